This design comes from an exercise in tuning for small area and a short achievable clock period on the open sky130 flow, not from production work. Only simulation tests tie the RTL to the original design; equivalence was not proved. Order is by start time. A run may have started before the one above it ended, and the first run may already hold edits. Not every run is shown, and edits may drop behaviour that the tests do not exercise. No activity file was given, so power comes from the tool's default toggle rates.

### flow/config.mk
export PLATFORM = sky130hd
export DESIGN_NAME = mips_core
export DESIGN_NICKNAME = mips_core
export VERILOG_FILES = /design/flow/design.v
export SDC_FILE = /design/flow/constraint.sdc
export NUM_CORES = 4
export LEC_CHECK = 0
export CAP_MARGIN = 20
export CORE_MARGIN = 2
export CORE_UTILIZATION = 40
export SLEW_MARGIN = 20
### flow/constraint.sdc
create_clock -name core_clock -period 6.5 [get_ports {clk}]
set_input_delay 1.3000 -clock core_clock [delete_from_list [all_inputs] [get_ports {clk}]]
set_output_delay 1.3000 -clock core_clock [all_outputs]
set_load 0.01 [all_outputs]
### flow/design.v
module adder(
    input [32-1:0] Ain,
    input [32-1:0] Bin,
    output [32-1:0] add_out
    );
    assign add_out = Ain+Bin;
endmodule
module mux#(
    parameter SIZE=8)(
    input [SIZE-1:0] Ain,
    input [SIZE-1:0] Bin,
    input control,
    output [SIZE-1:0] mux_out
    );
    assign mux_out = control?Bin:Ain;
endmodule
module register(
    input clk,
    input reset,
    input  [32-1:0] D,
    output reg [32-1:0] Q
    );
    always @(posedge(clk))begin
        if (reset==1'b1)
            Q<=32'b0;
        else
            Q <= D;
    end
endmodule
module sign_extender(
    input [(32/2)-1:0] in,
    output [32-1:0] out
    );
    assign out = {{(32/2){in[(32/2-1)]}} , in };
endmodule
module control(
    input [5:0] Opcode,
    output reg  RegDst,
    output reg  Branch,
    output reg  MemRead,
    output reg  MemtoReg,
    output reg  [1:0] ALUOp,
    output reg  MemWrite,
    output reg  ALUSrc,
    output reg  RegWrite
    );
    always@(*) begin
        case (Opcode)
        6'b000000: begin
                RegDst<=1;
                Branch<=0;
                MemRead<=0;
                MemtoReg<=0;
                ALUOp<=2'b10;
                MemWrite<=0;
                ALUSrc<=0;
                RegWrite<=1;
            end
        6'b100011: begin
                RegDst<=0;
                Branch<=0;
                MemRead<=1;
                MemtoReg<=1;
                ALUOp<=2'b00;
                MemWrite<=0;
                ALUSrc<=1;
                RegWrite<=1;
            end
        6'b101011: begin
                RegDst<=0;
                Branch<=0;
                MemRead<=0;
                MemtoReg<=0;
                ALUOp<=2'b00;
                MemWrite<=1;
                ALUSrc<=1;
                RegWrite<=0;
            end
        6'b000100: begin
                RegDst<=0;
                Branch<=1;
                MemRead<=0;
                MemtoReg<=0;
                ALUOp<=2'b01;
                MemWrite<=0;
                ALUSrc<=0;
                RegWrite<=0;
            end
        default: begin
                RegDst<=1;
                Branch<=1;
                MemRead<=1;
                MemtoReg<=1;
                ALUOp<=2'b00;
                MemWrite<=1;
                ALUSrc<=1;
                RegWrite<=1;
            end
        endcase
    end
endmodule
module ALU_control(
    input [1:0] ALUOp,
    input [5:0] funct,
    output reg  [3:0] ALU_control
    );
    always@(*) begin
    case (ALUOp)
    2'b00 : ALU_control = 4'b0010;
    2'b01 : ALU_control = 4'b0110;
    2'b10   :
                case (funct)
                6'b100000 : ALU_control = 4'b0010;
                6'b100010 : ALU_control = 4'b0110;
                6'b100100 : ALU_control = 4'b0000;
                6'b100101  : ALU_control = 4'b0001;
                6'b100111 : ALU_control = 4'b1100;
                6'b101010 : ALU_control = 4'b0111;
                default: ALU_control = 4'b0000;
                endcase
    default    : ALU_control = 4'b0000;    
                endcase
    end
endmodule
module ALU(
    input [32-1:0] A,
    input [32-1:0] B,
    input [3:0] ALU_control,
    output reg[32-1:0] ALUresult,
    output zero
    );
    assign zero = (A==B) ;  
    always@(*) begin
    case (ALU_control)
    4'b0010 : ALUresult = A + B;
    4'b0110 : ALUresult = A - B;
    4'b0000 : ALUresult = A & B;
    4'b0001  : ALUresult = A | B;
    4'b1100 : ALUresult = ~(A | B);
    4'b0111 : if (A < B)
                ALUresult = 4'h0001;
                else
                ALUresult = 4'h0000;
    default  : ALUresult = 32'b0;
    endcase
    end
endmodule
module regfile#(
    parameter SIZE=32, bits=$clog2(SIZE))(
    input clk,
    input reset,
    input write,
    input [(bits - 1):0] address_A,
    input [(bits - 1):0] address_B,
    input [(bits - 1):0] address_dest,
    input [32 - 1:0] write_data,
    output [32 - 1:0] A,
    output [32 - 1:0] B
    );
    reg[32 - 1:0] rf [SIZE-1:0];
    always @(posedge(clk))begin
        if (write) begin
        rf[address_dest] <= write_data;
        end
    end
    assign B = rf[address_B];
    assign A = rf[address_A];
endmodule
module buffer_ifid(
    input clk,
    input reset,
    input [32-1:0] nPC_if,
    input [32-1:0] IR_if,
    output reg[32-1:0] nPC_id,
    output reg[32-1:0] IR_id
    );
    always @(posedge(clk))
    begin
      if (reset)
      begin
        nPC_id<=32'b0;
        IR_id<=32'b0;
      end
      else
      begin
        nPC_id<=nPC_if;
        IR_id<=IR_if;
      end
    end
endmodule
module buffer_IDEX (
    input clk,
    input reset,
    input [32-1:0] nPC_in,
    input [32-1:0] A_in,
    input [32-1:0] B_in,
    input [32-1:0] SE_in,
    input [4:0] RT_in,
    input [4:0] RD_in,
    input [1:0] ALUOp_in,
    input ALUSrc_in,
    input Branch_in,
    input MemRead_in,
    input MemWrite_in,
    input MemtoReg_in,
    input RegWrite_in,
    input RegDst_in,
    output reg [32-1:0] nPC_out,
    output reg [32-1:0] A_out,
    output reg [32-1:0] B_out,
    output reg [32-1:0] SE_out,
    output reg [4:0] RT_out,
    output reg [4:0] RD_out,
    output reg [1:0] ALUOp_out,
    output reg ALUSrc_out,
    output reg Branch_out,
    output reg MemRead_out,
    output reg MemWrite_out,
    output reg MemtoReg_out,
    output reg RegWrite_out,
    output reg RegDst_out
    );
    always@(posedge(clk))
    begin
        if (reset)
          begin
            nPC_out<=32'b0;
            A_out<=32'b0;
            B_out<=32'b0;
            SE_out<=32'b0;
            RT_out<=5'b0;
            RD_out<=5'b0;
            ALUOp_out<=2'b0;
            ALUSrc_out<=1'b0;
            Branch_out<=1'b0;
            MemRead_out<=1'b0;
            MemWrite_out<=1'b0;
            MemtoReg_out<=1'b0;
            RegWrite_out<=1'b0;
            RegDst_out<=1'b0;
          end
        else
          begin  
              nPC_out<=nPC_in;
              A_out<=A_in;
              B_out<=B_in;
              SE_out<=SE_in;
              RT_out<=RT_in;
              RD_out<=RD_in;
              ALUOp_out<=ALUOp_in;
              ALUSrc_out<=ALUSrc_in;
              Branch_out<=Branch_in;
              MemRead_out<=MemRead_in;
              MemWrite_out<=MemWrite_in;
              MemtoReg_out<=MemtoReg_in;
              RegWrite_out<=RegWrite_in;
              RegDst_out<=RegDst_in;
          end
    end
    endmodule
module buffer_exmem(
    input clk, 
    input reset,
    input [32-1:0] Branch_Target_in,
    input [32-1:0] Result_in,
    input [32-1:0] MemWriteData_in,
    input [4:0] RegDstAddress_in,
    input zero_in,
    input Branch_in, 
    input MemRead_in, 
    input MemWrite_in, 
    input MemtoReg_in, 
    input RegWrite_in,
    output reg [32-1:0] Branch_Target_out,
    output reg [32-1:0] Result_out,
    output reg [32-1:0] MemWriteData_out,
    output reg [4:0] RegDstAddress_out,
    output reg zero_out,
    output reg Branch_out, 
    output reg MemRead_out, 
    output reg MemWrite_out, 
    output reg MemtoReg_out, 
    output reg RegWrite_out
);
always@(posedge(clk))
begin
    if (reset)
      begin
        Branch_Target_out<=32'b0;
        Result_out<=32'b0;
        MemWriteData_out<=32'b0;
        RegDstAddress_out<=5'b0;
        zero_out<=1'b0;
        Branch_out<=1'b0; 
        MemRead_out<=1'b0;
        MemWrite_out<=1'b0;
        MemtoReg_out<=1'b0;
        RegWrite_out<=1'b0;
      end
    else
      begin  
        Branch_Target_out<=Branch_Target_in;
        Result_out<=Result_in;
        MemWriteData_out<=MemWriteData_in;
        RegDstAddress_out<=RegDstAddress_in;
        zero_out<=zero_in;
        Branch_out<=Branch_in; 
        MemRead_out<=MemRead_in;
        MemWrite_out<=MemWrite_in;
        MemtoReg_out<=MemtoReg_in;
        RegWrite_out<=RegWrite_in;
      end
end
endmodule
module buffer_memwb(
    input clk, 
    input reset,
    input [4:0] RegDstAddress_in,
    input [32-1:0] MemReadData_in,
    input [32-1:0] ALUResult_in,
    input MemtoReg_in, 
    input RegWrite_in,
    output reg [4:0] RegDstAddress_out,
    output reg [32-1:0] MemReadData_out,
    output reg [32-1:0] ALUResult_out,
    output reg MemtoReg_out, 
    output reg RegWrite_out
);
always@(posedge(clk))
begin
    if (reset)
      begin
          RegDstAddress_out<=5'b0;
          MemReadData_out<=32'b0;
          ALUResult_out<=32'b0;
          MemtoReg_out<=1'b0; 
          RegWrite_out<=1'b0;
      end
    else
      begin  
         RegDstAddress_out<=RegDstAddress_in;
         MemReadData_out<=MemReadData_in;
         ALUResult_out<=ALUResult_in;
         MemtoReg_out<=MemtoReg_in; 
         RegWrite_out<=RegWrite_in;
      end
end
endmodule
module iFetch(
    input clk,
    input reset,
    input PCSrc,
    input [32-1:0] BrDest,
    output [32-1:0] imem_addr,
    input  [32-1:0] imem_data,
    output [32-1:0] nPC,
    output [32-1:0] IR
    );
    wire [32-1:0] PC;
    wire [32-1:0] new_PC;
    wire[32-1:0] nextPC;
    wire[32-1:0] nPC_if;
    mux#(32) PCsel(
    .Ain(nextPC),
    .Bin(BrDest),
    .control(PCSrc),
    .mux_out(new_PC)
    );
    register myPC(
    .clk(clk),
    .reset(reset),
    .D(new_PC),
    .Q(PC)
    );
    adder incrementer(
    .Ain(PC),
    .Bin(4),
    .add_out(nextPC)
    );
    adder nPC_calc(
    .Ain(new_PC),
    .Bin(4),
    .add_out(nPC_if)
    );
    assign imem_addr = PC;
    buffer_ifid fetchBuffer(
    .clk(clk),
    .reset(reset),
    .nPC_if(nPC_if),
    .IR_if(imem_data),
    .nPC_id(nPC),
    .IR_id(IR)
    );
endmodule
module iDecode(
    input clk,
    input reset,
    input [32-1:0] nPC,
    input [32-1:0] IR,   
    input [32-1:0] Result,
    input [4:0] WriteAddress,
    input RegWrite_in,
    output [32-1:0] nPCout,
    output [32-1:0] A,
    output [32-1:0] B,
    output [32-1:0] SE,
    output [4:0] RT,
    output [4:0] RD,
    output [1:0] ALUOp,
    output ALUSrc,
    output Branch,
    output MemRead,
    output MemWrite,
    output MemtoReg,
    output RegWrite,
    output RegDst
    );
    wire [32-1:0] A_nb;
    wire [32-1:0] B_nb;
    wire [32-1:0] SE_nb;
    wire [1:0] ALUOp_nb;
    wire ALUSrc_nb;
    wire Branch_nb;
    wire MemRead_nb;
    wire MemWrite_nb;
    wire MemtoReg_nb;
    wire RegWrite_nb;
    wire RegDst_nb;
    control  TheControl(
    .Opcode(IR[31:26]),
    .RegDst(RegDst_nb),
    .Branch(Branch_nb),
    .MemRead(MemRead_nb),
    .MemtoReg(MemtoReg_nb),
    .ALUOp(ALUOp_nb),
    .MemWrite(MemWrite_nb),
    .ALUSrc(ALUSrc_nb),
    .RegWrite(RegWrite_nb)
    );
    regfile myRegfile(
    .clk(clk),
    .reset(reset),
    .write(RegWrite_in),
    .address_A(IR[25:21]),
    .address_B(IR[20:16]),
    .address_dest(WriteAddress),
    .write_data(Result),
    .A(A_nb),
    .B(B_nb)
    );
    sign_extender mySE(
    .in(IR[15:0]),
    .out(SE_nb)
    );
    buffer_IDEX bufid(
        .clk(clk),
        .reset(reset),
        .nPC_in(nPC),
        .A_in(A_nb),
        .B_in(B_nb),
        .SE_in(SE_nb),
        .RT_in(IR[20:16]),
        .RD_in(IR[15:11]),
        .ALUOp_in(ALUOp_nb),
        .ALUSrc_in(ALUSrc_nb),
        .Branch_in(Branch_nb),
        .MemRead_in(MemRead_nb),
        .MemWrite_in(MemWrite_nb),
        .MemtoReg_in(MemtoReg_nb),
        .RegWrite_in(RegWrite_nb),
        .RegDst_in(RegDst_nb),
        .nPC_out(nPCout),
        .A_out(A),
        .B_out(B),
        .SE_out(SE),
        .RT_out(RT),
        .RD_out(RD),
        .ALUOp_out(ALUOp),
        .ALUSrc_out(ALUSrc),
        .Branch_out(Branch),
        .MemRead_out(MemRead),
        .MemWrite_out(MemWrite),
        .MemtoReg_out(MemtoReg),
        .RegWrite_out(RegWrite),
        .RegDst_out(RegDst)
        );
endmodule
module iExecute(
    input clk,
    input reset,
    input [32-1:0] n_PCin,
    input [32-1:0] A,
    input [32-1:0] B,
    input [32-1:0] SE,
    input [4:0] RT,
    input [4:0] RD,
    input [1:0] ALUOp,
    input ALUSrc,
    input RegDst,
    input Branch_in,
    input MemRead_in,
    input MemWrite_in,
    input RegWrite_in,
    input MemtoReg_in,
    output [32-1:0] Branch_Target,
    output [32-1:0] Result,
    output [32-1:0] MemWriteData,
    output [4:0] RegDstAddress,
    output zero,
    output Branch_out,
    output MemRead_out,
    output MemWrite_out,
    output RegWrite_out,
    output MemtoReg_out
    );
    wire [32-1:0] Data2;
    wire [3:0] ALUoperation;
    wire [32-1:0] Branch_Target_nb;
    wire [32-1:0] Result_nb;
    wire [4:0] RegDstAddress_nb;
    wire zero_nb;
mux#(32) alu_mux(
    .Ain(B),
    .Bin(SE),
    .control(ALUSrc),
    .mux_out(Data2)
    );
adder branch_target_calculator(
    .Ain(n_PCin),
    .Bin(SE),
    .add_out(Branch_Target_nb)
    );
ALU myALU(
    .A(A),
    .B(Data2),
    .ALU_control(ALUoperation),
    .ALUresult(Result_nb),
    .zero(zero_nb)
    );
ALU_control ALUcont(
    .ALUOp(ALUOp),
    .funct(SE[5:0]),
    .ALU_control(ALUoperation)
    );
mux#(5) RegDstMux(
    .Ain(RT),
    .Bin(RD),
    .control(RegDst),
    .mux_out(RegDstAddress_nb)
    );
buffer_exmem BufEXMEM(
    .clk(clk), 
    .reset(reset),
    .Branch_Target_in(Branch_Target_nb),
    .Result_in(Result_nb),
    .MemWriteData_in(B),
    .RegDstAddress_in(RegDstAddress_nb),
    .zero_in(zero_nb),
    .Branch_in(Branch_in), 
    .MemRead_in(MemRead_in), 
    .MemWrite_in(MemWrite_in), 
    .MemtoReg_in(MemtoReg_in), 
    .RegWrite_in(RegWrite_in),
    .Branch_Target_out(Branch_Target),
    .Result_out(Result),
    .MemWriteData_out(MemWriteData),
    .RegDstAddress_out(RegDstAddress),
    .zero_out(zero),
    .Branch_out(Branch_out), 
    .MemRead_out(MemRead_out), 
    .MemWrite_out(MemWrite_out), 
    .MemtoReg_out(MemtoReg_out), 
    .RegWrite_out(RegWrite_out)
);
endmodule
module iMemory(
    input clk,
    input reset,
    input zero,
    input Branch,
    input MemRead,
    input MemWrite,
    input RegWrite_in,
    input MemtoReg_in,
    input [4:0] RegDstAddress_in,
    input [32-1:0] ALUResult_in,
    input [32-1:0] MemWriteData,
    output dmem_we,
    output dmem_re,
    output [32-1:0] dmem_addr,
    output [32-1:0] dmem_wdata,
    input  [32-1:0] dmem_rdata,
    output RegWrite_out,
    output MemtoReg_out,
    output PCSrc,
    output [4:0] RegDstAddress_out,
    output [32-1:0] MemReadData,
    output [32-1:0] ALUResult_out
    );
    and branchAnd(PCSrc,zero,Branch);
    assign dmem_we    = MemWrite;
    assign dmem_re    = MemRead;
    assign dmem_addr  = ALUResult_in;
    assign dmem_wdata = MemWriteData;
buffer_memwb BufMemWB(
    .clk(clk), 
    .reset(reset),
    .RegDstAddress_in(RegDstAddress_in),
    .MemReadData_in(dmem_rdata),
    .ALUResult_in(ALUResult_in),
    .MemtoReg_in(MemtoReg_in), 
    .RegWrite_in(RegWrite_in),
    .RegDstAddress_out(RegDstAddress_out),
    .MemReadData_out(MemReadData),
    .ALUResult_out(ALUResult_out),
    .MemtoReg_out(MemtoReg_out), 
    .RegWrite_out(RegWrite_out)
);
endmodule
module iWriteBack(
    input MemToReg,
    input [32-1:0] ALU_result,
    input [32-1:0] Mem_result,
    output [32-1:0] result
    );
mux#(32) wbmux(
    .Bin(Mem_result),
    .Ain(ALU_result),
    .control(MemToReg),
    .mux_out(result)
    );
endmodule
module mips_core(
    input clk,
    input reset,
    output [32-1:0] imem_addr,
    input  [32-1:0] imem_data,
    output dmem_we,
    output dmem_re,
    output [32-1:0] dmem_addr,
    output [32-1:0] dmem_wdata,
    input  [32-1:0] dmem_rdata,
    output wb_we,
    output [4:0] wb_addr,
    output [32-1:0] wb_data
);
    wire [32-1:0] nPC;
    wire [32-1:0] IR;
    wire [32-1:0] nPCout;
    wire [32-1:0] A;
    wire [32-1:0] B;
    wire [32-1:0] SE;
    wire [4:0] RT;
    wire [4:0] RD;
    wire [1:0] ALUOp;
    wire ALUSrc;
    wire Branch;
    wire MemRead;
    wire MemWrite;
    wire MemtoReg;
    wire RegWrite;
    wire RegDst;
    wire [32-1:0] Branch_Target;
    wire [32-1:0] ALUResult_in;
    wire [32-1:0] MemWriteData;
    wire [4:0] RegDstAddress_in;
    wire zero;
    wire Branch_out;
    wire MemRead_out;
    wire MemWrite_out;
    wire RegWrite_out;
    wire MemtoReg_out;
   wire PCSrc;
   wire [4:0] RegDstAddress_out;
   wire [32-1:0] MemReadData;
   wire [32-1:0] ALUResult_out;
   wire RegWrite_in;
   wire MemtoReg_end;
    wire [32-1:0] result;
iFetch F(
.clk(clk),
.reset(reset),
.PCSrc(PCSrc),
.BrDest(Branch_Target),
.imem_addr(imem_addr),
.imem_data(imem_data),
.nPC(nPC),
.IR(IR)
);
iDecode D(
.clk(clk),
.reset(reset),
.nPC(nPC),
.IR(IR),
.Result(result),
.WriteAddress(RegDstAddress_out),
.RegWrite_in(RegWrite_in),
.nPCout(nPCout),
.A(A),
.B(B),
.SE(SE),
.RT(RT),
.RD(RD),
.ALUOp(ALUOp),
.ALUSrc(ALUSrc),
.Branch(Branch),
.MemRead(MemRead),
.MemWrite(MemWrite),
.MemtoReg(MemtoReg),
.RegWrite(RegWrite),
.RegDst(RegDst)
);
iExecute E(
.clk(clk),
.reset(reset),
.n_PCin(nPCout),
.A(A),
.B(B),
.SE(SE),
.RT(RT),
.RD(RD),
.ALUOp(ALUOp),
.ALUSrc(ALUSrc),
.RegDst(RegDst),
.Branch_in(Branch),
.MemRead_in(MemRead),
.MemWrite_in(MemWrite),
.RegWrite_in(RegWrite),
.MemtoReg_in(MemtoReg),
.Branch_Target(Branch_Target),
.Result(ALUResult_in),
.MemWriteData(MemWriteData),
.RegDstAddress(RegDstAddress_in),
.zero(zero),
.Branch_out(Branch_out),
.MemRead_out(MemRead_out),
.MemWrite_out(MemWrite_out),
.RegWrite_out(RegWrite_out),
.MemtoReg_out(MemtoReg_out)
 );
iMemory M(
.clk(clk),
.reset(reset),
.zero(zero),
.Branch(Branch_out),
.MemRead(MemRead_out),
.MemWrite(MemWrite_out),
.RegWrite_in(RegWrite_out),
.MemtoReg_in(MemtoReg_out),
.RegDstAddress_in(RegDstAddress_in),
.ALUResult_in(ALUResult_in),
.MemWriteData(MemWriteData),
.dmem_we(dmem_we),
.dmem_re(dmem_re),
.dmem_addr(dmem_addr),
.dmem_wdata(dmem_wdata),
.dmem_rdata(dmem_rdata),
.RegWrite_out(RegWrite_in),
.MemtoReg_out(MemtoReg_end),
.PCSrc(PCSrc),
.RegDstAddress_out(RegDstAddress_out),
.MemReadData(MemReadData),
.ALUResult_out(ALUResult_out)
);
iWriteBack WB(
.MemToReg(MemtoReg_end),
.ALU_result(ALUResult_out),
.Mem_result(MemReadData),
.result(result)
);
assign wb_we   = RegWrite_in;
assign wb_addr = RegDstAddress_out;
assign wb_data = result;
endmodule
### flow/run.sh
#!/bin/bash
# synth_recipe.tcl (not shown) runs the flow's synth.tcl, then flattens the netlist and writes it again
# the make line also repeats each setting of config.mk as NAME=value (left out here)
make -C /OpenROAD-flow-scripts/flow DESIGN_CONFIG=/design/flow/config.mk WORK_HOME=/design/flow/orfs CLKGATE_MAP_FILE= SYNTH_SCRIPT=/design/flow/synth_recipe.tcl finish
==> impl_metrics.json, run 1 <==
{
  "synth_ff_type": "edfxtp_1",
  "synthXorXnorAreaFrac": 0.0119,
  "yosys-top-cells-count": "edfxtp_1, mux4_2, dfxtp_1",
  "switching_share": 0.248,
  "pin_count": 202,
  "routed_wl_mm": 195,
  "ys_warn_count": 9,
  "grt_pass1_vias": 39900,
  "cts_buffer_depth": 3,
  "core.rowCount": 148,
  "grt_pass1_wl_mm": 280,
  "crit_chain": "buf_4 -> mux2_2 -> clkdlybuf4s50_1",
  "drive_above_1_share": 0.238,
  "cts-buffers-inserted": 154,
  "finalHoldViolCount": 0,
  "postSynthCellCount": 4105,
  "synth_largest_area_cell": "edfxtp_1",
  "cts_tree": "done",
  "cp.required_ns": 5.20,
  "synth_area_leaders": "edfxtp_1, mux4_2, dfxtp_1",
  "p_int_mw": 15.9,
  "start_kind": "flip-flop",
  "synth_top_family_by_area": "multiplexers",
  "synth_edf_count": 1024,
  "die_area_um2": 167000,
  "switching_power_mw": 5.22,
  "postSynth.asyncResetShare": 0,
  "clock_sinks": 1420,
  "cts-root-buf": "clkbuf_16",
  "combPwrFrac": 0.103,
  "synth.distinct_cells": 76,
  "yosysSeqAreaShare": 0.589,
  "critical_path.startpoint": "M.BufMemWB.MemtoReg_out",
  "hold_path.class": "reg2reg",
  "path_delay_family": "buffers and inverters",
  "place_area_um2": 70400,
  "clk_latency_ns": 0.81,
  "leakagePower_nw": 25.0,
  "die_height_um": 409,
  "place_congestion": 0.886,
  "design_area_um2": 75500,
  "path_class": "reg2out",
  "fin_ws_ns": 1.99,
  "outcome": "finished clean",
  "post-synth-top-count-cell": "edfxtp_1",
  "fin_util": 0.464,
  "ys_ff_latch": 1420,
  "synth_nets": 4303,
  "start_util": 0.403,
  "drtAntennaViolNets": 0,
  "multi_input_area_um2": 25700,
  "wl_per_cell_um": 29.6,
  "pre_cts_ws_ns": 2.10,
  "clkPwrFrac": 0.416,
  "postCtsSetupRepairBufs": 0,
  "synth-simple-area-share": 0.0643,
  "synth.mux.area_fraction": 0.240,
  "grt_antenna_before_repair": 8,
  "area_growth_pct": 15.0,
  "maxSlewHeadroom": 0.231,
  "die_w_um": 409,
  "max_clock_freq_ghz": 0.222,
  "cpMaxStageDelayCell": "mux2_2",
  "fill_cells": 13900,
  "cts_max_level": 4,
  "drtPass1Iterations": 5,
  "netlist_area_um2": 65600,
  "r2r_start": "D.bufid.ALUSrc_out",
  "rsz0062_at_grt": "no",
  "min_from": "F.fetchBuffer.nPC_id[3]",
  "crit_path_max_fanout": 33,
  "cap_violations": 0,
  "worst_pin_slew_ns": 1.15,
  "synth_compound_area_frac": 0.0463,
  "port_buffers": 201,
  "first_iter_violations": 4595,
  "grt-ovfl-total": 0,
  "post-dp-hpwl_mm": 117,
  "vias": 39300,
  "seq_area_um2": 38700,
  "viasPerCell": 5.97,
  "fin_crit_ns": 4.51,
  "endpoint_kind": "output pin",
  "ir_worst_vdd_v": 0.000215,
  "setup-tns-final_ns": 0,
  "track_usage": 0.231,
  "crit_arrival_ns": 3.21,
  "clk_pin_slew_ns": 0.06,
  "ctsResizeCount": 0,
  "maxSlewViolCount": 0,
  "core_um2": 163000,
  "period_share": 0.694,
  "synth_top_area_frac": 0.469,
  "layout.nets": 4472,
  "clock_skew_ns": 0.0390,
  "finalSetupViolCount": 0,
  "cp_num_buf_inv": 2,
  "grt_max_degree": 117,
  "postCtsHoldBufs": 0,
  "cellPowerDensity_nw_per_um2": 279,
  "drc": 0,
  "slowest_delay_ns": 0.80,
  "pwr-share-seq": 0.481,
  "synth-adder-area-share": 0.0255,
  "synth.avg_cell_area_um2": 16.0
}
worst paths after layout:
path,to,slack (ns),cells past startpoint
max reg2reg,E.BufEXMEM.Result_out[29],2.05,13
min,D.bufid.nPC_out[3],0.44,1
min reg2reg,D.bufid.nPC_out[3],0.44,1
max,wb_data[31],1.99,3
cell type report:
class                   instances  share of cell area
repair buffers                280              0.0367
multi-input cells            2298               0.341
clock buffers                 204              0.0560
well taps                    2175              0.0361
flip-flops and latches       1420               0.513
clock inverters                81              0.0111
diodes                          5            0.000166
inverters                     120             0.00597
registers in the layout, indices dropped and copies added, names as in the netlist, 2 cells and up:
name                          cells
D.bufid.A_out                    32
D.bufid.nPC_out                  32
D.bufid.B_out                    32
E.BufEXMEM.Branch_Target_out     32
D.myRegfile.rf                 1024
E.BufEXMEM.RegDstAddress_out      5
F.fetchBuffer.IR_id              32
F.fetchBuffer.nPC_id             32
E.BufEXMEM.Result_out            32
F.myPC.Q                         30
M.BufMemWB.ALUResult_out         32
D.bufid.RT_out                    5
E.BufEXMEM.MemWriteData_out      32
M.BufMemWB.RegDstAddress_out      5
D.bufid.ALUOp_out                 2
M.BufMemWB.MemReadData_out       32
D.bufid.SE_out                   16
metrics by stage:
step / hold slack, ns / total power, mW / cells
after global routing: 0.448 / 21.7 / 6578
after detailed placement: 0.423 / 12.5 / 6293
after floorplan: 0.403 / 11.6 / 4105
final: 0.435 / 21.1 / 6583
after global placement: 0.423 / 12.5 / 6292
after CTS: 0.438 / 21.2 / 6578
layout by cell type (no fill, tap or decap), types with 129 or more instances in the layout:
cell and count:
a21oi_1 137, clkbuf_16 156, clkdlybuf4s50_1 200, dfxtp_1 385
edfxtp_1 1024, ha_1 129, mux4_2 640, nor2_1 277
nor2b_1 198
power by group through the flow:
stage                     sequential [mW]  clock [mW]  combinational [mW]
after global placement               10.3           0                2.15
final                                10.1        8.77                2.17
after floorplan                      10.2           0                1.43
after global routing                 10.1        9.27                2.33
after CTS                            10.1        8.91                2.16
after detailed placement             10.3           0                2.15
per-layer routing:
metal	up-vias	global-route usage	wire (um)
li1	16600	-	-
met1	20600	0.311	78300
met2	1712	0.373	93000
met3	341	0.0477	16200
met4	2	0.0828	6830
met5	-	0	118
cell families after synthesis:
kind of cell / after synthesis
AND/OR/NAND/NOR: 839
XOR/XNOR: 89
adder cells (fa/ha/maj): 132
buffers and inverters: 387
multiplexers: 771
AO/OA/AOI/OAI: 467
flip-flops: 1420
==> run 2, diff against run 1 <==
==> flow/design.v (replaced) <==
module mips_core(
    input clk,
    input reset,
    output [32-1:0] imem_addr,
    input  [32-1:0] imem_data,
    output dmem_we,
    output dmem_re,
    output [32-1:0] dmem_addr,
    output [32-1:0] dmem_wdata,
    input  [32-1:0] dmem_rdata,
    output wb_we,
    output [4:0] wb_addr,
    output [32-1:0] wb_data
);
    reg [31:0] pc;
    reg [31:0] ir;               
    reg [31:0] e_a;              
    reg [31:0] e_b;              
    reg [31:0] e_sd;             
    reg [31:0] e_tgt;            
    reg [4:0]  e_dst;
    reg        e_cin, e_sum, e_slt, e_or, e_nor;
    reg        e_br, e_mr, e_mw, e_rw;
    reg [31:0] m_res;            
    reg [31:0] m_sd;
    reg [31:0] m_tgt;
    reg [4:0]  m_dst;
    reg        m_taken, m_mr, m_mw, m_rw;
    reg [31:0] w_data;           
    reg [4:0]  w_dst;
    reg        w_we;
    wire [31:0] pc_inc  = {pc[31:2] + 30'd1, pc[1:0]};
    wire [31:0] pc_next = m_taken ? m_tgt : pc_inc;
    always @(posedge clk) begin
        if (reset) begin
            pc <= 32'd0;
            ir <= 32'd0;
        end else begin
            pc <= pc_next;
            ir <= imem_data;
        end
    end
    assign imem_addr = pc;
    wire [31:0] rf [0:31];
    genvar gi;
    generate
        for (gi = 0; gi < 32; gi = gi + 1) begin : g_rf
            reg [31:0] q;
            always @(posedge clk)
                if (w_we && w_dst == gi)
                    q <= w_data;
            assign rf[gi] = q;
        end
    endgenerate
    wire [31:0] sel_a = 32'd1 << ir[25:21];
    wire [31:0] sel_b = 32'd1 << ir[20:16];
    reg  [31:0] rd_a, rd_b;
    integer k;
    always @(*) begin
        rd_a = 32'd0;
        rd_b = 32'd0;
        for (k = 0; k < 32; k = k + 1) begin
            rd_a = rd_a | ({32{sel_a[k]}} & rf[k]);
            rd_b = rd_b | ({32{sel_b[k]}} & rf[k]);
        end
    end
    wire [5:0] op    = ir[31:26];
    wire [5:0] funct = ir[5:0];
    wire is_r   = (op == 6'b000000);
    wire is_lw  = (op == 6'b100011);
    wire is_sw  = (op == 6'b101011);
    wire is_beq = (op == 6'b000100);
    wire is_oth = ~(is_r | is_lw | is_sw | is_beq);
    wire alusrc = is_lw | is_sw | is_oth;
    wire regdst = is_r | is_oth;
    wire f_sub  = is_r & (funct == 6'b100010);
    wire f_slt  = is_r & (funct == 6'b101010);
    wire f_add  = is_r & (funct == 6'b100000);
    wire f_or   = is_r & (funct == 6'b100101);
    wire f_nor  = is_r & (funct == 6'b100111);
    wire inv    = f_sub | f_slt;
    wire [31:0] se = {{16{ir[15]}}, ir[15:0]};
    wire [31:0] tgt = pc_inc + se;
    always @(posedge clk) begin
        e_a   <= rd_a;
        e_b   <= alusrc ? se : (inv ? ~rd_b : rd_b);
        e_sd  <= rd_b;
        e_tgt <= tgt;
        e_dst <= regdst ? ir[15:11] : ir[20:16];
        e_cin <= inv;
        e_sum <= ~is_r | f_add | f_sub;
        e_slt <= f_slt;
        e_or  <= f_or;
        e_nor <= f_nor;
        if (reset) begin
            e_br <= 1'b0;
            e_mr <= 1'b0;
            e_mw <= 1'b0;
            e_rw <= 1'b0;
        end else begin
            e_br <= is_beq | is_oth;
            e_mr <= is_lw | is_oth;
            e_mw <= is_sw | is_oth;
            e_rw <= is_r | is_lw | is_oth;
        end
    end
    wire [33:0] sum34 = {1'b0, e_a, 1'b1} + {1'b0, e_b, e_cin};
    wire [31:0] sum   = sum34[32:1];
    wire        lt    = ~sum34[33];           
    wire [31:0] orv   = e_a | e_b;
    wire [31:0] logic_res = e_nor ? ~orv : e_or ? orv : (e_a & e_b);
    wire [31:0] alu   = e_sum ? sum : e_slt ? {31'd0, lt} : logic_res;
    wire        zero  = (e_a == e_b);
    always @(posedge clk) begin
        m_res <= alu;
        m_sd  <= e_sd;
        m_tgt <= e_tgt;
        m_dst <= e_dst;
        if (reset) begin
            m_taken <= 1'b0;
            m_mr    <= 1'b0;
            m_mw    <= 1'b0;
            m_rw    <= 1'b0;
        end else begin
            m_taken <= e_br & zero;
            m_mr    <= e_mr;
            m_mw    <= e_mw;
            m_rw    <= e_rw;
        end
    end
    assign dmem_we    = m_mw;
    assign dmem_re    = m_mr;
    assign dmem_addr  = m_res;
    assign dmem_wdata = m_sd;
    always @(posedge clk) begin
        w_data <= m_mr ? dmem_rdata : m_res;
        w_dst  <= m_dst;
        if (reset)
            w_we <= 1'b0;
        else
            w_we <= m_rw;
    end
    assign wb_we   = w_we;
    assign wb_addr = w_dst;
    assign wb_data = w_data;
endmodule
==> run 2 against run 1 <==
Compared with the run above: sequential cell count down 47; largest power group unchanged; clock skew up 0.0038 ns; critical path depth up 13; setup slack better by 0.29 ns; via count up 14%.
==> impl_metrics.json, run 2 <==
{
  "period_share": 0.650,
  "crit_path_max_fanout": 6,
  "maxSlewHeadroom": 0.144,
  "fin_crit_ns": 4.23,
  "clock_sinks": 1373,
  "grt_pass1_wl_mm": 340,
  "place_congestion": 0.933,
  "fin_util": 0.473,
  "core_um2": 139000,
  "max_clock_freq_ghz": 0.237,
  "postSynth.asyncResetShare": 0,
  "drc": 0,
  "ir_worst_vdd_v": 0.000233,
  "grt_antenna_before_repair": 19,
  "fill_cells": 12200,
  "reg2reg_to": "e_tgt[29]",
  "setup-tns-final_ns": 0,
  "viasPerCell": 7.11,
  "die_area_um2": 143000,
  "totalPowerFinal_mw": 22.0,
  "largest_reg_flops": 1024,
  "cts_buffer_depth": 3,
  "r2r_start": "pc[2]",
  "synth_top_area_frac": 0.550,
  "grt_pass1_vias": 41500,
  "crit_arrival_ns": 4.89,
  "postCtsSetupRepairBufs": 0,
  "synth_nets": 4238,
  "final_common_cell": "edfxtp_1",
  "yosysSeqAreaShare": 0.674,
  "outcome": "finished clean",
  "cts_max_level": 4,
  "synth.distinct_cells": 62,
  "cts-root-buf": "clkbuf_16",
  "die_w_um": 378,
  "synth_edf_count": 1024,
  "crit_end": "e_tgt[29]",
  "cp.required_ns": 7.17,
  "first_iter_violations": 8838,
  "area_growth_pct": 17.7,
  "post-synth-top-count-cell": "edfxtp_1",
  "met1Wirelength_mm": 83.6,
  "seq_area_um2": 37800,
  "post-dp-hpwl_mm": 136,
  "path_class": "reg2reg",
  "cap_violations": 0,
  "yosys-top-cells-count": "edfxtp_1, a22oi_1, dfxtp_1",
  "port_buffers": 201,
  "critical_path.startpoint": "pc[2]",
  "clock_skew_ns": 0.0427,
  "cts_tree": "done",
  "leakagePower_nw": 21.7,
  "regToRegSetupSlack_ns": 2.27,
  "drive_above_1_share": 0.116,
  "synth_largest_area_cell": "edfxtp_1",
  "finalHoldViolCount": 0,
  "wl_per_cell_um": 40.3,
  "clk_latency_ns": 0.82,
  "worst_pin_slew_ns": 1.28,
  "postSynthCellCount": 4074,
  "synth_area_leaders": "edfxtp_1, dfxtp_1, a22oi_1",
  "synth.avg_cell_area_um2": 13.7,
  "pin_count": 202,
  "multi_input_area_um2": 17600,
  "rsz0062_at_grt": "no",
  "maxSlewViolCount": 0,
  "routed_wl_mm": 254,
  "layout.nets": 4455,
  "finalSetupViolCount": 0,
  "synth_ff_type": "edfxtp_1",
  "dr.max_layer_used": "met5",
  "drtPass1Iterations": 10,
  "placed_cells": 6022,
  "holdWs_ns": 0.323,
  "start_kind": "flip-flop",
  "vias": 44800,
  "die_height_um": 378,
  "netlist_area_um2": 56000,
  "endpoint_kind": "flip-flop",
  "final_cells": 6293,
  "r2r_cells": 16,
  "grt_max_degree": 74,
  "route.met3.wl_mm": 44.0,
  "ctsResizeCount": 0,
  "final_cell_mix": "edfxtp_1, a22oi_1, dfxtp_1",
  "postCtsHoldBufs": 0,
  "start_util": 0.402,
  "grt-ovfl-total": 0,
  "regMostFlops": "g_rf.q",
  "cellPowerDensity_nw_per_um2": 334,
  "core.rowCount": 137,
  "drtAntennaViolNets": 0,
  "cts-buffers-inserted": 140,
  "ys_ff_latch": 1373,
  "clk_pin_slew_ns": 0.06,
  "route.met2.wl_mm": 104,
  "track_usage": 0.346,
  "ys_warn_count": 1,
  "hold_path.class": "reg2reg"
}
-- run 2: kinds of logic (layout without fill, tap and decap cells) --
| kind of cell | after synthesis | in the layout | synth area share |
|---|---|---|---|
| flip-flops | 1373 | 1373 | 0.674 |
| AO/OA/AOI/OAI | 1307 | 1307 | 0.178 |
| AND/OR/NAND/NOR | 773 | 773 | 0.0729 |
| buffers and inverters | 350 | 679 | 0.0235 |
| XOR/XNOR | 115 | 115 | 0.0180 |
| adder cells (fa/ha/maj) | 98 | 98 | 0.0222 |
| multiplexers | 58 | 58 | 0.0112 |
| other | 0 | 14 | 0 |
-- run 2: worst min-delay path by stage --
stage              start         to  slack [ns]  cells past startpoint
2_1_floorplan   e_dst[0]   m_dst[0]        0.31                      0
3_3_place_gp   e_tgt[18]  m_tgt[18]        0.31                      0
3_5_place_dp    e_tgt[2]   m_tgt[2]        0.31                      0
4_1_cts         e_sd[26]   m_sd[26]        0.32                      0
5_1_grt        e_tgt[12]  m_tgt[12]        0.32                      0
6_report        e_sd[26]   m_sd[26]        0.32                      0
-- run 2: worst max-delay path, cell delays in order (launching register included) --
cell and delay, ns:
dfxtp_1 0.40, ha_1 0.23, and3_1 0.20, and2_1 0.32, nand2_1 0.11, xnor2_1 0.20
ha_1 0.32, a21oi_1 0.17, o21ai_0 0.16, a221oi_1 0.40, o221ai_1 0.19, o41a_1 0.41
a211oi_1 0.26, o31ai_1 0.14, a21oi_1 0.26, o21ai_0 0.17, xor2_1 0.16
-- run 2: final cells by class --
class / count / share of cell area
Clock buffer: 178 / 0.0588
Tap cell: 1876 / 0.0357
Antenna cell: 14 / 0.000532
Clock inverter: 76 / 0.0115
Multi-Input combinational cell: 2351 / 0.268
Inverter: 91 / 0.00519
Timing Repair Buffer: 334 / 0.0470
Sequential cell: 1373 / 0.574
-- run 2: through the flow --
stage | area, um^2 | setup WS [ns]
after floorplan | 56000 | 2.91
after global placement | 61000 | 2.26
after detailed placement | 61100 | 2.33
after CTS | 65700 | 2.30
after global routing | 65800 | 2.01
final | 65800 | 2.27
-- run 2: per-layer routing --
layer / GRT usage / vias up
met5: 0 / -
met4: 0.216 / 20
met3: 0.157 / 1462
met2: 0.503 / 4859
met1: 0.416 / 21400
li1: - / 17000
-- run 2: power by group --
group	switching, mW	internal, mW
registers	0.623	10.5
logic	1.66	0.932
clock network	3.57	4.65
total	5.85	16.1
==> run 3, diff against run 2 <==
--- a/flow/design.v
+++ b/flow/design.v
@@ -19,3 +19,5 @@
     reg [31:0] e_sd;             
-    reg [31:0] e_tgt;            
+    reg [15:0] e_tlo;            
+    reg [15:0] e_phi;            
+    reg        e_tc, e_ts;       
     reg [4:0]  e_dst;
@@ -82,3 +84,3 @@
     wire [31:0] se = {{16{ir[15]}}, ir[15:0]};
-    wire [31:0] tgt = pc_inc + se;
+    wire [16:0] tlo = {1'b0, pc_inc[15:0]} + {1'b0, ir[15:0]};
     always @(posedge clk) begin
@@ -87,3 +89,6 @@
         e_sd  <= rd_b;
-        e_tgt <= tgt;
+        e_tlo <= tlo[15:0];
+        e_tc  <= tlo[16];
+        e_ts  <= ir[15];
+        e_phi <= pc_inc[31:16];
         e_dst <= regdst ? ir[15:11] : ir[20:16];
@@ -106,5 +111,25 @@
     end
-    wire [33:0] sum34 = {1'b0, e_a, 1'b1} + {1'b0, e_b, e_cin};
-    wire [31:0] sum   = sum34[32:1];
-    wire        lt    = ~sum34[33];           
+    wire [31:0] kp = e_a ^ e_b;
+    wire [31:0] kg = e_a & e_b;
+    wire [31:0] pg [0:5];
+    wire [31:0] gg [0:5];
+    assign pg[0] = kp;
+    assign gg[0] = {kg[31:1], kg[0] | (kp[0] & e_cin)};
+    genvar kl, kb;
+    generate
+        for (kl = 0; kl < 5; kl = kl + 1) begin : g_ks
+            for (kb = 0; kb < 32; kb = kb + 1) begin : g_bit
+                if (kb >= (1 << kl)) begin : g_op
+                    assign gg[kl+1][kb] = gg[kl][kb] | (pg[kl][kb] & gg[kl][kb - (1 << kl)]);
+                    assign pg[kl+1][kb] = pg[kl][kb] & pg[kl][kb - (1 << kl)];
+                end else begin : g_pass
+                    assign gg[kl+1][kb] = gg[kl][kb];
+                    assign pg[kl+1][kb] = pg[kl][kb];
+                end
+            end
+        end
+    endgenerate
+    wire [31:0] carry = {gg[5][30:0], e_cin};   
+    wire [31:0] sum   = kp ^ carry;
+    wire        lt    = ~gg[5][31];           
     wire [31:0] orv   = e_a | e_b;
@@ -113,2 +138,4 @@
     wire        zero  = (e_a == e_b);
+    wire [15:0] thi = (e_tc & ~e_ts) ? e_phi + 16'd1 :
+                      (~e_tc & e_ts) ? e_phi - 16'd1 : e_phi;
     always @(posedge clk) begin
@@ -116,3 +143,3 @@
         m_sd  <= e_sd;
-        m_tgt <= e_tgt;
+        m_tgt <= {thi, e_tlo};
         m_dst <= e_dst;
==> flow/flow/run.sh (new file) <==
#!/bin/bash
# The standard ORFS layout (standard.sh, unchanged synthesis), with:
#  - port buffers of a plain buffer cell (buf_2) instead of the default pick,
#  - gate sizing not restricted to cells of the same footprint.
set -euo pipefail
bash standard.sh finish \
  "BUFFER_PORTS_ARGS=-buffer_cell sky130_fd_sc_hd__buf_2" \
  MATCH_CELL_FOOTPRINT=0 > flow_make.log 2>&1
==> flow/standard.sh (new file) <==
#!/bin/bash
# synth_recipe.tcl (not shown) runs the flow's synth.tcl, then flattens the netlist and writes it again
# the make line also repeats each setting of config.mk as NAME=value (left out here)
make -C /OpenROAD-flow-scripts/flow DESIGN_CONFIG=/design/flow/config.mk WORK_HOME=/design/flow/orfs CLKGATE_MAP_FILE= SYNTH_SCRIPT=/design/flow/synth_recipe.tcl "${@:-finish}"
--- a/flow/config.mk
+++ b/flow/config.mk
@@ -9,3 +9,6 @@
 export CORE_MARGIN = 2
-export CORE_UTILIZATION = 40
+export CORE_UTILIZATION = 35
+export CTS_CLUSTER_DIAMETER = 80
+export CTS_CLUSTER_SIZE = 24
+export SETUP_SLACK_MARGIN = 3.65
 export SLEW_MARGIN = 20
removed: flow/run.sh
==> run 3 against run 2 <==
Compared with the run above: via count increased by 1.7%; hold slack improved by 0.0070 ns; clock skew grew 0.024 ns; critical path depth down 10; wire length increased by 6.5%; synthesized cell count about the same; largest cell class unchanged; die area grew 14%; highest routed layer unchanged; sequential share of layout area up 0.92 points.
==> impl_metrics.json, run 3 <==
{
  "area_growth_pct": 16.6,
  "ys_ff_latch": 1375,
  "finalHoldViolCount": 0,
  "synth.avg_cell_area_um2": 13.7,
  "drtPass1Iterations": 13,
  "maxSlewViolCount": 0,
  "cp.required_ns": 7.15,
  "synth_top_area_frac": 0.551,
  "grt_max_degree": 74,
  "synth_edf_count": 1024,
  "crit_path_max_fanout": 14,
  "path_delay_family": "simple AND/OR/NAND/NOR gates",
  "crit_arrival_ns": 3.57,
  "path_depth": 6,
  "regMostFlops": "g_rf.q",
  "pre_cts_ws_ns": 2.80,
  "synth_area_leaders": "edfxtp_1, dfxtp_1, a22oi_1",
  "crit_chain": "or3b_2 -> nor2_4 -> buf_4 -> a22oi_1 -> nand4_1 -> or4_1",
  "clock_sinks": 1375,
  "grt-ovfl-total": 0,
  "viasPerCell": 7.00,
  "period_share": 0.449,
  "synth_ff_type": "edfxtp_1",
  "reg2reg_to": "e_a[12]",
  "r2r_start": "ir[24]",
  "synth_largest_area_cell": "edfxtp_1",
  "layout.nets": 4515,
  "die_area_um2": 163000,
  "yosys-top-cells-count": "edfxtp_1, a22oi_1, dfxtp_1",
  "endpoint_kind": "flip-flop",
  "totalPowerFinal_mw": 19.4,
  "cpMaxStageDelayCell": "nor2_4",
  "fill_cells": 14500,
  "post-dp-hpwl_mm": 148,
  "routed_wl_mm": 270,
  "yosysSeqAreaShare": 0.677,
  "rsz0062_at_grt": "yes",
  "core.rowCount": 146,
  "cts-buffers-inserted": 71,
  "maxSlewHeadroom": 0.238,
  "ir_worst_vdd_v": 0.000194,
  "final_cell_mix": "edfxtp_1, a22oi_1, dfxtp_1",
  "ys_warn_count": 1,
  "core_um2": 158000,
  "port_buffers": 201,
  "cts_max_level": 3,
  "cp_num_buf_inv": 1,
  "fin_util": 0.411,
  "cts_tree": "done",
  "critical_path.startpoint": "ir[24]",
  "placed_cells": 6225,
  "cts_buffer_depth": 3,
  "grt_pass1_vias": 42100,
  "first_iter_violations": 8941,
  "synth.distinct_cells": 67,
  "crit_end": "e_a[12]",
  "cts-root-buf": "clkbuf_16",
  "hold_path.class": "reg2reg",
  "largest_reg_flops": 1024,
  "design_area_um2": 65100,
  "fin_ws_ns": 3.58,
  "clock_skew_ns": 0.0665,
  "place_area_um2": 60200,
  "grt_pass1_wl_mm": 356,
  "start_util": 0.353,
  "post-synth-top-count-cell": "edfxtp_1",
  "postSynth.asyncResetShare": 0,
  "drive_above_1_share": 0.201,
  "die_w_um": 403,
  "drtAntennaViolNets": 0,
  "worst_pin_slew_ns": 1.14,
  "track_usage": 0.318,
  "place_congestion": 0.972,
  "pin_count": 202,
  "finalSetupViolCount": 0,
  "outcome": "finished clean",
  "fin_crit_ns": 2.92,
  "leakagePower_nw": 21.7,
  "cellPowerDensity_nw_per_um2": 299,
  "holdWs_ns": 0.330,
  "max_clock_freq_ghz": 0.343,
  "drc": 0,
  "final_cells": 6498,
  "die_height_um": 403,
  "regToRegSetupSlack_ns": 3.58,
  "path_class": "reg2reg",
  "netlist_area_um2": 55800,
  "clk_latency_ns": 0.75,
  "grt_antenna_before_repair": 11,
  "synth_nets": 4224,
  "start_kind": "flip-flop",
  "r2r_cells": 6,
  "final_common_cell": "edfxtp_1",
  "wl_per_cell_um": 41.6,
  "cap_violations": 0,
  "clk_pin_slew_ns": 0.10,
  "postSynthCellCount": 4072,
  "setup-tns-final_ns": 0,
  "vias": 45500,
  "slowest_delay_ns": 0.72
}
[run 3: cell types whose count changed after synthesis, moves of 10 or more]
cell | previous run | this run
clkbuf_1 | 238 | 189
nand2_1 | 61 | 107
buf_2 | 1 | 46
nor2_1 | 216 | 184
a22oi_1 | 640 | 623
nand3_1 | 96 | 112
nand4_1 | 174 | 159
nor2b_1 | 61 | 46
ha_1 | 96 | 83
inv_1 | 90 | 102
a21oi_1 | 80 | 90
mux2i_1 | 21 | 11
[run 3: cell type report]
class	count	area, um^2	area share
flip-flops and latches	1375	37900	0.583
multi-input cells	2331	18000	0.276
repair buffers	480	3990	0.0613
well taps	2072	2590	0.0398
clock buffers	105	1950	0.0299
inverters	104	390	0.00599
clock inverters	20	269	0.00413
diodes	11	27.5	0.000423
[run 3: how the worst min path moves through the flow]
stage                         from  depth (start not counted)       end
final                     m_dst[4]                          0  w_dst[4]
after global routing      e_sd[18]                          0  m_sd[18]
after CTS                 m_dst[4]                          0  w_dst[4]
after detailed placement  e_sd[31]                          0  m_sd[31]
after global placement    m_dst[3]                          0  w_dst[3]
after floorplan           e_dst[0]                          0  m_dst[0]
[run 3: cell families (layout without fill, tap and decap cells)]
| group | count (synthesis) | after routing | share of synthesized area |
|---|---|---|---|
| buf+inv | 366 | 709 | 0.0260 |
| fa+ha+maj | 86 | 86 | 0.0197 |
| simple gates | 786 | 786 | 0.0736 |
| mux | 49 | 49 | 0.00964 |
| flops | 1375 | 1375 | 0.677 |
| other cells | 0 | 11 | 0 |
| compound gates | 1299 | 1299 | 0.177 |
| xor+xnor | 111 | 111 | 0.0174 |
[run 3: report_power, final]
group / internal (mW) / switching (mW) / leakage (nW)
Sequential: 10.5 / 0.661 / 12.2
Clock: 2.22 / 3.03 / 1.06
Combinational: 1.07 / 1.93 / 8.40
[run 3: routing by layer]
layer,track usage,wire length (um),vias up
li1,-,-,17000
met1,0.372,88200,21900
met2,0.455,108000,4921
met3,0.153,46700,1675
met4,0.223,26400,14
met5,0.000595,336,-
[run 3: repair_timing]
item                       CTS  global route
buffers inserted            84            41
hold buffers                 0             0
setup endpoints to repair  201           100
pin swaps                   34            29
resized for setup          212           151
gates cloned                 6             5
==> run 4, diff against run 3 <==
--- a/flow/config.mk
+++ b/flow/config.mk
@@ -12,2 +12,3 @@
 export CTS_CLUSTER_SIZE = 24
+export PLACE_DENSITY = 0.42
 export SETUP_SLACK_MARGIN = 3.65
==> run 4 against run 3 <==
Compared with the run above: core utilization grew 0.97 points; cell area grew 2.4%; global-route usage grew 4.5 points; via count shrank 0.51%; sequential power is essentially flat; first-iteration DRC count shrank 4.6%; sequential share of layout area shrank 1.3 points; synthesized cell count is the same; critical path type unchanged; sequential cell count is the same; largest cell class unchanged; final cell count grew 1.2%.
==> impl_metrics.json, run 4 <==
{
  "pin_count": 202,
  "synth_ff_type": "edfxtp_1",
  "synth_nets": 4224,
  "ys_ff_latch": 1375,
  "final_cell_mix": "edfxtp_1, a22oi_1, dfxtp_1",
  "maxSlewViolCount": 0,
  "post-dp-hpwl_mm": 171,
  "drtPass1Iterations": 7,
  "period_share": 0.451,
  "holdWs_ns": 0.323,
  "synth.avg_cell_area_um2": 13.7,
  "ir_worst_vdd_v": 0.000225,
  "final_common_cell": "edfxtp_1",
  "endpoint_kind": "flip-flop",
  "pre_cts_ws_ns": 2.64,
  "clock_skew_ns": 0.0519,
  "start_util": 0.353,
  "fill_cells": 14600,
  "layout.nets": 4578,
  "met2_usage": 0.530,
  "area_growth_pct": 19.4,
  "outcome": "finished clean",
  "drive_above_1_share": 0.221,
  "cts_max_level": 3,
  "hold_path.class": "reg2reg",
  "cp.required_ns": 7.15,
  "slowest_delay_ns": 0.70,
  "synth.distinct_cells": 67,
  "die_w_um": 403,
  "synth_edf_count": 1024,
  "cts_tree": "done",
  "max_clock_freq_ghz": 0.341,
  "place_congestion": 0.913,
  "yosys-top-cells-count": "edfxtp_1, a22oi_1, dfxtp_1",
  "synth_largest_area_cell": "edfxtp_1",
  "finalHoldViolCount": 0,
  "largest_reg_flops": 1024,
  "drtAntennaViolNets": 0,
  "placed_cells": 6244,
  "grt_util_met3": 0.128,
  "postCtsHoldBufs": 0,
  "vias": 45300,
  "multi_input_area_um2": 18000,
  "port_buffers": 201,
  "crit_path_max_fanout": 22,
  "grt-ovfl-total": 0,
  "drc": 0,
  "grt_pass1_vias": 41900,
  "yosysSeqAreaShare": 0.677,
  "synth_top_area_frac": 0.551,
  "met1_usage": 0.474,
  "first_iter_violations": 8526,
  "rsz0062_at_grt": "yes",
  "grt_antenna_before_repair": 31,
  "cap_violations": 0,
  "routed_wl_mm": 305,
  "crit_chain": "or2_4 -> nor2_4 -> buf_4 -> a22o_1 -> a221oi_1 -> nand4_1 -> or3_1",
  "maxSlewHeadroom": 0.202,
  "netlist_area_um2": 55800,
  "fin_crit_ns": 2.93,
  "synth_area_leaders": "edfxtp_1, dfxtp_1, a22oi_1",
  "start_kind": "flip-flop",
  "grt_max_degree": 73,
  "wl_per_cell_um": 46.4,
  "worst_pin_slew_ns": 1.20,
  "cellPowerDensity_nw_per_um2": 314,
  "track_usage": 0.363,
  "grt_pass1_wl_mm": 396,
  "die_area_um2": 163000,
  "finalSetupViolCount": 0,
  "fin_ws_ns": 3.57,
  "busiest_layer": "met2",
  "cp_num_buf_inv": 1,
  "path_delay_family": "simple AND/OR/NAND/NOR gates",
  "cpMaxStageDelayCell": "buf_4",
  "path_class": "reg2reg",
  "crit_arrival_ns": 3.58,
  "viasPerCell": 6.88,
  "regMostFlops": "g_rf.q",
  "core_um2": 158000,
  "postSynthCellCount": 4072,
  "cts-root-buf": "clkbuf_16",
  "postSynth.asyncResetShare": 0,
  "ys_warn_count": 1,
  "leakagePower_nw": 22.5,
  "cts_buffer_depth": 3,
  "final_cells": 6579,
  "totalPowerFinal_mw": 20.9,
  "clk_latency_ns": 0.76,
  "cts-buffers-inserted": 84,
  "setup-tns-final_ns": 0,
  "clock_sinks": 1375,
  "post-synth-top-count-cell": "edfxtp_1",
  "clk_pin_slew_ns": 0.10,
  "seq_area_um2": 38000,
  "die_height_um": 403,
  "core.rowCount": 146
}
## run 4: worst paths after layout
kind                               start  endpoint  slack [ns]  cells after the start
worst max-delay path              ir[21]   e_a[27]        3.57                      7
worst min-delay path            e_tlo[7]  m_tgt[7]        0.32                      0
worst max register to register    ir[21]   e_a[27]        3.57                      7
worst min register to register  e_tlo[7]  m_tgt[7]        0.32                      0
## run 4: routing by layer
metal  share of wire  vias up
li1                -    17200
met4           0.067       22
met1            0.37    22800
met5         0.00054        -
met3            0.14     1141
met2            0.42     4148
## run 4: cell families after synthesis
group | Yosys count | share of synthesized area
buffers and inverters | 366 | 0.0260
XOR/XNOR | 111 | 0.0174
flip-flops | 1375 | 0.677
multiplexers | 49 | 0.00964
AO/OA/AOI/OAI | 1299 | 0.177
adder cells (fa/ha/maj) | 86 | 0.0197
AND/OR/NAND/NOR | 786 | 0.0736
## run 4: where the power goes
| part | total (mW) | internal [mW] | switching (mW) |
|---|---|---|---|
| logic | 3.65 | 1.31 | 2.33 |
| clock network | 6.23 | 2.81 | 3.41 |
| registers | 11.1 | 10.5 | 0.525 |
| total | 20.9 | 14.7 | 6.27 |
## run 4: final cells by class
class / instances / area share
repair buffers: 530 / 0.0712
well taps: 2072 / 0.0389
inverters: 104 / 0.00586
flip-flops and latches: 1375 / 0.570
multi-input cells: 2331 / 0.270
clock inverters: 50 / 0.00970
diodes: 10 / 0.000375
clock buffers: 107 / 0.0344
## run 4: timing repair
action,CTS,global route
buffers inserted,97,47
gates cloned,18,4
endpoints found under the hold margin,0,0
setup endpoints to repair,302,88
pin swaps,44,41
gates resized for setup,307,105
## run 4: worst reg2reg max path: cells and delay by family (launching register included)
| family | cells | cell delay, ns |
|---|---|---|
| and+or+nand+nor | 4 | 1.41 |
| DFF | 1 | 0.39 |
| AOI/OAI and AO/OA | 2 | 0.33 |
| buffers and inverters | 1 | 0.70 |
## run 4: stage by stage
| stage | util | area, um^2 |
|---|---|---|
| finish | 0.421 | 66700 |
| floorplan | - | 55800 |
| global route | 0.421 | 66600 |
| CTS | 0.415 | 65700 |
| global placement | 0.381 | 60300 |
| detailed placement | 0.382 | 60400 |
==> run 5, diff against run 4 <==
--- a/flow/design.v
+++ b/flow/design.v
@@ -16,4 +16,5 @@
     reg [31:0] ir;               
-    reg [31:0] e_a;              
-    reg [31:0] e_b;              
+    reg [31:0] sel_a, sel_b;     
+    reg [31:0] e_p;              
+    reg [31:0] e_g;              
     reg [31:0] e_sd;             
@@ -31,2 +32,3 @@
     reg [31:0] w_data;           
+    reg [31:0] w_rfd;            
     reg [4:0]  w_dst;
@@ -39,2 +41,4 @@
             ir <= 32'd0;
+            sel_a <= 32'd1;
+            sel_b <= 32'd1;
         end else begin
@@ -42,2 +46,4 @@
             ir <= imem_data;
+            sel_a <= 32'd1 << imem_data[25:21];
+            sel_b <= 32'd1 << imem_data[20:16];
         end
@@ -52,3 +58,3 @@
                 if (w_we && w_dst == gi)
-                    q <= w_data;
+                    q <= w_rfd;
             assign rf[gi] = q;
@@ -56,4 +62,2 @@
     endgenerate
-    wire [31:0] sel_a = 32'd1 << ir[25:21];
-    wire [31:0] sel_b = 32'd1 << ir[20:16];
     reg  [31:0] rd_a, rd_b;
@@ -85,5 +89,6 @@
     wire [16:0] tlo = {1'b0, pc_inc[15:0]} + {1'b0, ir[15:0]};
+    wire [31:0] op2 = alusrc ? se : (inv ? ~rd_b : rd_b);
     always @(posedge clk) begin
-        e_a   <= rd_a;
-        e_b   <= alusrc ? se : (inv ? ~rd_b : rd_b);
+        e_p   <= rd_a ^ op2;
+        e_g   <= {rd_a[31:1] & op2[31:1], (rd_a[0] & op2[0]) | ((rd_a[0] ^ op2[0]) & inv)};
         e_sd  <= rd_b;
@@ -111,8 +116,6 @@
     end
-    wire [31:0] kp = e_a ^ e_b;
-    wire [31:0] kg = e_a & e_b;
     wire [31:0] pg [0:5];
     wire [31:0] gg [0:5];
-    assign pg[0] = kp;
-    assign gg[0] = {kg[31:1], kg[0] | (kp[0] & e_cin)};
+    assign pg[0] = e_p;
+    assign gg[0] = e_g;
     genvar kl, kb;
@@ -132,8 +135,8 @@
     wire [31:0] carry = {gg[5][30:0], e_cin};   
-    wire [31:0] sum   = kp ^ carry;
+    wire [31:0] sum   = e_p ^ carry;
     wire        lt    = ~gg[5][31];           
-    wire [31:0] orv   = e_a | e_b;
-    wire [31:0] logic_res = e_nor ? ~orv : e_or ? orv : (e_a & e_b);
+    wire [31:0] orv   = e_p | e_g;
+    wire [31:0] logic_res = e_nor ? ~orv : e_or ? orv : e_g;
     wire [31:0] alu   = e_sum ? sum : e_slt ? {31'd0, lt} : logic_res;
-    wire        zero  = (e_a == e_b);
+    wire        zero  = ~|e_p;
     wire [15:0] thi = (e_tc & ~e_ts) ? e_phi + 16'd1 :
@@ -163,2 +166,4 @@
         w_data <= m_mr ? dmem_rdata : m_res;
+        if (m_rw)
+            w_rfd <= m_mr ? dmem_rdata : m_res;
         w_dst  <= m_dst;
--- a/flow/config.mk
+++ b/flow/config.mk
@@ -9,7 +9,6 @@
 export CORE_MARGIN = 2
-export CORE_UTILIZATION = 35
+export CORE_UTILIZATION = 45
 export CTS_CLUSTER_DIAMETER = 80
 export CTS_CLUSTER_SIZE = 24
-export PLACE_DENSITY = 0.42
-export SETUP_SLACK_MARGIN = 3.65
+export SETUP_SLACK_MARGIN = 4.0
 export SLEW_MARGIN = 20
==> run 5 against run 4 <==
Compared with the run above: still clean on timing, DRC and antenna; first-iteration DRC count increased by 16%; core utilization grew 9.7 points; sequential power about the same; clock-buffer cell count is 10 higher; register-to-register slack better by 0.35 ns; final cell count down 7.5%; synthesized area increased by 2.8%; total power is 15% lower; synthesized cell count increased by 1.2%; largest cell class unchanged; largest power group unchanged.
==> impl_metrics.json, run 5 <==
{
  "clkPwrFrac": 0.299,
  "postSynthCellCount": 4122,
  "cts_tree": "done",
  "grt_pass1_wl_mm": 339,
  "hold_path.class": "reg2reg",
  "pre_cts_ws_ns": 3.51,
  "crit_arrival_ns": 3.16,
  "clock_sinks": 1466,
  "synth_area_leaders": "edfxtp_1, dfxtp_1, a22oi_1",
  "yosys-top-cells-count": "edfxtp_1, a22oi_1, dfxtp_1",
  "synth_top_family_by_area": "compound AO/OA/AOI/OAI gates",
  "cts_buffer_depth": 3,
  "fin_crit_ns": 2.58,
  "place_congestion": 0.931,
  "pwr-share-seq": 0.615,
  "outcome": "finished clean",
  "clk_pin_slew_ns": 0.10,
  "cp.required_ns": 7.08,
  "post-synth-top-count-cell": "edfxtp_1",
  "layout.nets": 4472,
  "die_area_um2": 130000,
  "crit_path_max_fanout": 32,
  "switching_power_mw": 4.39,
  "drive_above_1_share": 0.195,
  "track_usage": 0.377,
  "synth_edf_count": 1056,
  "routed_wl_mm": 260,
  "maxSlewViolCount": 0,
  "synthXorXnorAreaFrac": 0.0172,
  "min_path_cells": 0,
  "min_from": "e_tlo[13]",
  "path_class": "reg2reg",
  "cap_violations": 0,
  "synth.mux.area_fraction": 0.0106,
  "synth_ff_type": "edfxtp_1",
  "grt-ovfl-total": 0,
  "drtPass1Iterations": 10,
  "synth_nets": 4241,
  "start_util": 0.452,
  "grt_pass1_vias": 42000,
  "drtAntennaViolNets": 0,
  "met1_usage": 0.466,
  "r2r_start": "sel_b[10]",
  "setup-tns-final_ns": 0,
  "clk_latency_ns": 0.71,
  "leakagePower_nw": 21.8,
  "pin_count": 202,
  "wl_per_cell_um": 42.7,
  "cts-root-buf": "clkbuf_16",
  "synth.avg_cell_area_um2": 13.9,
  "met2_usage": 0.532,
  "maxSlewHeadroom": 0.205,
  "final_common_cell": "edfxtp_1",
  "period_share": 0.397,
  "holdWs_ns": 0.326,
  "synth_largest_area_cell": "edfxtp_1",
  "worst_pin_slew_ns": 1.19,
  "reg2reg_to": "e_p[19]",
  "netlist_area_um2": 57400,
  "switching_share": 0.248,
  "crit_chain": "buf_12 -> a22o_1 -> a221oi_1 -> nand3_1 -> or4_4 -> xnor2_1 -> o21ai_0 -> ha_1",
  "rsz0062_at_grt": "yes",
  "max_clock_freq_ghz": 0.387,
  "port_buffers": 201,
  "finalHoldViolCount": 0,
  "r2r_cells": 8,
  "p_int_mw": 13.3,
  "combPwrFrac": 0.085,
  "regToRegSetupSlack_ns": 3.92,
  "postSynth.asyncResetShare": 0,
  "slowest_delay_ns": 0.56,
  "cpMaxStageDelayCell": "or4_4",
  "die_height_um": 361,
  "fin_ws_ns": 3.92,
  "area_growth_pct": 14.5,
  "final_cell_mix": "edfxtp_1, a22oi_1, dfxtp_1",
  "grt_util_met3": 0.190,
  "busiest_layer": "met2",
  "whs_endpoint": "m_tgt[13]",
  "cellPowerDensity_nw_per_um2": 270,
  "core.rowCount": 131,
  "synth-adder-area-share": 0.0117,
  "synth-simple-area-share": 0.0777,
  "post-dp-hpwl_mm": 124,
  "first_iter_violations": 9902,
  "path_delay_family": "simple AND/OR/NAND/NOR gates",
  "grt_antenna_before_repair": 17,
  "synth_compound_area_frac": 0.167,
  "grt_max_degree": 65,
  "finalSetupViolCount": 0,
  "synth_top_area_frac": 0.553,
  "fill_cells": 10500,
  "endpoint_kind": "flip-flop",
  "drc": 0,
  "yosysSeqAreaShare": 0.696,
  "start_kind": "flip-flop",
  "largest_reg_flops": 1024,
  "regMostFlops": "g_rf.q",
  "clock_skew_ns": 0.0445,
  "ir_worst_vdd_v": 0.000196,
  "ys_warn_count": 1,
  "synth.distinct_cells": 76,
  "viasPerCell": 7.53,
  "die_w_um": 361,
  "core_um2": 127000,
  "vias": 45800,
  "cp_num_buf_inv": 1,
  "cts-buffers-inserted": 72,
  "ys_ff_latch": 1466,
  "cts_max_level": 3
}
==> run 5: cell count changes in the layout (fill, tap and decap cells not counted), moves of 28 or more <==
cell and delta:
inv_1 -65, nand3_1 +51, a221oi_1 -87, nor2_1 +58
nor2_4 -54, o21ai_1 +29, a22oi_1 +144, dfxtp_2 +56
or4_4 +28, edfxtp_1 +32, a22o_1 -67, buf_4 -89
==> run 5: final cells by class <==
cell class,instances,area [um^2],share of cell area
multi-input cells,2356,17300,0.263
inverters,32,120,0.00183
well taps,1662,2080,0.0316
clock buffers,117,2020,0.0308
repair buffers,425,3800,0.0579
flip-flops and latches,1466,40200,0.612
diodes,15,37.5,0.000571
clock inverters,13,165,0.00251
==> run 5: worst max path at each step <==
stage | cells after the start | from | end | slack (ns)
4_1_cts | 1 | m_mr | dmem_re | 3.75
2_1_floorplan | 3 | w_we | g_rf[12].q[0] | 3.88
6_report | 8 | sel_b[10] | e_p[19] | 3.92
3_3_place_gp | 9 | sel_b[15] | e_g[0] | 3.49
5_1_grt | 8 | sel_b[16] | e_p[17] | 3.94
3_5_place_dp | 9 | sel_b[15] | e_g[0] | 3.51
==> run 5: cells by family after synthesis <==
family                     Yosys count
buffers and inverters              300
adders and majority gates           53
AOI/OAI and AO/OA                 1285
xor gates and xnor gates           110
and+or+nand+nor                    852
muxes                               56
DFF                               1466
==> run 5: what timing repair did <==
item                                    4_1_cts  5_1_grt
setup buffers                                54       55
pin swaps                                    13       55
gates resized for setup                     285      137
hold endpoints to repair                      0        0
cloned                                        2       10
endpoints found under the setup margin      171      131
hold buffers                                  0        0
==> run 5: routing by layer <==
layer,vias up,share of wire
li1,17100,-
met1,22000,0.33
met5,-,0.0016
met2,5147,0.40
met4,26,0.086
met3,1568,0.19
==> run 5: power groups by stage <==
stage	sequential (mW)	clock, mW	combinational (mW)
final	10.9	5.31	1.51
after global placement	11.2	0	1.24
after floorplan	11.0	0	0.633
after detailed placement	11.2	0	1.25
after global routing	10.9	5.64	1.58
after CTS	10.9	5.30	1.34
==> run 5: stage by stage <==
step           std cells  cell area [um^2]   util  power (mW)
6_report            6086             65700  0.517        17.7
3_5_place_dp        5814             60600  0.477        12.4
5_1_grt             6072             65700  0.517        18.2
3_3_place_gp        5812             60500  0.476        12.4
2_1_floorplan       4122             57400      -        11.6
4_1_cts             6000             64200  0.506        17.6
==> run 6, diff against run 5 <==
--- a/flow/config.mk
+++ b/flow/config.mk
@@ -9,3 +9,3 @@
 export CORE_MARGIN = 2
-export CORE_UTILIZATION = 45
+export CORE_UTILIZATION = 50
 export CTS_CLUSTER_DIAMETER = 80
==> run 6 against run 5 <==
Compared with the run above: total power increased by 0.57%; final cell count decreased by 2.7%; critical path depth decreased by 2; core utilization increased by 5.7 points; non-clock buffer count decreased by 13; synthesized cell count unchanged; first-iteration DRC count increased by 4.0%; critical endpoint is now e_p[23]; highest routed layer unchanged.
==> impl_metrics.json, run 6 <==
{
  "wl_per_cell_um": 43.3,
  "finalSetupViolCount": 0,
  "cts_buffer_depth": 3,
  "die_area_um2": 117000,
  "cts-buffers-inserted": 74,
  "die_height_um": 343,
  "synth_edf_count": 1056,
  "cp.required_ns": 7.10,
  "maxSlewViolCount": 0,
  "place_congestion": 0.947,
  "core_um2": 114000,
  "rsz0062_at_grt": "yes",
  "netlist_area_um2": 57400,
  "totalPowerFinal_mw": 17.8,
  "drc": 0,
  "min_from": "e_tlo[2]",
  "port_buffers": 201,
  "r2r_start": "sel_a[0]",
  "grt-ovfl-total": 0,
  "postSynth.asyncResetShare": 0,
  "synth.avg_cell_area_um2": 13.9,
  "synth_ff_type": "edfxtp_1",
  "hold_path.class": "reg2reg",
  "postSynthCellCount": 4122,
  "fill_cells": 9062,
  "period_share": 0.406,
  "finalHoldViolCount": 0,
  "layout.nets": 4461,
  "placed_cells": 5662,
  "endpoint_kind": "flip-flop",
  "cts-root-buf": "clkbuf_16",
  "drtAntennaViolNets": 0,
  "path_class": "reg2reg",
  "cts_max_level": 3,
  "clock_skew_ns": 0.0578,
  "synth_largest_area_cell": "edfxtp_1",
  "clk_latency_ns": 0.72,
  "worst_pin_slew_ns": 1.19,
  "core.rowCount": 124,
  "synth_top_area_frac": 0.553,
  "clock_sinks": 1466,
  "post-dp-hpwl_mm": 123,
  "grt_antenna_before_repair": 15,
  "setup-tns-final_ns": 0,
  "clk_pin_slew_ns": 0.09,
  "post-synth-top-count-cell": "edfxtp_1",
  "maxSlewHeadroom": 0.206,
  "ys_warn_count": 1,
  "regToRegSetupSlack_ns": 3.86,
  "drtPass1Iterations": 10,
  "yosysSeqAreaShare": 0.696,
  "cap_violations": 0,
  "pin_count": 202,
  "min_path_cells": 0,
  "synth_nets": 4241,
  "first_iter_violations": 10300,
  "r2r_cells": 6,
  "viasPerCell": 7.69,
  "whs_endpoint": "m_tgt[2]",
  "final_cell_mix": "edfxtp_1, a22oi_1, dfxtp_1",
  "area_growth_pct": 14.2,
  "synth_area_leaders": "edfxtp_1, dfxtp_1, a22oi_1",
  "die_w_um": 343,
  "crit_path_max_fanout": 32,
  "grt_max_degree": 65,
  "final_common_cell": "edfxtp_1",
  "grt_pass1_wl_mm": 333,
  "ir_worst_vdd_v": 0.000227,
  "vias": 45500,
  "ys_ff_latch": 1466,
  "synth.distinct_cells": 76,
  "reg2reg_to": "e_p[23]",
  "largest_reg_flops": 1024,
  "postCtsHoldBufs": 0,
  "start_kind": "flip-flop",
  "grt_pass1_vias": 41000,
  "leakagePower_nw": 21.8,
  "max_clock_freq_ghz": 0.379,
  "regMostFlops": "g_rf.q",
  "crit_arrival_ns": 3.23,
  "start_util": 0.503,
  "drive_above_1_share": 0.195,
  "yosys-top-cells-count": "edfxtp_1, a22oi_1, dfxtp_1",
  "routed_wl_mm": 256,
  "fin_crit_ns": 2.64,
  "outcome": "finished clean",
  "track_usage": 0.416,
  "cts_tree": "done",
  "cellPowerDensity_nw_per_um2": 272,
  "holdWs_ns": 0.324,
  "final_cells": 5919
}
## run 6: worst max path at each step
stage                     slack [ns]       endpoint      start
after floorplan                 3.88  g_rf[12].q[0]       w_we
after global placement          3.37      sel_a[26]      reset
after detailed placement        3.34      sel_a[30]      reset
after CTS                       3.97         e_g[0]     ir[27]
after global routing            3.92        e_p[24]  sel_b[18]
final                           3.86        e_p[23]   sel_a[0]
## run 6: worst max-delay path: stages, from the launching register on
cell,delay (ns)
dfxtp_2,0.32
buf_4,0.44
a22o_1,0.33
a221oi_1,0.39
nand3_1,0.11
or4_1,0.59
ha_1,0.32
## run 6: final cells by class
type	count	area (um^2)	share of cell area
Multi-Input combinational cell	2356	17300	0.264
Clock inverter	11	129	0.00197
Sequential cell	1466	40200	0.614
Timing Repair Buffer	412	3740	0.0570
Clock buffer	116	2120	0.0323
Inverter	32	120	0.00183
Tap cell	1512	1890	0.0289
Antenna cell	14	35.0	0.000534
## run 6: cells by family after synthesis
kind of cell	Yosys count	synth area share
fa+ha+maj	53	0.0117
compound gates	1285	0.167
mux	56	0.0106
xor+xnor	110	0.0172
buf+inv	300	0.0200
flops	1466	0.696
simple gates	852	0.0777
## run 6: metal layers
metal  vias up  global-route usage  share of wire
met2      5087               0.581           0.40
met3      1534               0.208           0.19
met1     21900               0.516           0.32
li1      17000                   -              -
met4        23               0.247          0.083
met5         -             0.00280         0.0020
## run 6: where the power goes
part	internal [mW]	total [mW]	switching [mW]	leakage, nW
registers	10.5	10.9	0.439	13.0
clock network	2.30	5.40	3.10	1.08
logic	0.566	1.52	0.950	7.72
total	13.3	17.8	4.49	21.8
## run 6: repair_timing
action,in CTS,in global routing
gates resized for setup,278,158
pin swaps,11,46
gates cloned,3,8
buffers inserted,60,41
setup endpoints to repair,219,156
## run 6: per-stage QoR
stage | setup slack (ns) | util | instance area (um^2)
final | 3.86 | 0.575 | 65500
after CTS | 3.97 | 0.563 | 64200
after global routing | 3.92 | 0.575 | 65500
after floorplan | 3.88 | - | 57400
after detailed placement | 3.34 | 0.529 | 60300
after global placement | 3.37 | 0.529 | 60300

## re-timing with driven ports
The flow's constraints put no driver on any port. The routed layouts listed below were extracted and timed again, unchanged, in two steps. Step 1, drivers: a clkbuf_16 drives clk and a buf_2 each remaining input, both assumed. Step 2 moves the port delays by t, midway between the first and last clock arrival at a register: inputs arrive t later, outputs are due t later. That takes back most of the time a late clock gives input paths. a / b / c = ideal ports / drivers / drivers and shift; a / b = the first two.
| run | t (ns) | setup WS [ns] | hold WS [ns] | latest minus earliest clock arrival (ns) |
|---|---|---|---|---|
| run 1 | 0.866 | 1.989 / 1.910 / 2.047 | 0.435 / 0.435 / 0.435 | 0.040 / 0.040 |
| run 2 | 0.873 | 2.274 / 2.274 / 2.274 | 0.323 / 0.323 / 0.323 | 0.045 / 0.045 |
| run 3 | 0.797 | 3.581 / 3.581 / 3.557 | 0.330 / 0.330 / 0.330 | 0.068 / 0.069 |
| run 4 | 0.816 | 3.567 / 3.567 / 3.567 | 0.323 / 0.323 / 0.323 | 0.063 / 0.062 |
| run 5 | 0.766 | 3.917 / 3.910 / 3.491 | 0.326 / 0.326 / 0.326 | 0.047 / 0.047 |
| run 6 | 0.762 | 3.863 / 3.863 / 3.374 | 0.324 / 0.324 / 0.324 | 0.066 / 0.066 |
After both steps every run listed still meets setup and hold. The setup slack of run 6, which loses most, moves by 0.000 ns with the drivers and by -0.489 ns with both steps.
